This design comes from an exercise in tuning for small area on the open sky130 flow, not from production work.
At most, simulation tests tie the RTL to the original design; equivalence was not proved.
Runs are listed by start time; runs that overlapped did not see each other's results, and the first one shown may already differ from the original design.
Some runs may be left out. An edit can pass the tests and still lose a function that they never use.
Function not checked in runs 5 to 9: the RTL went through the layout flow alone.
In runs 7 to 11, 13, 15 and 16 the design's own scripts or RTL, not TritonCTS, make the clock network.
The flow treats the clock pin as an ideal source. Dropping or thinning the clock tree relies on that and would not hold on a real chip.
Power is estimated from default activity; no workload was simulated.

File: flow/config.mk
export PLATFORM = sky130hd
export DESIGN_NAME = main
export DESIGN_NICKNAME = main
export VERILOG_FILES = /design/flow/design.v
export SDC_FILE = /design/flow/constraint.sdc
export NUM_CORES = 4
export LEC_CHECK = 0
export CAP_MARGIN = 20
export CORE_MARGIN = 2
export CORE_UTILIZATION = 40
export PLACE_DENSITY = 0.6
export SLEW_MARGIN = 20
File: flow/constraint.sdc
create_clock -name core_clock -period 10.0 [get_ports {clk}]
set_input_delay 2.0000 -clock core_clock [delete_from_list [all_inputs] [get_ports {clk}]]
set_output_delay 2.0000 -clock core_clock [all_outputs]
set_load 0.01 [all_outputs]
File: flow/design.v
module DFF (D, CLK, reset, Q);  
    output Q;  
    input D, CLK, reset;  
    reg Q;  
    always @(posedge CLK or negedge reset)  
        if (~reset)  
            Q <= 1'b0;  
        else Q <= D;  
endmodule
module debouncer #(parameter CLK_FREQUENCY = 4_000, DEBOUNCE_HZ = 2)(  
    input clk,  
    input reset_n,  
    input button,  
    output reg debounce  
);  
    localparam COUNT_VALUE = CLK_FREQUENCY / DEBOUNCE_HZ;  
    reg [1:0] state;  
    reg [25:0] count;  
    reg button_sync, button_sync_prev;  
    always @(posedge clk or negedge reset_n) begin  
        if (!reset_n) begin  
           state <= 0;  
           debounce <= 0;  
           count <= 0;  
           button_sync <= 0;  
           button_sync_prev <= 0;  
        end else begin  
           button_sync_prev <= button_sync;  
           button_sync <= button;  
           debounce <= 0;  
           case (state)  
             0: begin  
                  if (button_sync && !button_sync_prev) begin  
                      state <= 1;  
                      count <= 0;
                  end  
             end  
             1: begin  
                  if (count < COUNT_VALUE - 1) begin  
                      count <= count + 1;  
                  end else begin  
                      debounce <= 1;  
                      state <= 0;  
                  end  
             end  
           endcase  
        end  
    end  
endmodule  
module freqDivider500(input wire clk_in, input wire reset_n, output wire tick);  
    reg [25:0] counter;  
    reg clk_out;
    assign tick = (counter == 4 - 1) & ~clk_out;
    always @(posedge clk_in or negedge reset_n)  
        if (!reset_n) begin
            counter <= 0;
            clk_out <= 0;
        end else if (counter == 4 - 1) begin  
            counter <= 0;  
            clk_out <= ~clk_out;  
        end else counter <= counter + 1;  
endmodule  
module Door_flashing (  
    input wire clk,  
    input wire reset,  
    input wire entry_sensor,  
    input wire exit_sensor,  
    input wire full,  
    output reg door_open  
);  
    reg [25:0] timer;  
    reg [5:0] counter; 
    always @(posedge clk or negedge reset) begin  
        if (~reset) begin
            door_open <= 0;  
            timer <= 0;
            counter <= 0;
        end else if ((entry_sensor & ~full) | exit_sensor) begin  
            counter <= 39;  
            door_open <= 1;  
        end else if (counter > 0)  
            if (timer == 1000 - 1) begin  
                timer <= 0;  
                door_open <= ~door_open;  
                counter <= counter - 1;  
            end else timer <= timer + 1;  
    end  
endmodule  
module Full_flashing (  
    input wire clk,  
    input wire reset,  
    input wire entry_sensor,  
    input wire next_full,  
    output reg full  
);  
    reg [25:0] timer;  
    reg [4:0] counter;  
    always @(posedge clk or negedge reset) begin  
        if (~reset) begin
            full <= 0;
            timer <= 0;
            counter <= 0;
        end else if (next_full & entry_sensor) begin  
            counter <= 7;  
            full <= next_full;  
        end else if (counter > 0)  
            if (timer == 1500 - 1) begin  
                timer <= 0;  
                full <= ~full;  
                counter <= counter - 1;  
            end else timer <= timer + 1;  
        else full <= next_full;  
    end  
endmodule  
module SevenSegment(  
    input clk,  
    input reset_n,  
    input en,  
    input full,  
    input [1:0] L,  
    input [2:0] c,  
    output reg [4:0] seg_sel,  
    output reg [7:0] seg_data  
);  
    function [7:0] bcd_to_7segment(input [2:0] bcd);  
        case (bcd)  
            3'b000: bcd_to_7segment = 8'b00111111;  
            3'b001: bcd_to_7segment = 8'b00000110;  
            3'b010: bcd_to_7segment = 8'b01011011;  
            3'b011: bcd_to_7segment = 8'b01001111;  
            3'b100: bcd_to_7segment = 8'b01100110;  
            3'b101: bcd_to_7segment = 8'b01101101;  
            3'b110: bcd_to_7segment = 8'b01110001;  
            3'b111: bcd_to_7segment = 8'b01000000;  
            default: bcd_to_7segment = 8'b01000000;  
        endcase  
    endfunction  
    reg [1:0] digit_select;  
    reg [2:0] current_digit;  
    always @(posedge clk or negedge reset_n) begin 
        if (!reset_n) begin
            digit_select <= 0;
            current_digit <= 0;
            seg_sel <= 0;
            seg_data <= 0;
        end else if (en) begin
        if (digit_select == 2'b00) begin 
            current_digit <= c; 
            seg_sel <= 5'b01000; 
            digit_select <= digit_select + 1;
        end else if (digit_select == 2'b01) begin
            if (full)
                current_digit <= 3'b111;
            else
                current_digit <= {1'b0, L};
            seg_sel <= 5'b00010; 
            digit_select <= digit_select + 1;
        end else if (digit_select == 2'b10) begin
            if (full)
                current_digit <= 3'b110;
            else
                current_digit <= 3'b111; 
            seg_sel <= 5'b00001; 
            digit_select <= digit_select + 1;
        end else begin
            current_digit <= 3'b111; 
            seg_sel <= 5'b00100; 
            digit_select <= 2'b00;
        end  
        seg_data <= bcd_to_7segment(current_digit);  
        end
    end  
endmodule
module parking_fsm_gate (  
    input wire clk,  
    input wire reset,  
    input wire entry_sensor,  
    input wire exit_sensor,  
    input wire [1:0] switch,  
    output wire [2:0] c,  
    output wire [1:0] L,  
    output wire door_open,  
    output wire full,  
    output wire [3:0] current_state  
);  
    wire [3:0] next_state;  
    wire [2:0] next_c;  
    wire [1:0] next_L;  
    wire next_full;  
    assign next_state[0] = (entry_sensor & ~current_state[0]) ? 1'b1 :  
                           (exit_sensor & (switch == 2'b00)) ? 1'b0 : current_state[0];  
    assign next_state[1] = entry_sensor & current_state[0] & ~current_state[1] ? 1'b1 :  
                           (exit_sensor & (switch == 2'b01)) ? 1'b0 : current_state[1];
    assign next_state[2] = entry_sensor & current_state[0] & current_state[1] & ~current_state[2] ? 1'b1 :  
                           (exit_sensor & (switch == 2'b10)) ? 1'b0 : current_state[2];  
    assign next_state[3] = entry_sensor & current_state[0] & current_state[1] & current_state[2] & ~current_state[3] ? 1'b1 :  
                           (exit_sensor & (switch == 2'b11)) ? 1'b0 : current_state[3];  
    DFF dff_state0 (.D(next_state[0]), .CLK(clk), .reset(reset), .Q(current_state[0]));  
    DFF dff_state1 (.D(next_state[1]), .CLK(clk), .reset(reset), .Q(current_state[1]));  
    DFF dff_state2 (.D(next_state[2]), .CLK(clk), .reset(reset), .Q(current_state[2]));  
    DFF dff_state3 (.D(next_state[3]), .CLK(clk), .reset(reset), .Q(current_state[3]));  
    assign next_c = ~reset ? 3'b100 : (entry_sensor * ~next_full) ? c - 1 :  
                    exit_sensor ? c + 1 : c;  
    DFF dff_c0 (.D(next_c[0]), .CLK(clk) , .reset(1'b1), .Q(c[0]));  
    DFF dff_c1 (.D(next_c[1]), .CLK(clk), .reset(1'b1), .Q(c[1]));  
    DFF dff_c2 (.D(next_c[2]), .CLK(clk), .reset(1'b1), .Q(c[2]));  
    assign next_L[0] =  ~current_state[0] ? 1'b0 :  
                        ~current_state[1] ? 1'b1 :  
                        ~current_state[2] ? 1'b0 : 
                        ~current_state[3] ? 1'b1 : 1'b0;
    assign next_L[1] =  ~current_state[0] ? 1'b0 :  
                        ~current_state[1] ? 1'b0 :  
                        ~current_state[2] ? 1'b1 : 
                        ~current_state[3] ? 1'b1 : 1'b0;  
    DFF dff_L0 (.D(next_L[0]), .CLK(clk) , .reset(reset), .Q(L[0]));  
    DFF dff_L1 (.D(next_L[1]), .CLK(clk), .reset(reset), .Q(L[1]));  
    assign next_full = current_state[0] & current_state[1] & current_state[2] & current_state[3];  
    Door_flashing door_flashing (.clk(clk), .reset(reset), .entry_sensor(entry_sensor), .exit_sensor(exit_sensor), .full(full), .door_open(door_open));  
    Full_flashing full_flashing (.clk(clk), .reset(reset), .entry_sensor(entry_sensor), .next_full(next_full), .full(full));  
endmodule
module main(  
    input clk,  
    input reset,  
    input entry_sensor,  
    input exit_sensor,  
    input [1:0] switch, 
    input beep_in, 
    output beep,  
    output door_open,  
    output full,  
    output [2:0] c,  
    output [1:0] L,  
    output [3:0] state,  
    output [4:0] seg_sel,  
    output [7:0] seg_data  
);  
    wire entry_sensor_dbc;  
    wire exit_sensor_dbc;  
    wire tick_500HZ;  
    assign beep = beep_in; 
    debouncer dbc1 (.clk(clk), .reset_n(reset), .button(~entry_sensor), .debounce(entry_sensor_dbc));  
    debouncer dbc2 (.clk(clk), .reset_n(reset), .button(~exit_sensor), .debounce(exit_sensor_dbc));  
    freqDivider500 fd500 (.clk_in(clk), .reset_n(reset), .tick(tick_500HZ));
    parking_fsm_gate fsm (.clk(clk), .reset(reset), .entry_sensor(entry_sensor_dbc), .exit_sensor(exit_sensor_dbc), .switch(switch),  
        .c(c), .L(L), .door_open(door_open), .full(full), .current_state(state));  
    SevenSegment b (.clk(clk), .reset_n(reset), .en(tick_500HZ), .full(full), .L(L), .c(c), .seg_sel(seg_sel), .seg_data(seg_data));  
endmodule
File: flow/run.sh
#!/bin/bash
# synth_recipe.tcl (not shown) runs the flow's synth.tcl, then flattens the netlist and writes it again
# the make line also repeats each setting of config.mk as NAME=value (left out here)
make -C /OpenROAD-flow-scripts/flow DESIGN_CONFIG=/design/flow/config.mk WORK_HOME=/design/flow/orfs CLKGATE_MAP_FILE= SYNTH_SCRIPT=/design/flow/synth_recipe.tcl finish
==> summary.md, run 1 <==
Status
• outcome: complete, no violations

Worst setup path
• kind of start point of the critical path: input pin
• data required time at the worst endpoint: 8.00 ns
• kind of critical path: in2out
• launching element of the worst setup path: beep_in
• worst setup slack for register-to-register paths: 7.42 ns
• Critical R2R Launch: fsm.full_flashing.timer[19]
• critical register-to-register path endpoint: fsm.full_flashing.timer[6]
• Crit. End Element: primary output
• crit-path max FO: 1
• data arrival time at the worst-slack endpoint: 2.00 ns
• Setup crit end: beep
• CP Depth: 0
• number of cell instances on the worst register-to-register path: 5

STA
• number of slew-limit violations in the final report: 0
• final number of setup-violating endpoints: 0
• Worst Skew: 0.0106 ns
• setup repair after global routing missed its margin: false
• Slew @ Worst Pin: 0.933 ns
• Final Hold Viols: 0
• post-route clock period utilization: 0.400
• worst-case headroom to the max-slew limit: 0.378
• final critical-path required period: 4.00 ns
• final setup TNS: 0 ns
• final hold slack: 0.397 ns
• achievable clock frequency: 0.250 GHz

Synth
• most area-hungry cell type in the Yosys netlist: dfrtp_1
• flip-flop and latch count after synthesis: 177
• top cell type's share of synthesized area: 0.522
• number of enable-type register cells in the synthesized netlist: 0
• sequential-to-total area share from yosys stat: 0.529
• Post-Synthesis Cell Area: 8340 um2
• top post-synthesis cells by area: dfrtp_1 52%, xnor2_1 5.3%, nand2_1 3.6%, ha_1 2.9%, nor2_1 2.6%
• Unique masters post-synth: 62
• count of warnings emitted by yosys: 6
• dominant register cell in the synthesized netlist: dfrtp_1
• number of standard cells after synthesis: 807
• proportion of register bits with asynchronous set or reset after synthesis: 0.983
• Avg Inst Size Synth: 10.3 um2
• Synth top cells by count: 174 x dfrtp_1, 81 x nand2_1, 57 x nor2_1
• cell with the most instances after synthesis: dfrtp_1

Global route
• first-pass GRT wire length: 27.3 mm
• number of antenna violations at the first check in global routing: 0
• GRT Total Usage: 0.152
• pin count of the biggest net entering global routing: 103
• residual overflow from global routing: 0
• number of global-route vias before repair: 5,662

CTS
• Reg clk slew, reported paths: 0.07 ns
• clock tree from TritonCTS: yes
• Setup Buffers After CTS: 0
• worst-skew pair later-pin latency: 0.43 ns
• number of buffers created by CTS: 17
• clock tree sinks: 177
• Resized Gates After CTS: 0
• buffer depth of the longest clock path: 2
• H-tree Lvls: 4
• cts-stage hold buffer count: 0
• cell at the root of the clock tree: clkbuf_16

Floorplanning
• standard-cell rows: 52
• Vert. Die Dim: 148 um
• Die ar.: 22,000 um2
• I/O pin count: 32
• initial core utilization: 0.410
• Core Region: 20,400 um2
• die width: 148 um

Cells and area
• fraction of layout cells with a size suffix above 1: 0.0631
• final standard cell area without fillers: 9390 um2
• Layout Area Growth over Synthesis: 12.5%
• net count of the finished layout: 854
• Inserted Diodes: 0
• total of fill cells in the finished design: 1,927

Worst hold path
• hold crit path type: reg2reg
• startpoint of the tightest hold check path: dbc2.button_sync

Place
• I/O Buffers: 27
• half-perimeter wire length after placement: 10.4 mm
• total placed instance area: 8800 um2
• routability congestion estimate from global placement: 0.801

Power and ir drop
• fraction of power consumed by sequential logic: 0.506
• worst ir drop on vdd: 0.000102 V
• Switching Fraction: 0.241
• total leakage power: 4.42 nW
• combinational cell fraction of total power: 0.056
• internal portion of total power: 1.15 mW
• power density over the cells: 161 nW/um2
• P_sw: 366 uW
• share of power burned in the clock network: 0.438
• Pwr Total: 1.51 mW

Detailed routing
• average detailed-routed wire length per instance: 13.9 um
• vias after detailed routing: 5,714
• per-cell via count in the routed design: 5.15
• first-pass detailed-route iteration total: 5
• total detailed-routing wirelength: 15.4 mm
• DR DRC count: 0
• count of antenna-violating nets left after detailed routing: 0
• initial drt markers: 322

Run
• number of max-cap violations: 0

cells in the final DEF (no fill, tap or decap), types with 4 or more instances in the layout:
master and n:
a21oi_1 17, xnor2_1 50, nand2b_1 5, a31oi_1 6
nor3_1 23, or3_1 11, and3_1 25, mux2i_1 9
nand4_1 32, and2_1 16, or4_1 9, a21o_1 4
xor2_1 21, ha_1 19, and4_1 12, nand3_1 36
nor4_1 24, o21ai_0 27, nor2b_1 22, dfrtp_1 174
inv_1 35, clkbuf_16 17, nor4b_1 6, mux2_2 10
clkdlybuf4s50_1 26, nand2_1 81, nor2_1 57
registers in the layout, indices dropped and copies added, names as in the netlist, 2 cells and up:
signal                     cells
dbc1.count                    26
dbc2.count                    26
fd500.counter                 26
fsm.door_flashing.timer       26
fsm.full_flashing.timer       26
b.seg_data                     7
fsm.door_flashing.counter      6
fsm.full_flashing.counter      5
b.seg_sel                      4
b.current_digit                3
b.digit_select                 2
worst min-delay path by stage:
| stage | endpoint | slack, ns | cells past startpoint |
|---|---|---|---|
| 6_report | dbc2.button_sync_prev | 0.40 | 0 |
| 5_1_grt | dbc2.button_sync_prev | 0.42 | 0 |
| 4_1_cts | dbc1.button_sync_prev | 0.40 | 0 |
| 3_5_place_dp | dbc1.button_sync_prev | 0.38 | 0 |
| 3_3_place_gp | dbc1.button_sync_prev | 0.38 | 0 |
| 2_1_floorplan | dbc1.button_sync_prev | 0.36 | 0 |
layer usage:
layer | track usage | vias up | wire, um
met5 | 0 | - | 0
met4 | 0.0452 | 0 | 121
met3 | 0.0322 | 12 | 425
met2 | 0.240 | 61 | 6960
met1 | 0.213 | 2766 | 7910
li1 | - | 2875 | -
metrics by stage:
stage,util,setup slack [ns],cells
after floorplan,-,5.88,808
after global placement,0.432,6.00,1078
after detailed placement,0.432,6.00,1078
after CTS,0.461,6.00,1110
after global routing,0.461,6.00,1110
final,0.461,6.00,1110
logic make-up (layout without fill, tap and decap cells):
| kind of cell | Yosys count | after routing | synth area share |
|---|---|---|---|
| mux | 19 | 19 | 0.0243 |
| buf+inv | 64 | 96 | 0.0360 |
| xor+xnor | 71 | 71 | 0.0746 |
| other cells | 1 | 2 | 0.000450 |
| compound gates | 85 | 85 | 0.0651 |
| flops | 177 | 177 | 0.529 |
| fa+ha+maj | 20 | 20 | 0.0309 |
| simple gates | 370 | 370 | 0.239 |
power groups by stage:
stage | Combinational (mW) | Sequential [mW] | Clock (mW)
floorplan | 0.0617 | 0.772 | 0
global placement | 0.0840 | 0.778 | 0
detailed placement | 0.0865 | 0.778 | 0
CTS | 0.0876 | 0.765 | 0.680
global route | 0.0996 | 0.769 | 0.713
finish | 0.0852 | 0.766 | 0.664
area by class of cell:
type	instances	area (um2)	share of cell area
Tap cell	270	338	0.0360
Clock inverter	14	156	0.0167
Sequential cell	177	4410	0.470
Inverter	35	131	0.0140
Multi-Input combinational cell	567	3630	0.387
Timing Repair Buffer	29	287	0.0305
Clock buffer	18	429	0.0457
==> run 2: changes to the inputs <==
==> flow/design.v (replaced) <==
module dbc_lfsr (
    input clk,
    input rst_n,
    input button,
    output event_o
);
    localparam [10:0] P = 11'b10000000110;
    reg s1, s2;
    reg [10:0] q;
    wire z = ~|q[9:0];
    wire start = s1 & ~s2 & z;
    wire f = (q[10] ^ q[8]) & ~z;
    assign event_o = z & q[10];
    always @(posedge clk) begin
        s1 <= rst_n & button;
        s2 <= rst_n & s1;
        if (!rst_n) q <= 11'd0;
        else if (start) q <= P;
        else q <= {q[9:0], f};
    end
endmodule
module main(
    input clk,
    input reset,
    input entry_sensor,
    input exit_sensor,
    input [1:0] switch,
    input beep_in,
    output beep,
    output door_open,
    output full,
    output [2:0] c,
    output [1:0] L,
    output [3:0] state,
    output [4:0] seg_sel,
    output [7:0] seg_data
);
    assign beep = beep_in;
    wire rst_n = reset;
    wire ent, ext;
    dbc_lfsr dbc1 (.clk(clk), .rst_n(rst_n), .button(~entry_sensor), .event_o(ent));
    dbc_lfsr dbc2 (.clk(clk), .rst_n(rst_n), .button(~exit_sensor), .event_o(ext));
    reg [3:0] st;
    reg [2:0] cr;
    reg [1:0] Lr;
    assign state = st;
    assign c = cr;
    assign L = Lr;
    wire nf = &st;
    wire [3:0] nst;
    assign nst[0] = (ent & ~st[0]) | (st[0] & ~(ext & (switch == 2'd0)));
    assign nst[1] = (ent & st[0] & ~st[1]) | (st[1] & ~(ext & (switch == 2'd1)));
    assign nst[2] = (ent & st[0] & st[1] & ~st[2]) | (st[2] & ~(ext & (switch == 2'd2)));
    assign nst[3] = (ent & st[0] & st[1] & st[2] & ~st[3]) | (st[3] & ~(ext & (switch == 2'd3)));
    wire [1:0] nL = ~st[0] ? 2'd0 : ~st[1] ? 2'd1 : ~st[2] ? 2'd2 : ~st[3] ? 2'd3 : 2'd0;
    always @(posedge clk) begin
        if (!rst_n) begin
            st <= 4'd0;
            cr <= 3'd4;
            Lr <= 2'd0;
        end else begin
            st <= nst;
            cr <= (ent & ~nf) ? cr - 3'd1 : ext ? cr + 3'd1 : cr;
            Lr <= nL;
        end
    end
    localparam [9:0] DW = 10'b1010110010;
    reg [5:0] dcnt;
    reg [9:0] dt;
    wire dev = (ent & ~full) | ext;
    wire drun = |dcnt;
    wire dwrap = (dt == DW);
    assign door_open = dcnt[0];
    always @(posedge clk) begin
        if (!rst_n) begin
            dcnt <= 6'd0;
            dt <= 10'd0;
        end else if (dev) begin
            dcnt <= 6'd39;
        end else if (drun) begin
            if (dwrap) begin
                dt <= 10'd0;
                dcnt <= dcnt - 6'd1;
            end else
                dt <= {dt[8:0], ~(dt[9] ^ dt[6])};
        end
    end
    localparam [10:0] FW = 11'b00000010111;
    reg fr;
    reg [2:0] fcnt;
    reg [10:0] ft;
    wire ftrig = nf & ent;
    wire frun = |fcnt;
    wire fwrap = (ft == FW);
    assign full = fr;
    always @(posedge clk) begin
        if (!rst_n) begin
            fr <= 1'b0;
            fcnt <= 3'd0;
            ft <= 11'd0;
        end else if (ftrig) begin
            fcnt <= 3'd7;
            fr <= 1'b1;
        end else if (frun) begin
            if (fwrap) begin
                ft <= 11'd0;
                fr <= ~fr;
                fcnt <= fcnt - 3'd1;
            end else
                ft <= {ft[9:0], ~(ft[10] ^ ft[8])};
        end else
            fr <= nf;
    end
    reg [4:0] q;
    reg [2:0] A, B;
    wire tick = &q[2:0];
    wire [1:0] ds = q[4:3];
    reg [2:0] nA;
    always @* begin
        case (ds)
            2'd0: nA = cr;
            2'd1: nA = fr ? 3'd7 : {1'b0, Lr};
            2'd2: nA = fr ? 3'd6 : 3'd7;
            default: nA = 3'd7;
        endcase
    end
    always @(posedge clk) begin
        if (!rst_n) begin
            q <= 5'b00100;
            A <= 3'd0;
            B <= 3'd0;
        end else begin
            q <= q + 5'd1;
            if (tick) begin
                A <= nA;
                B <= A;
            end
        end
    end
    wire blank = (ds == 2'd0) & ~B[2];
    reg [7:0] seg;
    always @* begin
        case (B)
            3'd0: seg = 8'b00111111;
            3'd1: seg = 8'b00000110;
            3'd2: seg = 8'b01011011;
            3'd3: seg = 8'b01001111;
            3'd4: seg = 8'b01100110;
            3'd5: seg = 8'b01101101;
            3'd6: seg = 8'b01110001;
            default: seg = 8'b01000000;
        endcase
    end
    assign seg_data = blank ? 8'd0 : seg;
    assign seg_sel = {1'b0, ds == 2'd1, (ds == 2'd0) & B[2], ds == 2'd2, ds == 2'd3};
endmodule
==> summary.md, run 2 <==
Status
• outcome: complete, no violations

Synth
• top post-synthesis cells by area: dfxtp_1 48%, mux2i_1 4.6%, nand2_1 4.0%, nor2_1 4.0%, nand3_1 3.1%
• cell with the most instances after synthesis: dfxtp_1
• Synth top cells by count: 77 x dfxtp_1, 34 x nand2_1, 34 x nor2_1
• sequential-to-total area share from yosys stat: 0.477
• most area-hungry cell type in the Yosys netlist: dfxtp_1
• flip-flop and latch count after synthesis: 77
• top cell type's share of synthesized area: 0.477
• Unique masters post-synth: 47
• number of enable-type register cells in the synthesized netlist: 0
• Post-Synthesis Cell Area: 3230 um2
• Avg Inst Size Synth: 9.12 um2
• count of warnings emitted by yosys: 2
• number of standard cells after synthesis: 354
• dominant register cell in the synthesized netlist: dfxtp_1
• proportion of register bits with asynchronous set or reset after synthesis: 0

Global route
• number of antenna violations at the first check in global routing: 0
• pin count of the biggest net entering global routing: 60
• number of global-route vias before repair: 2,262
• residual overflow from global routing: 0
• GRT Total Usage: 0.151
• first-pass GRT wire length: 10.6 mm

CTS
• worst-skew pair later-pin latency: 0.33 ns
• buffer depth of the longest clock path: 2
• clock tree from TritonCTS: yes
• H-tree Lvls: 3
• number of buffers created by CTS: 9
• cts-stage hold buffer count: 0
• clock tree sinks: 77
• Setup Buffers After CTS: 0
• Resized Gates After CTS: 0
• cell at the root of the clock tree: clkbuf_8
• Reg clk slew, reported paths: 0.08 ns

Floorplanning
• die width: 93.9 um
• Vert. Die Dim: 93.9 um
• initial core utilization: 0.416
• I/O pin count: 32
• Die ar.: 8810 um2
• standard-cell rows: 32
• Core Region: 7770 um2

Place
• I/O Buffers: 27
• routability congestion estimate from global placement: 0.778
• half-perimeter wire length after placement: 4.26 mm
• placed insts: 468

Cells and area
• Layout Area Growth over Synthesis: 16.5%
• registers with the most flip-flops: dbc1.q (11), dbc2.q (11), ft (11)
• Inserted Diodes: 0
• net count of the finished layout: 390
• most used cells in the layout excluding fill and tap cells: 77 x dfxtp_1, 34 x nand2_1, 34 x nor2_1, 27 x clkdlybuf4s50_1, 20 x nand3_1
• final non-filler cell total: 484
• fraction of layout cells with a size suffix above 1: 0.0785
• most frequent standard cell in the layout excluding fill and tap cells: dfxtp_1

STA
• achievable clock frequency: 0.230 GHz
• number of slew-limit violations in the final report: 0
• Final Hold Viols: 0
• final number of setup-violating endpoints: 0
• setup repair after global routing missed its margin: false
• worst-case headroom to the max-slew limit: 0.444
• Slew @ Worst Pin: 0.830 ns
• Worst Skew: 0.00891 ns
• post-route clock period utilization: 0.434
• final critical-path required period: 4.34 ns
• final setup TNS: 0 ns

Worst setup path
• launching element of the worst setup path: reset
• critical register-to-register path endpoint: cr[2]
• data required time at the worst endpoint: 10.26 ns
• number of cell instances on the worst register-to-register path: 8
• Critical R2R Launch: dbc1.q[8]
• kind of start point of the critical path: input pin
• data arrival time at the worst-slack endpoint: 4.61 ns
• Crit. End Element: flop
• kind of critical path: in2reg
• crit-path max FO: 59
• worst setup slack for register-to-register paths: 7.51 ns

Detailed routing
• first-pass detailed-route iteration total: 4
• count of antenna-violating nets left after detailed routing: 0
• per-cell via count in the routed design: 5.02
• initial drt markers: 91
• total detailed-routing wirelength: 6.17 mm
• DR DRC count: 0
• average detailed-routed wire length per instance: 12.8 um
• vias after detailed routing: 2,428

Run
• number of max-cap violations: 0

Worst hold path
• hold crit path type: reg2reg
• startpoint of the tightest hold check path: A[0]
• Hold Path Cell Cnt: 2
• Worst Hold End: A[0]

Power and ir drop
• total leakage power: 1.43 nW
• worst ir drop on vdd: 0.0000664 V
• power density over the cells: 164 nW/um2
• Pwr Total: 618 uW

## run 2: changes by cell type after synthesis, sizes merged, moves of 15 or more
cell and delta:
xnor2 -42, nand4 -26, nor4 -21, xor2 -17, nor2 -22, inv -25, and3 -15, dfxtp +74
nor2b -19, dfrtp -174, nand2 -47, nand3 -16
## run 2: metrics by stage
step / cell area, um2 / hold slack, ns / worst slack (ns) / util
2_1_floorplan: 3230 / 0.418 / 5.88 / -
3_3_place_gp: 3560 / 0.433 / 5.35 / 0.458
3_5_place_dp: 3560 / 0.441 / 5.29 / 0.458
4_1_cts: 3760 / 0.459 / 5.66 / 0.484
5_1_grt: 3760 / 0.479 / 5.40 / 0.484
6_report: 3760 / 0.458 / 5.66 / 0.484
## run 2: report_power, final
part	total (mW)	leakage, nW	switching (mW)	internal (mW)
clock	0.231	0.0943	0.110	0.121
sequential	0.324	0.624	0.00853	0.316
combinational	0.0625	0.710	0.0335	0.0290
## run 2: layout make-up
cell class                      instances  area [um2]
Sequential cell                        77        1540
Clock inverter                          6        62.6
Tap cell                              102         128
Fill cell                             774        4010
Multi-Input combinational cell        250        1570
Inverter                               11        41.3
Timing Repair Buffer                   28         278
Clock buffer                           10         138
## run 2: worst max-delay path by stage
stage | slack (ns) | to | cells past startpoint
2_1_floorplan | 5.88 | beep | 1
3_3_place_gp | 5.35 | ft[3] | 6
3_5_place_dp | 5.29 | ft[3] | 6
5_1_grt | 5.40 | ft[1] | 6
6_report | 5.66 | ft[5] | 6
4_1_cts | 5.66 | ft[5] | 6
## run 2: layer usage
| metal | share of wire | vias to the layer above | track usage |
|---|---|---|---|
| li1 | - | 1271 | - |
| met1 | 0.51 | 1121 | 0.206 |
| met2 | 0.45 | 30 | 0.236 |
| met3 | 0.027 | 6 | 0.0305 |
| met4 | 0.0096 | 0 | 0.0543 |
| met5 | 0 | - | 0 |
## run 2: critical path, stage by stage
cell             delay [ns]
clkdlybuf4s50_1        0.45
buf_4                  0.43
clkinv_1               0.82
a31oi_1                0.65
nand3_1                0.12
o21ai_0                0.08
## run 2: cells by family after synthesis
family                     count (synthesis)  share of synthesized area
muxes                                     18                     0.0570
xor gates and xnor gates                  12                     0.0325
adders and majority gates                  6                     0.0232
DFF                                       77                      0.477
AOI/OAI and AO/OA                         55                     0.0992
buffers and inverters                     28                     0.0368
other                                      1                    0.00116
and+or+nand+nor                          157                      0.273
==> run 3: changes to the inputs <==
==> flow/flow/run.sh (new file) <==
#!/bin/bash
# Own layout flow: the standard ORFS flow (standard.sh) with three changes:
#  - synthesis is synth_recipe.tcl unchanged except that its abc call uses an
#    area-oriented ABC script (flow/area.abc) instead of ORFS's speed script;
#    registers, their names and cell types are untouched;
#  - every input and output port still gets a buffer, but a buf_1;
#  - CTS uses no dummy loads.
set -euo pipefail
W=$(pwd)
F=$W/flow
cat > "$W/own_synth.tcl" <<TCL
proc abc {args} {
  set i [lsearch -exact \$args -script]
  if {\$i >= 0} { lset args [expr {\$i + 1}] {$F/area.abc} }
  yosys abc {*}\$args
}
source {$W/synth_recipe.tcl}
TCL
CTS="-sink_clustering_enable -repair_clock_nets -dont_use_dummy_load"
if [[ -f "$F/cts_args" ]]; then CTS="$(cat "$F/cts_args")"; fi
bash "$W/standard.sh" \
  "SYNTH_SCRIPT=$W/own_synth.tcl" \
  "BUFFER_PORTS_ARGS=-buffer_cell sky130_fd_sc_hd__buf_1" \
  "CTS_ARGS=$CTS" \
  finish > "$W/own_flow.log" 2>&1
==> flow/flow/area.abc (new file) <==
strash
dc2
dch -f
map -a
topo
==> flow/standard.sh (new file) <==
#!/bin/bash
# synth_recipe.tcl (not shown) runs the flow's synth.tcl, then flattens the netlist and writes it again
# the make line also repeats each setting of config.mk as NAME=value (left out here)
make -C /OpenROAD-flow-scripts/flow DESIGN_CONFIG=/design/flow/config.mk WORK_HOME=/design/flow/orfs CLKGATE_MAP_FILE= SYNTH_SCRIPT=/design/flow/synth_recipe.tcl "${@:-finish}"
removed: flow/run.sh
==> summary.md, run 3 <==
Status
• outcome: complete, no violations

CTS
• cell at the root of the clock tree: clkbuf_8
• clock tree sinks: 77
• Resized Gates After CTS: 0
• Reg clk slew, reported paths: 0.07 ns
• H-tree Lvls: 3
• clock tree from TritonCTS: yes
• cts-stage hold buffer count: 0
• Setup Buffers After CTS: 0
• number of buffers created by CTS: 9
• buffer depth of the longest clock path: 2
• worst-skew pair later-pin latency: 0.35 ns

Global route
• layer with the highest usage after global routing: met2
• GRT Total Usage: 0.149
• pin count of the biggest net entering global routing: 26
• number of global-route vias before repair: 2,302
• number of antenna violations at the first check in global routing: 0
• met3 demand-to-capacity share in global routing: 0.0357
• first-pass GRT wire length: 10.1 mm
• grt met2 use: 0.231
• residual overflow from global routing: 0
• met1 usage in global routing: 0.191

STA
• setup repair after global routing missed its margin: false
• Final Hold Viols: 0
• Worst Skew: 0.0325 ns
• final critical-path required period: 4.00 ns
• final number of setup-violating endpoints: 0
• Slew @ Worst Pin: 0.583 ns
• number of slew-limit violations in the final report: 0
• post-route clock period utilization: 0.400
• achievable clock frequency: 0.250 GHz
• final setup TNS: 0 ns
• worst-case headroom to the max-slew limit: 0.610

Worst setup path
• kind of start point of the critical path: input pin
• CP Depth: 0
• Setup crit end: beep
• Critical R2R Launch: dbc1.q[0]
• critical register-to-register path endpoint: cr[2]
• crit-path max FO: 1
• worst setup slack for register-to-register paths: 7.61 ns
• data arrival time at the worst-slack endpoint: 2.00 ns
• kind of critical path: in2out
• number of cell instances on the worst register-to-register path: 12
• Crit. End Element: primary output
• launching element of the worst setup path: beep_in
• data required time at the worst endpoint: 8.00 ns

Cells and area
• area occupied by multi-input gates: 1210 um2
• total of fill cells in the finished design: 769
• final standard cell area without fillers: 3390 um2
• most used cells in the layout excluding fill and tap cells: 77 x dfxtp_1, 73 x nor2_1, 72 x clkinv_1, 41 x a21oi_1, 31 x o21ai_0
• registers with the most flip-flops: dbc1.q (11), dbc2.q (11), ft (11)
• Inserted Diodes: 0
• fraction of layout cells with a size suffix above 1: 0.0302
• net count of the finished layout: 446
• final non-filler cell total: 530
• register area: 1540 um2
• Layout Area Growth over Synthesis: 11.3%
• most frequent standard cell in the layout excluding fill and tap cells: dfxtp_1

Synth
• number of enable-type register cells in the synthesized netlist: 0
• cell with the most instances after synthesis: dfxtp_1
• number of standard cells after synthesis: 395
• Unique masters post-synth: 22
• Synth top cells by count: 77 x dfxtp_1, 73 x nor2_1, 72 x clkinv_1
• proportion of register bits with asynchronous set or reset after synthesis: 0
• dominant register cell in the synthesized netlist: dfxtp_1
• top cell type's share of synthesized area: 0.506
• sequential-to-total area share from yosys stat: 0.506
• most area-hungry cell type in the Yosys netlist: dfxtp_1
• top post-synthesis cells by area: dfxtp_1 51%, nor2_1 9.0%, clkinv_1 8.9%, a21oi_1 6.7%, o21ai_0 5.1%
• Avg Inst Size Synth: 7.71 um2
• flip-flop and latch count after synthesis: 77
• Post-Synthesis Cell Area: 3040 um2
• count of warnings emitted by yosys: 2

Floorplanning
• I/O pin count: 32
• standard-cell rows: 31
• Die ar.: 8320 um2
• die width: 91.2 um
• initial core utilization: 0.417
• Core Region: 7290 um2
• Vert. Die Dim: 91.2 um

Place
• half-perimeter wire length after placement: 4.18 mm
• routability congestion estimate from global placement: 0.753
• total placed instance area: 3270 um2
• I/O Buffers: 27
• placed insts: 521

Detailed routing
• per-cell via count in the routed design: 4.75
• count of antenna-violating nets left after detailed routing: 0
• DR DRC count: 0
• initial drt markers: 129
• first-pass detailed-route iteration total: 4
• total detailed-routing wirelength: 5.73 mm
• average detailed-routed wire length per instance: 10.8 um
• vias after detailed routing: 2,518

Power and ir drop
• total leakage power: 1.20 nW
• worst ir drop on vdd: 0.0000733 V
• power density over the cells: 169 nW/um2

Worst hold path
• hold crit path type: reg2reg

Run
• number of max-cap violations: 0

==> run 3: worst min path at each step <==
stage              start  cells past startpoint   endpoint
6_report       dbc1.q[5]                      2  dbc1.q[6]
3_5_place_dp     dbc1.s1                      2    dbc1.s2
4_1_cts        dbc1.q[5]                      2  dbc1.q[6]
5_1_grt          dbc1.s1                      2    dbc1.s2
3_3_place_gp   dbc1.q[7]                      2  dbc1.q[8]
2_1_floorplan  dbc1.q[7]                      2  dbc1.q[8]
==> run 3: report_power, final <==
part / total (mW) / switching, mW / internal [mW]
logic: 0.0654 / 0.0428 / 0.0225
clock network: 0.173 / 0.0927 / 0.0803
registers: 0.335 / 0.0120 / 0.323
total: 0.574 / 0.148 / 0.426
==> run 3: cell families after synthesis <==
family | synth area share
flops | 0.506
xor+xnor | 0.0144
buf+inv | 0.0962
other cells | 0.00123
fa+ha+maj | 0.0247
simple gates | 0.192
compound gates | 0.165
==> run 3: layout make-up <==
type                    count  area share
inverters                  72      0.0797
clock buffers               9      0.0365
multi-input cells         244       0.358
well taps                  99      0.0365
flip-flops and latches     77       0.455
repair buffers             29      0.0343
==> run 3: through the flow <==
step / total power [mW] / hold slack (ns) / utilization / worst slack [ns]
finish: 0.574 / 0.412 / 0.465 / 6.00
global route: 0.608 / 0.433 / 0.465 / 6.00
CTS: 0.584 / 0.419 / 0.465 / 6.00
detailed placement: 0.407 / 0.412 / 0.448 / 6.00
global placement: 0.406 / 0.408 / 0.448 / 6.00
floorplan: 0.389 / 0.403 / - / 5.88
==> run 3: per-layer routing <==
metal	share of wire	vias up
li1	-	1363
met5	0	-
met2	0.44	35
met3	0.037	8
met1	0.50	1112
met4	0.015	0
==> run 4: changes to the inputs <==
==> flow/flow/cts_args (new file) <==
-sink_clustering_enable -repair_clock_nets -dont_use_dummy_load -buf_list sky130_fd_sc_hd__clkbuf_16 -root_buf sky130_fd_sc_hd__clkbuf_16 -sink_clustering_size 100 -sink_clustering_max_diameter 500
==> summary.md, run 4 <==
Status
• outcome: complete, no violations

Synth
• top cell type's share of synthesized area: 0.506
• Unique masters post-synth: 22
• proportion of register bits with asynchronous set or reset after synthesis: 0
• flip-flop and latch count after synthesis: 77
• Avg Inst Size Synth: 7.71 um2
• count of warnings emitted by yosys: 2
• cell with the most instances after synthesis: dfxtp_1
• dominant register cell in the synthesized netlist: dfxtp_1
• sequential-to-total area share from yosys stat: 0.506
• Synth top cells by count: 77 x dfxtp_1, 73 x nor2_1, 72 x clkinv_1
• most area-hungry cell type in the Yosys netlist: dfxtp_1
• number of standard cells after synthesis: 395
• Post-Synthesis Cell Area: 3040 um2
• top post-synthesis cells by area: dfxtp_1 51%, nor2_1 9.0%, clkinv_1 8.9%, a21oi_1 6.7%, o21ai_0 5.1%
• number of enable-type register cells in the synthesized netlist: 0

STA
• PnR worst setup slack: 6.00 ns
• Worst Skew: 0.0206 ns
• achievable clock frequency: 0.250 GHz
• number of slew-limit violations in the final report: 0
• final setup TNS: 0 ns
• post-route clock period utilization: 0.400
• worst-case headroom to the max-slew limit: 0.615
• setup repair after global routing missed its margin: false
• Slew @ Worst Pin: 0.576 ns
• final hold slack: 0.417 ns
• final critical-path required period: 4.00 ns
• final number of setup-violating endpoints: 0
• Final Hold Viols: 0

Floorplanning
• I/O pin count: 32
• Vert. Die Dim: 91.2 um
• Core Region: 7290 um2
• Die ar.: 8320 um2
• standard-cell rows: 31
• die width: 91.2 um
• initial core utilization: 0.417

Worst setup path
• Critical R2R Launch: dbc1.q[0]
• Crit. End Element: primary output
• worst setup slack for register-to-register paths: 7.63 ns
• data arrival time at the worst-slack endpoint: 2.00 ns
• kind of start point of the critical path: input pin
• data required time at the worst endpoint: 8.00 ns
• kind of critical path: in2out
• crit-path max FO: 1
• launching element of the worst setup path: beep_in

Cells and area
• final standard cell area without fillers: 3490 um2
• Post-Route Utilization: 0.479
• net count of the finished layout: 446
• most used cells in the layout excluding fill and tap cells: 77 x dfxtp_1, 73 x nor2_1, 72 x clkinv_1, 41 x a21oi_1, 31 x o21ai_0
• registers with the most flip-flops: dbc1.q (11), dbc2.q (11), ft (11)
• total of fill cells in the finished design: 756
• most frequent standard cell in the layout excluding fill and tap cells: dfxtp_1
• fraction of layout cells with a size suffix above 1: 0.0302
• Layout Area Growth over Synthesis: 14.7%
• Inserted Diodes: 0

CTS
• Setup Buffers After CTS: 0
• worst-skew pair later-pin latency: 0.32 ns
• cell at the root of the clock tree: clkbuf_16
• Reg clk slew, reported paths: 0.05 ns
• buffer depth of the longest clock path: 2
• Resized Gates After CTS: 0
• number of buffers created by CTS: 9
• cts-stage hold buffer count: 0
• H-tree Lvls: 3
• clock tree from TritonCTS: yes
• clock tree sinks: 77

Place
• placement-stage worst setup slack: 6.00 ns
• half-perimeter wire length after placement: 4.18 mm
• I/O Buffers: 27
• total placed instance area: 3270 um2
• routability congestion estimate from global placement: 0.753

Global route
• number of global-route vias before repair: 2,329
• first-pass GRT wire length: 10.2 mm
• pin count of the biggest net entering global routing: 26
• number of antenna violations at the first check in global routing: 0
• residual overflow from global routing: 0
• GRT Total Usage: 0.150

Detailed routing
• DR DRC count: 0
• per-cell via count in the routed design: 4.76
• first-pass detailed-route iteration total: 4
• initial drt markers: 124
• total detailed-routing wirelength: 5.74 mm
• count of antenna-violating nets left after detailed routing: 0
• vias after detailed routing: 2,524
• average detailed-routed wire length per instance: 10.8 um

Power and ir drop
• worst ir drop on vdd: 0.000103 V
• power density over the cells: 189 nW/um2
• total leakage power: 1.25 nW

Run
• number of max-cap violations: 0

Worst hold path
• hold crit path type: reg2reg
• startpoint of the tightest hold check path: dbc1.s1

==> run 4: cell counts after synthesis <==
No cell type changed its count.
==> run 4: metrics by stage <==
| step | std cells | total power [mW] |
|---|---|---|
| after global routing | 530 | 0.696 |
| after detailed placement | 521 | 0.407 |
| after floorplan | 396 | 0.389 |
| after global placement | 521 | 0.406 |
| after CTS | 530 | 0.671 |
| final | 530 | 0.660 |
==> run 4: final cells by class <==
cell class	count	area (um2)	share of cell area
sequential	77	1540	0.442
timing repair buffer	29	116	0.0333
multi-input combinational	244	1210	0.348
tap	99	124	0.0355
inverter	72	270	0.0774
clock buffer	9	225	0.0645
==> run 4: logic make-up (layout without fill, tap and decap cells) <==
kind of cell | after synthesis | in the layout | share of synthesized area
buf+inv | 75 | 110 | 0.0962
flops | 77 | 77 | 0.506
fa+ha+maj | 6 | 6 | 0.0247
xor+xnor | 5 | 5 | 0.0144
simple gates | 139 | 139 | 0.192
other cells | 1 | 2 | 0.00123
compound gates | 92 | 92 | 0.165
==> run 4: final timing paths <==
path / to / cells after the start
max: beep / 0
min: dbc1.s2 / 2
max reg2reg: cr[2] / 12
min reg2reg: dbc1.s2 / 2
==> run 4: power breakdown <==
part / internal (mW) / switching [mW] / leakage (nW)
Sequential: 0.324 / 0.0121 / 0.626
Combinational: 0.0225 / 0.0428 / 0.511
Clock: 0.157 / 0.102 / 0.111
Total: 0.504 / 0.157 / 1.25
==> run 4: routing by layer <==
metal | wire, um | vias up | track usage
li1 | - | 1365 | -
met2 | 2590 | 32 | 0.238
met4 | 74 | 0 | 0.0720
met5 | 0 | - | 0
met3 | 177 | 6 | 0.0357
met1 | 2900 | 1121 | 0.192
==> run 5: changes to the inputs <==
==> flow/design.v (replaced) <==
module dbc_lfsr (
    input clk,
    input rst_n,
    input button,
    output event_o
);
    localparam [10:0] P = 11'b10000000110;
    localparam [10:0] POL = 11'b10101010101;
    localparam S1P = 1'b1, S2P = 1'b0;
    reg s1q, s2q;
    reg [10:0] q;
    wire s1 = s1q ^ S1P;
    wire s2 = s2q ^ S2P;
    wire [10:0] t = q ^ POL;
    wire z = ~|t[9:0];
    wire start = s1 & ~s2 & z;
    wire f = (t[10] ^ t[8]) & ~z;
    assign event_o = z & t[10];
    wire [10:0] tn = !rst_n ? 11'd0 : start ? P : {t[9:0], f};
    always @(posedge clk) begin
        s1q <= (rst_n & button) ^ S1P;
        s2q <= (rst_n & s1) ^ S2P;
        q <= tn ^ POL;
    end
endmodule
module slot_fsm (
    input clk,
    input rst_n,
    input ent,
    input ext,
    input [1:0] switch,
    output reg [3:0] st,
    output reg [2:0] cr,
    output reg [1:0] Lr,
    output nf
);
    assign nf = &st;
    wire [3:0] nst;
    assign nst[0] = (ent & ~st[0]) | (st[0] & ~(ext & (switch == 2'd0)));
    assign nst[1] = (ent & st[0] & ~st[1]) | (st[1] & ~(ext & (switch == 2'd1)));
    assign nst[2] = (ent & st[0] & st[1] & ~st[2]) | (st[2] & ~(ext & (switch == 2'd2)));
    assign nst[3] = (ent & st[0] & st[1] & st[2] & ~st[3]) | (st[3] & ~(ext & (switch == 2'd3)));
    wire [1:0] nL = ~st[0] ? 2'd0 : ~st[1] ? 2'd1 : ~st[2] ? 2'd2 : ~st[3] ? 2'd3 : 2'd0;
    always @(posedge clk) begin
        if (!rst_n) begin
            st <= 4'd0;
            cr <= 3'd4;
            Lr <= 2'd0;
        end else begin
            st <= nst;
            cr <= (ent & ~nf) ? cr - 3'd1 : ext ? cr + 3'd1 : cr;
            Lr <= nL;
        end
    end
endmodule
module door_blink (
    input clk,
    input rst_n,
    input dev,
    output door_open
);
    localparam [9:0] DW = 10'b1010110010;
    reg [5:0] dcnt;
    reg [9:0] dt;
    wire drun = |dcnt;
    wire dwrap = (dt == DW);
    wire hold = rst_n & dev;
    wire step = rst_n & ~dev & drun & ~dwrap;
    assign door_open = dcnt[0];
    wire [9:0] sh = {dt[8:0], ~(dt[9] ^ dt[6])};
    always @(posedge clk) begin
        dt <= ({10{hold}} & dt) | ({10{step}} & sh);
        if (!rst_n) dcnt <= 6'd0;
        else if (dev) dcnt <= 6'd39;
        else if (drun & dwrap) dcnt <= dcnt - 6'd1;
    end
endmodule
module full_blink (
    input clk,
    input rst_n,
    input ftrig,
    input nf,
    output full
);
    localparam [10:0] FW = 11'b00000010111;
    reg [2:0] k;
    reg [10:0] ft;
    wire run = |k;
    wire fwrap = (ft == FW);
    assign full = run ? k[0] : ft[0];
    wire hold = rst_n & ftrig & run;
    wire step = rst_n & ~ftrig & run & ~fwrap;
    wire idle = rst_n & ~ftrig & ~run;
    wire [10:0] sh = {ft[9:0], ~(ft[10] ^ ft[8])};
    always @(posedge clk) begin
        ft <= ({11{hold}} & ft) | ({11{step}} & sh) | {10'd0, idle & nf};
        if (!rst_n) k <= 3'd0;
        else if (ftrig) k <= 3'd7;
        else if (run & fwrap) k <= k - 3'd1;
    end
endmodule
module scanner (
    input clk,
    input rst_n,
    input [2:0] cr,
    input [1:0] Lr,
    input fr,
    output [4:0] seg_sel,
    output [7:0] seg_data
);
    reg [4:0] q;
    reg [2:0] A, B;
    wire tick = &q[2:0];
    wire [1:0] ds = q[4:3];
    reg [2:0] nA;
    always @* begin
        case (ds)
            2'd0: nA = cr;
            2'd1: nA = fr ? 3'd7 : {1'b0, Lr};
            2'd2: nA = fr ? 3'd6 : 3'd7;
            default: nA = 3'd7;
        endcase
    end
    always @(posedge clk) begin
        if (!rst_n) begin
            q <= 5'b00100;
            A <= 3'd0;
            B <= 3'd0;
        end else begin
            q <= q + 5'd1;
            if (tick) begin
                A <= nA;
                B <= A;
            end
        end
    end
    wire blank = (ds == 2'd0) & ~B[2];
    reg [7:0] seg;
    always @* begin
        case (B)
            3'd0: seg = 8'b00111111;
            3'd1: seg = 8'b00000110;
            3'd2: seg = 8'b01011011;
            3'd3: seg = 8'b01001111;
            3'd4: seg = 8'b01100110;
            3'd5: seg = 8'b01101101;
            3'd6: seg = 8'b01110001;
            default: seg = 8'b01000000;
        endcase
    end
    assign seg_data = blank ? 8'd0 : seg;
    assign seg_sel = {1'b0, ds == 2'd1, (ds == 2'd0) & B[2], ds == 2'd2, ds == 2'd3};
endmodule
module main(
    input clk,
    input reset,
    input entry_sensor,
    input exit_sensor,
    input [1:0] switch,
    input beep_in,
    output beep,
    output door_open,
    output full,
    output [2:0] c,
    output [1:0] L,
    output [3:0] state,
    output [4:0] seg_sel,
    output [7:0] seg_data
);
    assign beep = beep_in;
    wire ent, ext, nf;
    dbc_lfsr dbc1 (.clk(clk), .rst_n(reset), .button(~entry_sensor), .event_o(ent));
    dbc_lfsr dbc2 (.clk(clk), .rst_n(reset), .button(~exit_sensor), .event_o(ext));
    slot_fsm fsm (.clk(clk), .rst_n(reset), .ent(ent), .ext(ext), .switch(switch),
                  .st(state), .cr(c), .Lr(L), .nf(nf));
    door_blink door (.clk(clk), .rst_n(reset), .dev((ent & ~full) | ext), .door_open(door_open));
    full_blink fb (.clk(clk), .rst_n(reset), .ftrig(nf & ent), .nf(nf), .full(full));
    scanner scan (.clk(clk), .rst_n(reset), .cr(c), .Lr(L), .fr(full), .seg_sel(seg_sel), .seg_data(seg_data));
endmodule
--- a/flow/flow/run.sh
+++ b/flow/flow/run.sh
@@ -21,3 +21,3 @@
 bash "$W/standard.sh" \
-  "SYNTH_SCRIPT=$W/own_synth.tcl" \
+  "SYNTH_SCRIPT=$W/own_synth.tcl" "ADDER_MAP_FILE=" \
   "BUFFER_PORTS_ARGS=-buffer_cell sky130_fd_sc_hd__buf_1" \
==> flow/flow/area.abc (replaced) <==
strash
&get -n
&st
&dch
&nf -a
&put
topo
--- a/flow/config.mk
+++ b/flow/config.mk
@@ -9,4 +9,4 @@
 export CORE_MARGIN = 2
-export CORE_UTILIZATION = 40
-export PLACE_DENSITY = 0.6
+export CORE_UTILIZATION = 70
+export PLACE_DENSITY = 0.8
 export SLEW_MARGIN = 20
removed: flow/flow/cts_args
==> summary.md, run 5 <==
Status
• outcome: complete, no violations

Global route
• first-pass GRT wire length: 9.18 mm
• number of global-route vias before repair: 2,102
• GRT Total Usage: 0.270
• number of antenna violations at the first check in global routing: 0
• pin count of the biggest net entering global routing: 34
• residual overflow from global routing: 0

CTS
• H-tree Lvls: 3
• Resized Gates After CTS: 0
• clock tree sinks: 76
• number of buffers created by CTS: 9
• clock tree from TritonCTS: yes
• buffer depth of the longest clock path: 2
• cts-stage hold buffer count: 0
• cell at the root of the clock tree: clkbuf_8
• worst-skew pair later-pin latency: 0.35 ns
• Reg clk slew, reported paths: 0.08 ns
• Setup Buffers After CTS: 0

STA
• post-route clock period utilization: 0.420
• Worst Skew: 0.0212 ns
• Slew @ Worst Pin: 1.06 ns
• final critical-path required period: 4.20 ns
• setup repair after global routing missed its margin: false
• final setup TNS: 0 ns
• Final Hold Viols: 0
• worst-case headroom to the max-slew limit: 0.289
• number of slew-limit violations in the final report: 0
• final number of setup-violating endpoints: 0
• achievable clock frequency: 0.238 GHz
• final hold slack: 0.394 ns

Synth
• number of enable-type register cells in the synthesized netlist: 0
• proportion of register bits with asynchronous set or reset after synthesis: 0
• cell with the most instances after synthesis: dfxtp_1
• dominant register cell in the synthesized netlist: dfxtp_1
• sequential-to-total area share from yosys stat: 0.539
• top post-synthesis cells by area: dfxtp_1 54%, a22o_1 6.2%, nor2_1 4.4%, a21oi_1 4.3%, o21ai_0 3.7%
• Post-Synthesis Cell Area: 2820 um2
• top cell type's share of synthesized area: 0.539
• flip-flop and latch count after synthesis: 76
• Avg Inst Size Synth: 9.38 um2
• count of warnings emitted by yosys: 5
• number of standard cells after synthesis: 301
• Unique masters post-synth: 40
• most area-hungry cell type in the Yosys netlist: dfxtp_1
• Synth top cells by count: 76 x dfxtp_1, 33 x nor2_1, 24 x a21oi_1

Cells and area
• Layout Area Growth over Synthesis: 10.6%
• area occupied by multi-input gates: 1250 um2
• final non-filler cell total: 389
• most frequent standard cell in the layout excluding fill and tap cells: dfxtp_1
• fraction of layout cells with a size suffix above 1: 0.0383
• Post-Route Utilization: 0.792
• net count of the finished layout: 348
• Inserted Diodes: 0
• register area: 1520 um2
• total of fill cells in the finished design: 280
• registers with the most flip-flops: dbc1.q (11), dbc2.q (11), fb.ft (11)
• most used cells in the layout excluding fill and tap cells: 76 x dfxtp_1, 33 x nor2_1, 27 x buf_1, 24 x a21oi_1, 23 x nand2_1

Floorplanning
• Vert. Die Dim: 67.5 um
• initial core utilization: 0.716
• die width: 67.5 um
• I/O pin count: 32
• standard-cell rows: 23
• Core Region: 3940 um2
• Die ar.: 4560 um2

Detailed routing
• total detailed-routing wirelength: 5.80 mm
• per-cell via count in the routed design: 6.04
• initial drt markers: 136
• average detailed-routed wire length per instance: 14.9 um
• count of antenna-violating nets left after detailed routing: 0
• first-pass detailed-route iteration total: 4
• vias after detailed routing: 2,351
• DR DRC count: 0

Worst hold path
• startpoint of the tightest hold check path: dbc2.q[5]
• Worst Hold End: dbc2.q[6]
• hold crit path type: reg2reg
• Hold Path Cell Cnt: 1

Power and ir drop
• share of power burned in the clock network: 0.326
• total leakage power: 1.17 nW
• Pwr Total: 536 uW
• internal portion of total power: 407 uW
• fraction of power consumed by sequential logic: 0.597
• power density over the cells: 172 nW/um2
• worst ir drop on vdd: 0.000136 V
• Switching Fraction: 0.241
• P_sw: 129 uW
• combinational cell fraction of total power: 0.076

Place
• half-perimeter wire length after placement: 3.92 mm
• routability congestion estimate from global placement: 0.817
• I/O Buffers: 27
• placed insts: 380

Worst setup path
• kind of start point of the critical path: input pin
• critical register-to-register path endpoint: fsm.cr[2]
• Critical R2R Launch: dbc1.q[5]
• worst setup slack for register-to-register paths: 7.44 ns
• data required time at the worst endpoint: 10.30 ns
• number of cell instances on the worst register-to-register path: 5
• kind of critical path: in2reg
• Crit. End Element: flop
• crit-path max FO: 33
• data arrival time at the worst-slack endpoint: 4.49 ns

Run
• number of max-cap violations: 0

-- run 5: cell count changes in the layout (fill, tap and decap cells not counted), sizes merged, moves of 5 or more --
| cell | previous run | this run |
|---|---|---|
| clkinv | 72 | 8 |
| nor2 | 73 | 33 |
| a22o | 0 | 20 |
| a21oi | 41 | 24 |
| o21ai | 31 | 21 |
| or3 | 0 | 9 |
| a22oi | 7 | 0 |
| nand2 | 30 | 23 |
| ha | 6 | 0 |
| nand4 | 7 | 1 |
| nand4b | 0 | 5 |
-- run 5: per-stage QoR --
stage                     setup WS, ns  instance area (um2)
after floorplan                   5.88                 2830
after global placement            5.58                 3000
after detailed placement          5.49                 3000
after CTS                         5.83                 3120
after global routing              5.59                 3120
final                             5.80                 3120
-- run 5: area by class of cell --
class	instances	area share
repair buffers	31	0.0421
well taps	50	0.0200
clock buffers	9	0.0397
flip-flops and latches	76	0.487
multi-input cells	215	0.401
inverters	8	0.00962
-- run 5: routing by layer --
metal	track usage	share of wire	up-vias	wire [um]
li1	-	-	1187	-
met1	0.326	0.46	1107	2700
met2	0.449	0.48	50	2780
met3	0.0867	0.043	7	250
met4	0.102	0.014	0	81
met5	0	0	-	0
-- run 5: power groups by stage --
stage          clock (mW)  sequential, mW  combinational [mW]
2_1_floorplan           0           0.325              0.0287
3_3_place_gp            0           0.327              0.0391
3_5_place_dp            0           0.327              0.0405
4_1_cts             0.177           0.320              0.0410
5_1_grt             0.188           0.322              0.0461
6_report            0.175           0.320              0.0409
-- run 5: cell families after synthesis --
| logic type | after synthesis | share of synthesized area |
|---|---|---|
| other cells | 1 | 0.00133 |
| buf+inv | 11 | 0.0186 |
| fa+ha+maj | 1 | 0.00355 |
| compound gates | 89 | 0.205 |
| flops | 76 | 0.539 |
| simple gates | 118 | 0.216 |
| xor+xnor | 4 | 0.0124 |
| mux | 1 | 0.00355 |
-- run 5: worst max-delay path by stage --
stage	from	endpoint	cells past startpoint
2_1_floorplan	beep_in	beep	1
3_3_place_gp	reset	door.dt[8]	6
3_5_place_dp	reset	door.dt[8]	6
4_1_cts	reset	door.dt[4]	6
5_1_grt	reset	door.dt[8]	6
6_report	reset	door.dt[4]	6
-- run 5: critical path, stage by stage --
cell and delay, ns:
buf_1 0.06, buf_4 0.29, clkinv_1 0.53, a211o_1 0.44, nor3b_1 0.88, a22o_1 0.28
==> run 6: changes to the inputs <==
==> flow/flow/cts_args (new file) <==
-sink_clustering_enable -repair_clock_nets -dont_use_dummy_load -buf_list sky130_fd_sc_hd__clkbuf_4 -root_buf sky130_fd_sc_hd__clkbuf_8
==> summary.md, run 6 <==
Power and ir drop
• internal portion of total power: 407 uW
• power density over the cells: 172 nW/um2
• worst ir drop on vdd: 0.000136 V
• total leakage power: 1.17 nW
• Switching Fraction: 0.241
• share of power burned in the clock network: 0.326
• fraction of power consumed by sequential logic: 0.597
• P_sw: 129 uW
• combinational cell fraction of total power: 0.076

CTS
• number of buffers created by CTS: 9
• Resized Gates After CTS: 0
• clock tree sinks: 76
• Setup Buffers After CTS: 0
• buffer depth of the longest clock path: 2
• worst-skew pair later-pin latency: 0.35 ns
• Reg clk slew, reported paths: 0.08 ns
• clock tree from TritonCTS: yes
• cts-stage hold buffer count: 0
• cell at the root of the clock tree: clkbuf_8
• H-tree Lvls: 3

Synth
• dominant register cell in the synthesized netlist: dfxtp_1
• sequential-to-total area share from yosys stat: 0.539
• top cell type's share of synthesized area: 0.539
• Post-Synthesis Cell Area: 2820 um2
• number of enable-type register cells in the synthesized netlist: 0
• most area-hungry cell type in the Yosys netlist: dfxtp_1
• count of warnings emitted by yosys: 5
• flip-flop and latch count after synthesis: 76
• cell with the most instances after synthesis: dfxtp_1
• Avg Inst Size Synth: 9.38 um2
• number of standard cells after synthesis: 301
• proportion of register bits with asynchronous set or reset after synthesis: 0
• Unique masters post-synth: 40
• top post-synthesis cells by area: dfxtp_1 54%, a22o_1 6.2%, nor2_1 4.4%, a21oi_1 4.3%, o21ai_0 3.7%
• Synth top cells by count: 76 x dfxtp_1, 33 x nor2_1, 24 x a21oi_1

Worst setup path
• worst setup slack for register-to-register paths: 7.44 ns
• number of buffer and inverter instances along the worst setup path: 3
• crit-path max FO: 33
• data arrival time at the worst-slack endpoint: 4.49 ns
• ordered list of cells on the worst path: buf_1, buf_4, clkinv_1, a211o_1, nor3b_1, a22o_1
• kind of start point of the critical path: input pin
• critical register-to-register path endpoint: fsm.cr[2]
• kind of critical path: in2reg
• delay-heaviest family, CP: buffers and inverters
• Crit. End Element: flop
• max incr delay on CP: 0.88 ns
• Critical R2R Launch: dbc1.q[5]
• crit path max-delay cell type: nor3b_1
• number of cell instances on the worst register-to-register path: 5
• data required time at the worst endpoint: 10.30 ns

STA
• setup repair after global routing missed its margin: false
• number of slew-limit violations in the final report: 0
• final setup TNS: 0 ns
• final number of setup-violating endpoints: 0
• post-route clock period utilization: 0.420
• Slew @ Worst Pin: 1.06 ns
• Worst Skew: 0.0212 ns
• final hold slack: 0.394 ns
• achievable clock frequency: 0.238 GHz
• final critical-path required period: 4.20 ns
• worst-case headroom to the max-slew limit: 0.289
• Final Hold Viols: 0

Floorplanning
• Core Region: 3940 um2
• I/O pin count: 32
• initial core utilization: 0.716
• standard-cell rows: 23
• Die ar.: 4560 um2
• Vert. Die Dim: 67.5 um
• die width: 67.5 um

Place
• routability congestion estimate from global placement: 0.817
• half-perimeter wire length after placement: 3.92 mm
• placed insts: 380
• I/O Buffers: 27

Detailed routing
• first-pass detailed-route iteration total: 4
• count of antenna-violating nets left after detailed routing: 0
• initial drt markers: 136
• total detailed-routing wirelength: 5.80 mm
• vias after detailed routing: 2,351
• per-cell via count in the routed design: 6.04
• DR DRC count: 0
• average detailed-routed wire length per instance: 14.9 um

Cells and area
• net count of the finished layout: 348
• most used cells in the layout excluding fill and tap cells: 76 x dfxtp_1, 33 x nor2_1, 27 x buf_1, 24 x a21oi_1, 23 x nand2_1
• registers with the most flip-flops: dbc1.q (11), dbc2.q (11), fb.ft (11)
• most frequent standard cell in the layout excluding fill and tap cells: dfxtp_1
• Layout Area Growth over Synthesis: 10.6%
• fraction of layout cells with a size suffix above 1: 0.0383
• final non-filler cell total: 389
• Inserted Diodes: 0
• Post-Route Utilization: 0.792

Status
• outcome: complete, no violations

Global route
• number of antenna violations at the first check in global routing: 0
• GRT Total Usage: 0.270
• number of global-route vias before repair: 2,102
• pin count of the biggest net entering global routing: 34
• residual overflow from global routing: 0
• first-pass GRT wire length: 9.18 mm

Worst hold path
• Hold Path Cell Cnt: 1
• startpoint of the tightest hold check path: dbc2.q[5]
• Worst Hold End: dbc2.q[6]
• hold crit path type: reg2reg

Run
• number of max-cap violations: 0

## run 6: how the worst max path moves through the flow
stage                 start          to  slack (ns)  cells past startpoint
global placement      reset  door.dt[8]        5.58                      6
finish                reset  door.dt[4]        5.80                      6
global route          reset  door.dt[8]        5.59                      6
floorplan           beep_in        beep        5.88                      1
detailed placement    reset  door.dt[8]        5.49                      6
CTS                   reset  door.dt[4]        5.83                      6
## run 6: final cells by class
| class | count | area [um2] |
|---|---|---|
| Multi-Input combinational cell | 215 | 1250 |
| Fill cell | 280 | 821 |
| Timing Repair Buffer | 31 | 131 |
| Tap cell | 50 | 62.6 |
| Inverter | 8 | 30.0 |
| Clock buffer | 9 | 124 |
| Sequential cell | 76 | 1520 |
## run 6: cell families (layout without fill, tap and decap cells)
logic type	Yosys count	count (layout)	synth area share
AND/OR/NAND/NOR	118	118	0.216
AO/OA/AOI/OAI	89	89	0.205
flip-flops	76	76	0.539
buffers and inverters	11	48	0.0186
XOR/XNOR	4	4	0.0124
adder cells (fa/ha/maj)	1	1	0.00355
other	1	2	0.00133
multiplexers	1	1	0.00355
## run 6: worst reg2reg max path, cell delays in order, from the launching register on
cell and delay [ns]:
dfxtp_1 0.33, or4_1 0.61, or4_1 0.59, o31a_1 0.32, o31a_1 0.24, or3_1 0.34
## run 6: power groups by stage
stage / clock (mW) / sequential, mW / combinational, mW
floorplan: 0 / 0.325 / 0.0287
global placement: 0 / 0.327 / 0.0391
detailed placement: 0 / 0.327 / 0.0405
CTS: 0.177 / 0.320 / 0.0410
global route: 0.188 / 0.322 / 0.0461
finish: 0.175 / 0.320 / 0.0409
## run 6: routing by layer
layer / vias to the layer above / global-route usage / wire [um]
li1: 1187 / - / -
met5: - / 0 / 0
met2: 50 / 0.449 / 2780
met3: 7 / 0.0867 / 250
met1: 1107 / 0.326 / 2700
met4: 0 / 0.102 / 81
## run 6: stage by stage
stage | setup WS (ns) | area (um2) | total power [mW]
global placement | 5.58 | 3000 | 0.366
global route | 5.59 | 3120 | 0.556
CTS | 5.83 | 3120 | 0.538
finish | 5.80 | 3120 | 0.536
detailed placement | 5.49 | 3000 | 0.367
floorplan | 5.88 | 2830 | 0.354
==> run 7: changes to the inputs <==
--- a/flow/design.v
+++ b/flow/design.v
@@ -62,5 +62,7 @@
     localparam [9:0] DW = 10'b1010110010;
-    reg [5:0] dcnt;
+    localparam [4:0] M19 = 5'b00101;
+    reg d;
+    reg [4:0] m;
     reg [9:0] dt;
-    wire drun = |dcnt;
+    wire drun = d | (|m);
     wire dwrap = (dt == DW);
@@ -68,9 +70,12 @@
     wire step = rst_n & ~dev & drun & ~dwrap;
-    assign door_open = dcnt[0];
+    wire adv = ~dev & drun & dwrap;
+    wire mstep = rst_n & adv & ~d;
+    wire mhold = rst_n & ~dev & ~(adv & ~d);
+    assign door_open = d;
     wire [9:0] sh = {dt[8:0], ~(dt[9] ^ dt[6])};
+    wire [4:0] shm = {m[3:0], ~(m[4] ^ m[2])};
     always @(posedge clk) begin
         dt <= ({10{hold}} & dt) | ({10{step}} & sh);
-        if (!rst_n) dcnt <= 6'd0;
-        else if (dev) dcnt <= 6'd39;
-        else if (drun & dwrap) dcnt <= dcnt - 6'd1;
+        d <= rst_n & (dev | (d ^ adv));
+        m <= ({5{mhold}} & m) | ({5{mstep}} & shm) | ({5{hold}} & M19);
     end
==> flow/flow/run.sh (replaced) <==
#!/bin/bash
# Own layout flow: the standard ORFS flow (standard.sh) with these changes:
#  - synthesis is synth_recipe.tcl unchanged except that its abc call uses an
#    area-oriented ABC script (flow/area.abc) instead of ORFS's speed script,
#    and adders are left to ABC instead of ORFS's half/full adder cells;
#    registers, their names and cell types are untouched;
#  - every input and output port still gets a buffer, but a buf_1;
#  - clock tree: one clock buffer (flow/clkbuf) drives all register clock
#    pins, see flow/pre_cts.tcl.
# The make output goes to own_flow.log; ORFS's per-step logs are under orfs/logs.
set -euo pipefail
W=$(pwd)
F=$W/flow
cat > "$W/own_synth.tcl" <<TCL
proc abc {args} {
  set i [lsearch -exact \$args -script]
  if {\$i >= 0} { lset args [expr {\$i + 1}] {$F/area.abc} }
  yosys abc {*}\$args
}
source {$W/synth_recipe.tcl}
TCL
export OWN_FLOW_DIR=$F
bash "$W/standard.sh" \
  "SYNTH_SCRIPT=$W/own_synth.tcl" "ADDER_MAP_FILE=" \
  "BUFFER_PORTS_ARGS=-buffer_cell sky130_fd_sc_hd__buf_1" \
  "PRE_CTS_TCL=$F/pre_cts.tcl" \
  finish > "$W/own_flow.log" 2>&1
==> flow/flow/clkbuf (new file) <==
sky130_fd_sc_hd__clkbuf_8 sky130_fd_sc_hd__clkbuf_8 4
==> flow/flow/pre_cts.tcl (new file) <==
# Sourced by ORFS's cts.tcl before CTS (PRE_CTS_TCL). The design has few
# registers, so instead of TritonCTS's H-tree the clock tree is built here:
# the register clock pins are split into NGROUPS groups of near-equal size by
# recursive median bisection of their positions; each group is driven by one
# LEAF buffer at its centre, and one ROOT buffer at the centre of all
# registers, driven by the clock port, drives the leaf buffers. Every
# register sees the same two buffer levels. flow/clkbuf holds "ROOT LEAF
# NGROUPS".
proc own_split {pts n} {
  if {$n <= 1 || [llength $pts] < 2} { return [list $pts] }
  set xs [lmap p $pts {lindex $p 1}]
  set ys [lmap p $pts {lindex $p 2}]
  set dx [expr {[tcl::mathfunc::max {*}$xs] - [tcl::mathfunc::min {*}$xs]}]
  set dy [expr {[tcl::mathfunc::max {*}$ys] - [tcl::mathfunc::min {*}$ys]}]
  set idx [expr {$dx >= $dy ? 1 : 2}]
  set s [lsort -integer -index $idx $pts]
  set h [expr {[llength $s] / 2}]
  set half [expr {$n / 2}]
  return [concat [own_split [lrange $s 0 [expr {$h - 1}]] $half] \
                 [own_split [lrange $s $h end] [expr {$n - $half}]]]
}
proc own_place {block master name net_in net_out x y} {
  set buf [odb::dbInst_create $block $master $name]
  [$buf findITerm A] connect $net_in
  [$buf findITerm X] connect $net_out
  $buf setLocation $x $y
  $buf setPlacementStatus PLACED
  return $buf
}
proc clock_tree_synthesis {args} {
  set db [ord::get_db]
  set block [ord::get_db_block]
  set f [open $::env(OWN_FLOW_DIR)/clkbuf]
  lassign [string trim [read $f]] rootname leafname ngroups
  close $f
  set clk [[$block findBTerm clk] getNet]
  set pts {}
  foreach it [$clk getITerms] {
    set bb [[$it getInst] getBBox]
    lappend pts [list $it [expr {([$bb xMin] + [$bb xMax]) / 2}] [expr {([$bb yMin] + [$bb yMax]) / 2}]]
  }
  foreach it [$clk getITerms] { $it disconnect }
  set trunk [odb::dbNet_create $block clknet_trunk]
  $trunk setSigType CLOCK
  set g 0
  set ax 0
  set ay 0
  set total 0
  foreach grp [own_split $pts $ngroups] {
    set net [odb::dbNet_create $block clknet_leaf_$g]
    $net setSigType CLOCK
    set sx 0
    set sy 0
    foreach p $grp {
      [lindex $p 0] connect $net
      incr sx [lindex $p 1]
      incr sy [lindex $p 2]
    }
    set n [llength $grp]
    incr ax $sx
    incr ay $sy
    incr total $n
    own_place $block [$db findMaster $leafname] clkbuf_leaf_$g $trunk $net [expr {$sx / $n}] [expr {$sy / $n}]
    puts "own CTS: clkbuf_leaf_$g ($leafname) drives $n clock pins"
    incr g
  }
  own_place $block [$db findMaster $rootname] clkbuf_root $clk $trunk [expr {$ax / $total}] [expr {$ay / $total}]
  global_connect
  set_propagated_clock [all_clocks]
}
removed: flow/flow/cts_args
==> summary.md, run 7 <==
Synth
• most area-hungry cell type in the Yosys netlist: dfxtp_1
• number of standard cells after synthesis: 293
• Unique masters post-synth: 40
• sequential-to-total area share from yosys stat: 0.544
• Avg Inst Size Synth: 9.54 um2
• top cell type's share of synthesized area: 0.544
• proportion of register bits with asynchronous set or reset after synthesis: 0
• Synth top cells by count: 76 x dfxtp_1, 31 x nor2_1, 23 x a21oi_1, 23 x a22o_1, 20 x nand2_1
• flip-flop and latch count after synthesis: 76
• cell with the most instances after synthesis: dfxtp_1
• Post-Synthesis Cell Area: 2800 um2
• top post-synthesis cells by area: dfxtp_1 54%, a22o_1 7.2%, nor2_1 4.2%, a21oi_1 4.1%, o21ai_0 3.4%
• count of warnings emitted by yosys: 5
• dominant register cell in the synthesized netlist: dfxtp_1
• number of enable-type register cells in the synthesized netlist: 0

Power and ir drop
• Pwr Total: 486 uW
• fraction of power consumed by sequential logic: 0.657
• internal portion of total power: 371 uW
• total leakage power: 1.16 nW
• combinational cell fraction of total power: 0.079
• Switching Fraction: 0.236
• P_sw: 115 uW
• power density over the cells: 160 nW/um2
• worst ir drop on vdd: 0.000145 V
• share of power burned in the clock network: 0.264

Cells and area
• net count of the finished layout: 336
• registers with the most flip-flops: dbc1.q (11), dbc2.q (11), fb.ft (11)
• most used cells in the layout excluding fill and tap cells: 76 x dfxtp_1, 31 x nor2_1, 27 x buf_1, 23 x a21oi_1, 23 x a22o_1
• final standard cell area without fillers: 3040 um2
• Post-Route Utilization: 0.813
• Layout Area Growth over Synthesis: 8.82%
• fraction of layout cells with a size suffix above 1: 0.0306
• Inserted Diodes: 0
• most frequent standard cell in the layout excluding fill and tap cells: dfxtp_1

STA
• final number of setup-violating endpoints: 0
• Slew @ Worst Pin: 0.749 ns
• final critical-path required period: 4.00 ns
• post-route clock period utilization: 0.400
• number of slew-limit violations in the final report: 0
• Final Hold Viols: 0
• setup repair after global routing missed its margin: false
• Worst Skew: 0.00947 ns
• achievable clock frequency: 0.250 GHz
• final setup TNS: 0 ns
• worst-case headroom to the max-slew limit: 0.496

Worst setup path
• kind of critical path: in2out
• kind of start point of the critical path: input pin
• data required time at the worst endpoint: 8.00 ns
• Critical R2R Launch: dbc1.q[5]
• data arrival time at the worst-slack endpoint: 2.00 ns
• worst setup slack for register-to-register paths: 7.17 ns
• crit-path max FO: 1
• Crit. End Element: primary output
• number of cell instances on the worst register-to-register path: 5
• critical register-to-register path endpoint: fb.ft[10]

Floorplanning
• standard-cell rows: 22
• I/O pin count: 32
• Core Region: 3740 um2
• initial core utilization: 0.747
• Vert. Die Dim: 67.2 um
• Die ar.: 4510 um2
• die width: 67.2 um

Detailed routing
• total detailed-routing wirelength: 5.59 mm
• initial drt markers: 210
• vias after detailed routing: 2,277
• DR DRC count: 0
• first-pass detailed-route iteration total: 4
• average detailed-routed wire length per instance: 14.9 um
• count of antenna-violating nets left after detailed routing: 0
• per-cell via count in the routed design: 6.07

Global route
• GRT Total Usage: 0.258
• first-pass GRT wire length: 9.34 mm
• pin count of the biggest net entering global routing: 33
• number of antenna violations at the first check in global routing: 0
• number of global-route vias before repair: 2,144
• residual overflow from global routing: 0

Place
• total placed instance area: 2970 um2
• I/O Buffers: 27
• half-perimeter wire length after placement: 4.04 mm
• routability congestion estimate from global placement: 0.887

CTS
• cts-stage hold buffer count: 0
• worst-skew pair later-pin latency: 0.33 ns
• Reg clk slew, reported paths: 0.10 ns
• Resized Gates After CTS: 0
• Setup Buffers After CTS: 0

Worst hold path
• startpoint of the tightest hold check path: dbc2.q[5]
• hold crit path type: reg2reg
• Worst Hold End: dbc2.q[6]
• Hold Path Cell Cnt: 1

Status
• outcome: complete, no violations

Run
• number of max-cap violations: 0

==> run 7: power groups by stage <==
stage	combinational, mW	sequential (mW)	clock [mW]
4_1_cts	0.0381	0.319	0.131
3_5_place_dp	0.0379	0.326	0
6_report	0.0383	0.319	0.128
2_1_floorplan	0.0268	0.324	0
3_3_place_gp	0.0363	0.325	0
5_1_grt	0.0438	0.320	0.141
==> run 7: logic make-up (layout without fill, tap and decap cells) <==
family                    count (synthesis)  after routing  share of synthesized area
and+or+nand+nor                         113            113                      0.212
DFF                                      76             76                      0.544
buffers and inverters                    11             44                     0.0188
AOI/OAI and AO/OA                        89             89                      0.214
other                                     1              2                    0.00134
xor gates and xnor gates                  3              3                    0.00940
==> run 7: how the worst max path moves through the flow <==
| stage | start | end | cells after the start |
|---|---|---|---|
| final | beep_in | beep | 0 |
| after floorplan | beep_in | beep | 1 |
| after detailed placement | reset | door.dt[4] | 6 |
| after global routing | reset | door.dt[4] | 6 |
| after CTS | reset | door.dt[4] | 6 |
| after global placement | reset | door.dt[1] | 6 |
==> run 7: layout make-up <==
cell class              count  area [um2]
multi-input cells         207        1230
flip-flops and latches     76        1520
plain buffers               5        68.8
inverters                   8        30.0
repair buffers             31         131
well taps                  48        60.1
fillers                   255         702
==> run 7: through the flow <==
step                worst slack, ns  hold slack [ns]  std cells
finish                         6.00            0.398        375
global route                   5.99            0.414        375
detailed placement             5.42            0.372        370
global placement               5.57            0.366        370
CTS                            5.77            0.403        375
floorplan                      5.88            0.359        294
==> run 7: layer usage <==
layer,vias to the layer above,global-route usage,wire [um]
met4,0,0.0587,85
li1,1159,-,-
met5,-,0,0
met2,56,0.469,2750
met3,9,0.0267,241
met1,1053,0.330,2510
==> run 8: changes to the inputs <==
==> flow/flow/area.abc (replaced) <==
strash
&get -n
&st
&dc2
&dch -f
&nf -a -R 1000
&put
topo
==> flow/flow/clkbuf (replaced) <==
sky130_fd_sc_hd__clkbuf_2 sky130_fd_sc_hd__clkbuf_4 8
==> summary.md, run 8 <==
Power and ir drop
• power density over the cells: 163 nW/um2
• total leakage power: 1.07 nW
• Pwr Total: 481 uW
• worst ir drop on vdd: 0.000104 V

Worst setup path
• crit-path max FO: 1
• kind of start point of the critical path: input pin
• data required time at the worst endpoint: 8.00 ns
• data arrival time at the worst-slack endpoint: 2.00 ns
• Crit. End Element: primary output
• kind of critical path: in2out

Place
• placed insts: 360
• I/O Buffers: 27
• total placed instance area: 2880 um2
• half-perimeter wire length after placement: 3.80 mm
• routability congestion estimate from global placement: 0.777

Worst hold path
• hold crit path type: reg2reg

Synth
• top cell type's share of synthesized area: 0.558
• sequential-to-total area share from yosys stat: 0.558
• most area-hungry cell type in the Yosys netlist: dfxtp_1
• proportion of register bits with asynchronous set or reset after synthesis: 0
• flip-flop and latch count after synthesis: 76
• Avg Inst Size Synth: 9.56 um2
• Post-Synthesis Cell Area: 2730 um2
• Synth top cells by count: 76 x dfxtp_1, 29 x a21oi_1, 28 x nor2_1
• number of enable-type register cells in the synthesized netlist: 0
• dominant register cell in the synthesized netlist: dfxtp_1
• cell with the most instances after synthesis: dfxtp_1
• number of standard cells after synthesis: 285
• Unique masters post-synth: 34
• top post-synthesis cells by area: dfxtp_1 56%, a22o_1 7.4%, a21oi_1 5.3%, nor2_1 3.9%, o21ai_0 3.7%
• count of warnings emitted by yosys: 5

Cells and area
• most used cells in the layout excluding fill and tap cells: 76 x dfxtp_1, 29 x a21oi_1, 28 x nor2_1, 27 x buf_1, 25 x nand2_1
• Inserted Diodes: 0
• net count of the finished layout: 330
• Layout Area Growth over Synthesis: 8.36%
• final standard cell area without fillers: 2950 um2
• final non-filler cell total: 369
• registers with the most flip-flops: dbc1.q (11), dbc2.q (11), fb.ft (11)
• Post-Route Utilization: 0.801
• fraction of layout cells with a size suffix above 1: 0.0374
• total of fill cells in the finished design: 262
• most frequent standard cell in the layout excluding fill and tap cells: dfxtp_1

CTS
• Reg clk slew, reported paths: 0.08 ns
• Setup Buffers After CTS: 0
• Resized Gates After CTS: 0
• worst-skew pair later-pin latency: 0.50 ns
• cts-stage hold buffer count: 0

Floorplanning
• Die ar.: 4410 um2
• standard-cell rows: 22
• I/O pin count: 32
• Core Region: 3690 um2
• Vert. Die Dim: 66.4 um
• initial core utilization: 0.739
• die width: 66.4 um

Detailed routing
• count of antenna-violating nets left after detailed routing: 0
• first-pass detailed-route iteration total: 5
• total detailed-routing wirelength: 5.39 mm
• initial drt markers: 134
• vias after detailed routing: 2,255
• average detailed-routed wire length per instance: 14.6 um
• per-cell via count in the routed design: 6.11
• DR DRC count: 0

Global route
• number of antenna violations at the first check in global routing: 0
• first-pass GRT wire length: 9.14 mm
• number of global-route vias before repair: 2,123
• residual overflow from global routing: 0
• pin count of the biggest net entering global routing: 29
• GRT Total Usage: 0.257

STA
• number of slew-limit violations in the final report: 0
• Final Hold Viols: 0
• worst-case headroom to the max-slew limit: 0.426
• final number of setup-violating endpoints: 0
• final setup TNS: 0 ns
• achievable clock frequency: 0.250 GHz
• final critical-path required period: 4.00 ns
• Worst Skew: 0.0187 ns
• setup repair after global routing missed its margin: false
• post-route clock period utilization: 0.400
• Slew @ Worst Pin: 0.862 ns

Run
• number of max-cap violations: 0

Status
• outcome: complete, no violations

-- run 8: cell count changes after synthesis, sizes merged, moves of 3 or more --
cell	previous run	this run
a21oi	23	29
nand2	20	25
a211o	4	0
or3	7	3
a221o	0	3
nand4b	4	1
nor2	31	28
nor4	6	3
-- run 8: power by group --
group | switching [mW] | leakage [nW] | internal (mW)
Combinational | 0.0232 | 0.417 | 0.0135
Sequential | 0.00820 | 0.617 | 0.311
Clock | 0.0862 | 0.0410 | 0.0391
-- run 8: cells by family (layout without fill, tap and decap cells) --
| kind of cell | Yosys count | after routing | synth area share |
|---|---|---|---|
| buf+inv | 9 | 44 | 0.0165 |
| xor+xnor | 4 | 4 | 0.0129 |
| compound gates | 86 | 86 | 0.206 |
| simple gates | 109 | 109 | 0.205 |
| flops | 76 | 76 | 0.558 |
| other cells | 1 | 2 | 0.00138 |
-- run 8: per-layer routing --
layer,routed length (um),part of all wire,vias up,global-route usage
met1,2370,0.44,1058,0.334
met3,259,0.048,9,0.0307
met4,65,0.012,0,0.0536
li1,-,-,1127,-
met5,0,0,-,0
met2,2700,0.50,61,0.459
-- run 8: through the flow --
stage | setup slack [ns] | hold slack (ns)
floorplan | 5.88 | 0.358
global placement | 5.76 | 0.361
detailed placement | 5.66 | 0.366
CTS | 6.00 | 0.383
global route | 6.00 | 0.410
finish | 6.00 | 0.387
-- run 8: final timing paths --
kind / startpoint / to / slack (ns) / cells past startpoint
setup / recovery: beep_in / beep / 6.00 / 0
hold / removal: dbc2.q[3] / dbc2.q[4] / 0.39 / 1
setup reg to reg: dbc1.q[3] / fb.ft[0] / 7.56 / 7
hold reg to reg: dbc2.q[3] / dbc2.q[4] / 0.39 / 1
-- run 8: area by class of cell --
class	count	area, um2	area share
Sequential cell	76	1520	0.515
Multi-Input combinational cell	201	1170	0.395
Timing Repair Buffer	29	116	0.0394
Buffer	9	65.1	0.0220
Tap cell	48	60.1	0.0203
Inverter	6	22.5	0.00763
==> run 9: changes to the inputs <==
==> flow/flow/clkbuf (replaced) <==
sky130_fd_sc_hd__clkbuf_2 sky130_fd_sc_hd__clkbuf_8 4
==> summary.md, run 9 <==
Cells and area
• register area: 1520 um2
• fraction of layout cells with a size suffix above 1: 0.0252
• Layout Area Growth over Synthesis: 8.17%
• total of fill cells in the finished design: 257
• most frequent standard cell in the layout excluding fill and tap cells: dfxtp_1
• Inserted Diodes: 0
• most used cells in the layout excluding fill and tap cells: 76 x dfxtp_1, 29 x a21oi_1, 28 x nor2_1, 27 x buf_1, 25 x nand2_1
• area occupied by multi-input gates: 1170 um2
• net count of the finished layout: 326
• registers with the most flip-flops: dbc1.q (11), dbc2.q (11), fb.ft (11)

Floorplanning
• I/O pin count: 32
• Core Region: 3690 um2
• initial core utilization: 0.739
• Die ar.: 4410 um2
• standard-cell rows: 22
• die width: 66.4 um
• Vert. Die Dim: 66.4 um

STA
• final setup TNS: 0 ns
• worst-case headroom to the max-slew limit: 0.419
• final critical-path required period: 4.00 ns
• number of slew-limit violations in the final report: 0
• PnR worst setup slack: 6.00 ns
• setup repair after global routing missed its margin: false
• Final Hold Viols: 0
• achievable clock frequency: 0.250 GHz
• post-route clock period utilization: 0.400
• final number of setup-violating endpoints: 0
• final hold slack: 0.389 ns
• Worst Skew: 0.0156 ns
• Slew @ Worst Pin: 0.871 ns

Detailed routing
• average detailed-routed wire length per instance: 14.5 um
• first-pass detailed-route iteration total: 4
• DR DRC count: 0
• initial drt markers: 142
• vias after detailed routing: 2,252
• total detailed-routing wirelength: 5.28 mm
• per-cell via count in the routed design: 6.17
• count of antenna-violating nets left after detailed routing: 0

Place
• routability congestion estimate from global placement: 0.777
• half-perimeter wire length after placement: 3.80 mm
• I/O Buffers: 27
• placement-stage worst setup slack: 5.66 ns

Synth
• sequential-to-total area share from yosys stat: 0.558
• Compound-Gate Fraction of Synth Area: 0.206
• top post-synthesis cells by area: dfxtp_1 56%, a22o_1 7.4%, a21oi_1 5.3%, nor2_1 3.9%, o21ai_0 3.7%
• count of warnings emitted by yosys: 5
• Unique masters post-synth: 34
• proportion of register bits with asynchronous set or reset after synthesis: 0
• number of standard cells after synthesis: 285
• Synth top cells by count: 76 x dfxtp_1, 29 x a21oi_1, 28 x nor2_1
• dominant register cell in the synthesized netlist: dfxtp_1
• top cell type's share of synthesized area: 0.558
• number of enable-type register cells in the synthesized netlist: 0
• Post-Synthesis Cell Area: 2730 um2
• flip-flop and latch count after synthesis: 76
• simple-gate share of the synthesized area: 0.205
• cell with the most instances after synthesis: dfxtp_1
• share of cell area taken by muxes after synthesis: 0
• xor and xnor fraction of the mapped netlist area: 0.0129
• combinational family with the most area after synthesis: compound AO/OA/AOI/OAI gates
• Avg Inst Size Synth: 9.56 um2
• most area-hungry cell type in the Yosys netlist: dfxtp_1
• arithmetic-cell share of the synthesized area counting full adders, half adders and majority gates: 0

Power and ir drop
• total leakage power: 1.07 nW
• worst ir drop on vdd: 0.000131 V
• power density over the cells: 162 nW/um2

Global route
• GRT Total Usage: 0.253
• first-pass GRT wire length: 8.98 mm
• pin count of the biggest net entering global routing: 29
• number of antenna violations at the first check in global routing: 0
• number of global-route vias before repair: 2,084
• residual overflow from global routing: 0

CTS
• Setup Buffers After CTS: 0
• Reg clk slew, reported paths: 0.10 ns
• Resized Gates After CTS: 0
• worst-skew pair later-pin latency: 0.43 ns
• cts-stage hold buffer count: 0

Worst setup path
• data arrival time at the worst-slack endpoint: 2.00 ns
• crit-path max FO: 1
• kind of critical path: in2out
• worst setup slack for register-to-register paths: 7.56 ns
• data required time at the worst endpoint: 8.00 ns
• Crit. End Element: primary output
• kind of start point of the critical path: input pin

Run
• number of max-cap violations: 0

Worst hold path
• hold crit path type: reg2reg

Status
• outcome: complete, no violations

[run 9: cell counts after synthesis]
Identical to the previous run, type by type.
[run 9: per-layer routing]
| layer | track usage | wire length [um] | up-vias |
|---|---|---|---|
| met5 | 0 | 0 | - |
| met4 | 0.0510 | 67 | 0 |
| li1 | - | - | 1116 |
| met3 | 0.0256 | 258 | 7 |
| met2 | 0.455 | 2610 | 63 |
| met1 | 0.329 | 2350 | 1066 |
[run 9: cell type report]
| type | instances | area share |
|---|---|---|
| Buffer | 5 | 0.0204 |
| Timing Repair Buffer | 29 | 0.0395 |
| Sequential cell | 76 | 0.516 |
| Tap cell | 48 | 0.0204 |
| Inverter | 6 | 0.00764 |
| Multi-Input combinational cell | 201 | 0.396 |
[run 9: kinds of logic (layout without fill, tap and decap cells)]
family | after synthesis | in the layout
simple gates | 109 | 109
compound gates | 86 | 86
flops | 76 | 76
buf+inv | 9 | 40
xor+xnor | 4 | 4
other cells | 1 | 2
[run 9: worst paths after layout]
path         startpoint   endpoint  depth (start not counted)
max             beep_in       beep                          0
min           dbc1.q[5]  dbc1.q[6]                          1
max reg2reg   dbc1.q[3]   fb.ft[3]                          7
min reg2reg   dbc1.q[5]  dbc1.q[6]                          1
[run 9: through the flow]
stage | util | power (mW) | std cells | area (um2)
final | 0.799 | 0.476 | 365 | 2950
after global routing | 0.799 | 0.493 | 365 | 2950
after CTS | 0.798 | 0.476 | 365 | 2940
after detailed placement | 0.782 | 0.362 | 360 | 2880
after global placement | 0.782 | 0.360 | 360 | 2880
after floorplan | - | 0.350 | 286 | 2730
[run 9: report_power, final]
group | internal (mW) | switching (mW) | total, mW
Combinational | 0.0135 | 0.0233 | 0.0367
Sequential | 0.311 | 0.00824 | 0.319
Clock | 0.0386 | 0.0820 | 0.121
==> run 10: changes to the inputs <==
--- a/flow/design.v
+++ b/flow/design.v
@@ -7,3 +7,3 @@
     localparam [10:0] P = 11'b10000000110;
-    localparam [10:0] POL = 11'b10101010101;
+    localparam [10:0] POL = 11'b10101010111;
     localparam S1P = 1'b1, S2P = 1'b0;
@@ -64,4 +64,8 @@
     reg d;
-    reg [4:0] m;
-    reg [9:0] dt;
+    localparam [9:0] DTP = 10'b1000000000;
+    localparam [4:0] MP = 5'b00000;
+    reg [4:0] mq;
+    reg [9:0] dtq;
+    wire [4:0] m = mq ^ MP;
+    wire [9:0] dt = dtq ^ DTP;
     wire drun = d | (|m);
@@ -77,5 +81,5 @@
     always @(posedge clk) begin
-        dt <= ({10{hold}} & dt) | ({10{step}} & sh);
+        dtq <= (({10{hold}} & dt) | ({10{step}} & sh)) ^ DTP;
         d <= rst_n & (dev | (d ^ adv));
-        m <= ({5{mhold}} & m) | ({5{mstep}} & shm) | ({5{hold}} & M19);
+        mq <= (({5{mhold}} & m) | ({5{mstep}} & shm) | ({5{hold}} & M19)) ^ MP;
     end
@@ -90,4 +94,9 @@
     localparam [10:0] FW = 11'b00000010111;
-    reg [2:0] k;
-    reg [10:0] ft;
+    localparam [2:0] KP = 3'b000;
+    localparam [10:0] FP = 11'b00000000000;
+    reg [2:0] kq;
+    reg [10:0] ftq;
+    wire [2:0] k = kq ^ KP;
+    wire [10:0] ft = ftq ^ FP;
+    reg [2:0] kn;
     wire run = |k;
@@ -100,6 +109,10 @@
     always @(posedge clk) begin
-        ft <= ({11{hold}} & ft) | ({11{step}} & sh) | {10'd0, idle & nf};
-        if (!rst_n) k <= 3'd0;
-        else if (ftrig) k <= 3'd7;
-        else if (run & fwrap) k <= k - 3'd1;
+        ftq <= (({11{hold}} & ft) | ({11{step}} & sh) | {10'd0, idle & nf}) ^ FP;
+        kq <= kn ^ KP;
+    end
+    always @* begin
+        if (!rst_n) kn = 3'd0;
+        else if (ftrig) kn = 3'd7;
+        else if (run & fwrap) kn = k - 3'd1;
+        else kn = k;
     end
@@ -115,4 +128,11 @@
 );
-    reg [4:0] q;
-    reg [2:0] A, B;
+    localparam [4:0] QP = 5'b00000;
+    localparam [2:0] AP = 3'b000, BP = 3'b010;
+    reg [4:0] qq;
+    reg [2:0] Aq, Bq;
+    wire [4:0] q = qq ^ QP;
+    wire [2:0] A = Aq ^ AP;
+    wire [2:0] B = Bq ^ BP;
+    reg [4:0] qn;
+    reg [2:0] An, Bn;
     wire tick = &q[2:0];
@@ -128,14 +148,17 @@
     end
-    always @(posedge clk) begin
+    always @* begin
         if (!rst_n) begin
-            q <= 5'b00100;
-            A <= 3'd0;
-            B <= 3'd0;
+            qn = 5'b00100;
+            An = 3'd0;
+            Bn = 3'd0;
         end else begin
-            q <= q + 5'd1;
-            if (tick) begin
-                A <= nA;
-                B <= A;
-            end
+            qn = q + 5'd1;
+            An = tick ? nA : A;
+            Bn = tick ? A : B;
         end
+    end
+    always @(posedge clk) begin
+        qq <= qn ^ QP;
+        Aq <= An ^ AP;
+        Bq <= Bn ^ BP;
     end
==> flow/flow/clkbuf (replaced) <==
sky130_fd_sc_hd__clkbuf_2 sky130_fd_sc_hd__clkbuf_4 8
==> summary.md, run 10 <==
STA
• achievable clock frequency: 0.250 GHz
• post-route clock period utilization: 0.400
• worst-case headroom to the max-slew limit: 0.403
• Worst Skew: 0.0133 ns
• final setup TNS: 0 ns
• number of slew-limit violations in the final report: 0
• PnR worst setup slack: 6.00 ns
• Final Hold Viols: 0
• final number of setup-violating endpoints: 0
• final critical-path required period: 4.00 ns
• setup repair after global routing missed its margin: false
• Slew @ Worst Pin: 0.895 ns

Worst setup path
• kind of start point of the critical path: input pin
• data required time at the worst endpoint: 8.00 ns
• crit-path max FO: 1
• Crit. End Element: primary output
• worst setup slack for register-to-register paths: 7.62 ns
• data arrival time at the worst-slack endpoint: 2.00 ns
• kind of critical path: in2out

Global route
• residual overflow from global routing: 0
• pin count of the biggest net entering global routing: 31
• number of global-route vias before repair: 2,025
• GRT Total Usage: 0.241
• first-pass GRT wire length: 8.67 mm
• number of antenna violations at the first check in global routing: 0

Synth
• most area-hungry cell type in the Yosys netlist: dfxtp_1
• number of standard cells after synthesis: 295
• Post-Synthesis Cell Area: 2740 um2
• flip-flop and latch count after synthesis: 76
• Synth top cells by count: 76 x dfxtp_1, 32 x nor2_1, 27 x a21oi_1
• Avg Inst Size Synth: 9.30 um2
• number of enable-type register cells in the synthesized netlist: 0
• cell with the most instances after synthesis: dfxtp_1
• dominant register cell in the synthesized netlist: dfxtp_1
• top cell type's share of synthesized area: 0.555
• sequential-to-total area share from yosys stat: 0.555
• proportion of register bits with asynchronous set or reset after synthesis: 0
• Unique masters post-synth: 35
• count of warnings emitted by yosys: 5
• top post-synthesis cells by area: dfxtp_1 55%, a22o_1 7.0%, a21oi_1 4.9%, o21ai_0 4.4%, nor2_1 4.4%

Cells and area
• registers with the most flip-flops: dbc1.q (11), dbc2.q (11), fb.ftq (11)
• most frequent standard cell in the layout excluding fill and tap cells: dfxtp_1
• Layout Area Growth over Synthesis: 8.21%
• total of fill cells in the finished design: 249
• most used cells in the layout excluding fill and tap cells: 76 x dfxtp_1, 32 x nor2_1, 27 x a21oi_1, 27 x buf_1, 24 x o21ai_0
• net count of the finished layout: 339
• fraction of layout cells with a size suffix above 1: 0.0364
• Inserted Diodes: 0
• final standard cell area without fillers: 2970 um2
• Post-Route Utilization: 0.799
• final non-filler cell total: 378

Detailed routing
• highest routed metal layer: met4
• first-pass detailed-route iteration total: 5
• average detailed-routed wire length per instance: 13.7 um
• vias after detailed routing: 2,281
• routed wl met2: 2.44 mm
• DR DRC count: 0
• routed length on met3: 252 um
• wire length on met1: 2.39 mm
• per-cell via count in the routed design: 6.03
• count of antenna-violating nets left after detailed routing: 0
• total detailed-routing wirelength: 5.17 mm
• initial drt markers: 188

CTS
• worst-skew pair later-pin latency: 0.48 ns
• Resized Gates After CTS: 0
• Reg clk slew, reported paths: 0.09 ns
• Setup Buffers After CTS: 0
• cts-stage hold buffer count: 0

Floorplanning
• standard-cell rows: 22
• die width: 66.6 um
• Core Region: 3720 um2
• I/O pin count: 32
• Vert. Die Dim: 66.6 um
• Die ar.: 4430 um2
• initial core utilization: 0.738

Place
• placement-stage worst setup slack: 5.87 ns
• placed insts: 369
• total placed instance area: 2890 um2
• I/O Buffers: 27
• half-perimeter wire length after placement: 3.65 mm
• routability congestion estimate from global placement: 0.849

Status
• outcome: complete, no violations

Power and ir drop
• worst ir drop on vdd: 0.000104 V
• total leakage power: 1.09 nW
• power density over the cells: 162 nW/um2

Run
• number of max-cap violations: 0

Worst hold path
• hold crit path type: reg2reg

## run 10: changes by cell type after synthesis, sizes merged, moves of 2 or more
cell | before | now
nand2 | 25 | 22
o21ai | 20 | 24
nor4b | 3 | 1
a21oi | 29 | 27
nand3 | 5 | 8
xnor2 | 4 | 2
clkinv | 6 | 12
nor4 | 3 | 5
nand2b | 4 | 6
nor3 | 13 | 15
and4b | 3 | 0
or4b | 1 | 3
nor2 | 28 | 32
## run 10: per-layer routing
| metal | vias to the layer above | GRT usage |
|---|---|---|
| li1 | 1152 | - |
| met1 | 1060 | 0.329 |
| met2 | 60 | 0.416 |
| met3 | 9 | 0.0186 |
| met4 | 0 | 0.0536 |
| met5 | - | 0 |
## run 10: worst paths after layout
kind | to | startpoint | cells past startpoint
setup reg to reg | door.dtq[0] | dbc1.q[5] | 6
hold / removal | dbc1.q[4] | dbc1.q[3] | 1
hold reg to reg | dbc1.q[4] | dbc1.q[3] | 1
setup / recovery | beep | beep_in | 0
## run 10: final cells by class
type	instances	area [um2]	share of cell area
Buffer	9	65.1	0.0219
Inverter	12	45.0	0.0152
Multi-Input combinational cell	205	1170	0.393
Sequential cell	76	1520	0.513
Tap cell	48	60.1	0.0202
Timing Repair Buffer	28	109	0.0367
## run 10: per-stage QoR
step | hold WS, ns | power, mW
global placement | 0.361 | 0.360
global route | 0.412 | 0.500
detailed placement | 0.369 | 0.362
floorplan | 0.358 | 0.350
CTS | 0.390 | 0.480
finish | 0.387 | 0.481
## run 10: power by group
| part | leakage, nW | switching [mW] | internal, mW |
|---|---|---|---|
| clock | 0.0410 | 0.0867 | 0.0392 |
| sequential | 0.617 | 0.00824 | 0.311 |
| combinational | 0.435 | 0.0228 | 0.0129 |
## run 10: cells by family after synthesis
logic type      count (synthesis)  share of synthesized area
compound gates                 86                      0.201
xor+xnor                        3                    0.00958
buf+inv                        15                     0.0246
flops                          76                      0.555
other cells                     1                    0.00137
simple gates                  114                      0.208
==> run 11: changes to the inputs <==
--- a/flow/config.mk
+++ b/flow/config.mk
@@ -10,2 +10,4 @@
 export CORE_UTILIZATION = 70
+export GPL_ROUTABILITY_DRIVEN = 0
+export GPL_TIMING_DRIVEN = 0
 export PLACE_DENSITY = 0.8
==> summary.md, run 11 <==
Cells and area
• register area: 1520 um2
• fraction of layout cells with a size suffix above 1: 0.0450
• registers with the most flip-flops: dbc1.q (11), dbc2.q (11), fb.ftq (11)
• net count of the finished layout: 342
• most frequent standard cell in the layout excluding fill and tap cells: dfxtp_1
• total of fill cells in the finished design: 263
• most used cells in the layout excluding fill and tap cells: 76 x dfxtp_1, 32 x nor2_1, 27 x a21oi_1, 27 x buf_1, 24 x o21ai_0
• final non-filler cell total: 381
• Post-Route Utilization: 0.804
• area occupied by multi-input gates: 1170 um2
• Inserted Diodes: 0
• Layout Area Growth over Synthesis: 8.94%
• final standard cell area without fillers: 2990 um2

Detailed routing
• average detailed-routed wire length per instance: 14.2 um
• vias after detailed routing: 2,257
• total detailed-routing wirelength: 5.39 mm
• per-cell via count in the routed design: 5.92
• DR DRC count: 0
• first-pass detailed-route iteration total: 5
• initial drt markers: 116
• count of antenna-violating nets left after detailed routing: 0

Floorplanning
• Die ar.: 4430 um2
• I/O pin count: 32
• initial core utilization: 0.738
• standard-cell rows: 22
• Core Region: 3720 um2
• Vert. Die Dim: 66.6 um
• die width: 66.6 um

STA
• worst-case headroom to the max-slew limit: 0.390
• Final Hold Viols: 0
• number of slew-limit violations in the final report: 0
• achievable clock frequency: 0.237 GHz
• PnR worst setup slack: 5.78 ns
• post-route clock period utilization: 0.422
• final hold slack: 0.392 ns
• Slew @ Worst Pin: 0.915 ns
• final setup TNS: 0 ns
• final critical-path required period: 4.22 ns
• final number of setup-violating endpoints: 0
• setup repair after global routing missed its margin: false
• Worst Skew: 0.0172 ns

Global route
• number of global-route vias before repair: 2,013
• pin count of the biggest net entering global routing: 31
• GRT Total Usage: 0.243
• grt met2 use: 0.429
• first-pass GRT wire length: 8.71 mm
• number of antenna violations at the first check in global routing: 0
• residual overflow from global routing: 0
• met1 usage in global routing: 0.322
• layer with the highest usage after global routing: met2
• met3 demand-to-capacity share in global routing: 0.0203

Power and ir drop
• combinational cell fraction of total power: 0.077
• worst ir drop on vdd: 0.000108 V
• Switching Fraction: 0.244
• fraction of power consumed by sequential logic: 0.664
• internal portion of total power: 364 uW
• share of power burned in the clock network: 0.259
• Pwr Total: 481 uW
• total leakage power: 1.11 nW
• power density over the cells: 161 nW/um2
• P_sw: 117 uW

Worst setup path
• Crit. End Element: primary output
• crit path max-delay cell type: buf_1
• max incr delay on CP: 0.11 ns
• crit-path max FO: 1
• kind of critical path: in2out
• number of buffer and inverter instances along the worst setup path: 2
• kind of start point of the critical path: input pin
• ordered list of cells on the worst path: buf_4, buf_1
• data arrival time at the worst-slack endpoint: 2.22 ns
• data required time at the worst endpoint: 8.00 ns
• delay-heaviest family, CP: buffers and inverters

Synth
• most area-hungry cell type in the Yosys netlist: dfxtp_1
• top cell type's share of synthesized area: 0.555
• count of warnings emitted by yosys: 5
• top post-synthesis cells by area: dfxtp_1 55%, a22o_1 7.0%, a21oi_1 4.9%, o21ai_0 4.4%, nor2_1 4.4%
• Avg Inst Size Synth: 9.30 um2
• proportion of register bits with asynchronous set or reset after synthesis: 0
• number of enable-type register cells in the synthesized netlist: 0
• cell with the most instances after synthesis: dfxtp_1
• sequential-to-total area share from yosys stat: 0.555
• Post-Synthesis Cell Area: 2740 um2
• Synth top cells by count: 76 x dfxtp_1, 32 x nor2_1, 27 x a21oi_1
• number of standard cells after synthesis: 295
• flip-flop and latch count after synthesis: 76
• dominant register cell in the synthesized netlist: dfxtp_1
• Unique masters post-synth: 35

Worst hold path
• hold crit path type: reg2reg

CTS
• Reg clk slew, reported paths: 0.08 ns
• Setup Buffers After CTS: 0
• cts-stage hold buffer count: 0
• worst-skew pair later-pin latency: 0.48 ns
• Resized Gates After CTS: 0

Place
• half-perimeter wire length after placement: 3.73 mm
• total placed instance area: 2910 um2
• I/O Buffers: 28
• placed insts: 372
• placement-stage worst setup slack: 4.93 ns

Run
• number of max-cap violations: 0

Status
• outcome: complete, no violations

run 11: cell counts after synthesis:
No cell type changed its count.
run 11: routing by layer:
metal  part of all wire  wire [um]
met5                  0          0
met2               0.49       2620
met3              0.042        226
met1               0.46       2490
met4             0.0096         52
run 11: cell type report:
type | count | area share
Buffer | 12 | 0.0293
Tap cell | 48 | 0.0201
Timing Repair Buffer | 28 | 0.0356
Inverter | 12 | 0.0151
Sequential cell | 76 | 0.509
Multi-Input combinational cell | 205 | 0.391
run 11: path summary, 6_finish.rpt:
path	slack, ns	start	cells past startpoint	end
max reg2reg	7.67	dbc1.q[5]	6	door.dtq[0]
min reg2reg	0.39	dbc1.q[7]	1	dbc1.q[8]
min	0.39	dbc1.q[7]	1	dbc1.q[8]
max	5.78	beep_in	2	beep
run 11: cell families (layout without fill, tap and decap cells):
family / after synthesis / in the layout / synth area share
AND/OR/NAND/NOR: 114 / 114 / 0.208
AO/OA/AOI/OAI: 86 / 86 / 0.201
flip-flops: 76 / 76 / 0.555
buffers and inverters: 15 / 52 / 0.0246
XOR/XNOR: 3 / 3 / 0.00958
other: 1 / 2 / 0.00137
run 11: power groups by stage:
stage	Combinational [mW]	Sequential, mW	Clock (mW)
CTS	0.0372	0.319	0.126
detailed placement	0.0372	0.326	0
floorplan	0.0257	0.325	0
global route	0.0418	0.321	0.139
global placement	0.0358	0.325	0
finish	0.0371	0.319	0.125
==> run 12: changes to the inputs <==
==> flow/flow/area.abc (replaced) <==
strash
&get -n
&st
&dc2
&dc2
&dch -f
&nf -a -R 1000
&put
topo
--- a/flow/config.mk
+++ b/flow/config.mk
@@ -7,8 +7,8 @@
 export LEC_CHECK = 0
-export CAP_MARGIN = 20
+export CAP_MARGIN = 0
 export CORE_MARGIN = 2
-export CORE_UTILIZATION = 70
+export CORE_UTILIZATION = 90
 export GPL_ROUTABILITY_DRIVEN = 0
 export GPL_TIMING_DRIVEN = 0
-export PLACE_DENSITY = 0.8
-export SLEW_MARGIN = 20
+export PLACE_DENSITY = 0.95
+export SLEW_MARGIN = 0
==> summary.md, run 12 <==
Synth
• Synth top cells by count: 76 x dfxtp_1, 29 x nor2_1, 27 x a21oi_1
• flip-flop and latch count after synthesis: 76
• number of standard cells after synthesis: 289
• cell with the most instances after synthesis: dfxtp_1
• Unique masters post-synth: 39
• top post-synthesis cells by area: dfxtp_1 56%, a22o_1 7.1%, a21oi_1 5.0%, o21ai_0 4.4%, nor2_1 4.0%
• dominant register cell in the synthesized netlist: dfxtp_1
• most area-hungry cell type in the Yosys netlist: dfxtp_1
• number of enable-type register cells in the synthesized netlist: 0
• count of warnings emitted by yosys: 5
• Avg Inst Size Synth: 9.38 um2
• Post-Synthesis Cell Area: 2710 um2
• sequential-to-total area share from yosys stat: 0.561
• proportion of register bits with asynchronous set or reset after synthesis: 0
• top cell type's share of synthesized area: 0.561

Floorplanning
• initial core utilization: 0.966
• Vert. Die Dim: 58.9 um
• standard-cell rows: 19
• die width: 58.9 um

Status
• stop err: [ERROR GPL-0301] Utilization 109.412 % exceeds 100%.
• Stop stage: 3_1_place_gp_skip_io
• outcome: aborted with a tool error

==> run 12: cells by family after synthesis <==
| logic type | after synthesis | share of synthesized area |
|---|---|---|
| buffers and inverters | 14 | 0.0235 |
| and+or+nand+nor | 108 | 0.197 |
| DFF | 76 | 0.561 |
| AOI/OAI and AO/OA | 87 | 0.207 |
| xor gates and xnor gates | 3 | 0.00970 |
| other | 1 | 0.00138 |
==> run 13: changes to the inputs <==
--- a/flow/config.mk
+++ b/flow/config.mk
@@ -9,6 +9,6 @@
 export CORE_MARGIN = 2
-export CORE_UTILIZATION = 90
+export CORE_UTILIZATION = 80
 export GPL_ROUTABILITY_DRIVEN = 0
 export GPL_TIMING_DRIVEN = 0
-export PLACE_DENSITY = 0.95
+export PLACE_DENSITY = 0.9
 export SLEW_MARGIN = 0
==> summary.md, run 13 <==
Power and ir drop
• total leakage power: 1.10 nW
• Pwr Total: 483 uW
• power density over the cells: 164 nW/um2
• worst ir drop on vdd: 0.000113 V

Worst hold path
• hold crit path type: reg2reg

Floorplanning
• Core Region: 3280 um2
• Die ar.: 3870 um2
• die width: 62.2 um
• standard-cell rows: 21
• initial core utilization: 0.825
• Vert. Die Dim: 62.2 um
• I/O pin count: 32

Global route
• first-pass GRT wire length: 9.48 mm
• number of antenna violations at the first check in global routing: 0
• pin count of the biggest net entering global routing: 33
• GRT Total Usage: 0.291
• residual overflow from global routing: 0
• number of global-route vias before repair: 2,109

Cells and area
• Inserted Diodes: 0
• Layout Area Growth over Synthesis: 8.54%
• most used cells in the layout excluding fill and tap cells: 76 x dfxtp_1, 29 x nor2_1, 28 x buf_1, 27 x a21oi_1, 25 x nand2_1
• Post-Route Utilization: 0.896
• most frequent standard cell in the layout excluding fill and tap cells: dfxtp_1
• net count of the finished layout: 336
• fraction of layout cells with a size suffix above 1: 0.0367
• registers with the most flip-flops: dbc1.q (11), dbc2.q (11), fb.ftq (11)

Synth
• top post-synthesis cells by area: dfxtp_1 56%, a22o_1 7.1%, a21oi_1 5.0%, o21ai_0 4.4%, nor2_1 4.0%
• number of standard cells after synthesis: 289
• Post-Synthesis Cell Area: 2710 um2
• dominant register cell in the synthesized netlist: dfxtp_1
• cell with the most instances after synthesis: dfxtp_1
• top cell type's share of synthesized area: 0.561
• flip-flop and latch count after synthesis: 76
• Synth top cells by count: 76 x dfxtp_1, 29 x nor2_1, 27 x a21oi_1
• count of warnings emitted by yosys: 5
• Avg Inst Size Synth: 9.38 um2
• sequential-to-total area share from yosys stat: 0.561
• most area-hungry cell type in the Yosys netlist: dfxtp_1
• number of enable-type register cells in the synthesized netlist: 0
• Unique masters post-synth: 39
• proportion of register bits with asynchronous set or reset after synthesis: 0

STA
• Slew @ Worst Pin: 1.31 ns
• worst-case headroom to the max-slew limit: 0.130
• final setup TNS: 0 ns
• final critical-path required period: 4.92 ns
• setup repair after global routing missed its margin: false
• achievable clock frequency: 0.203 GHz
• final number of setup-violating endpoints: 0
• Worst Skew: 0.0114 ns
• post-route clock period utilization: 0.492
• Final Hold Viols: 0
• number of slew-limit violations in the final report: 0

CTS
• cts-stage hold buffer count: 0
• Setup Buffers After CTS: 0
• worst-skew pair later-pin latency: 0.47 ns
• Resized Gates After CTS: 0
• Reg clk slew, reported paths: 0.10 ns

Place
• I/O Buffers: 28
• half-perimeter wire length after placement: 3.92 mm

Detailed routing
• vias after detailed routing: 2,351
• initial drt markers: 272
• total detailed-routing wirelength: 5.69 mm
• first-pass detailed-route iteration total: 5
• count of antenna-violating nets left after detailed routing: 0
• per-cell via count in the routed design: 6.30
• DR DRC count: 0
• average detailed-routed wire length per instance: 15.2 um

Worst setup path
• kind of critical path: in2reg
• data arrival time at the worst-slack endpoint: 5.34 ns
• crit-path max FO: 32
• Crit. End Element: flop
• data required time at the worst endpoint: 10.42 ns
• kind of start point of the critical path: input pin

Run
• number of max-cap violations: 0

Status
• outcome: complete, no violations

run 13: cell counts after synthesis:
No cell type changed its count.
run 13: per-stage QoR:
step                setup WS (ns)  area, um2  cells  hold WS [ns]
floorplan                    5.88       2710    290         0.358
global placement             4.71       2880    364         0.364
detailed placement           4.72       2880    364         0.375
CTS                          5.19       2940    373         0.402
global route                 4.83       2940    373         0.409
finish                       5.08       2940    373         0.394
run 13: worst max-delay path, stage by stage:
cell	delay, ns
buf_1	0.93
clkinv_1	1.00
nor3_1	1.07
a22oi_1	0.21
nand2_1	0.10
run 13: path summary, 6_finish.rpt:
kind,start,end,slack (ns),cells past startpoint
hold / removal,dbc1.q[5],dbc1.q[6],0.39,1
hold reg to reg,dbc1.q[5],dbc1.q[6],0.39,1
setup reg to reg,dbc1.q[8],fb.ftq[0],7.02,9
setup / recovery,reset,fb.ftq[0],5.08,5
run 13: power breakdown:
group	internal (mW)	leakage, nW	switching (mW)
registers	0.311	0.617	0.00865
logic	0.0144	0.445	0.0254
clock network	0.0392	0.0410	0.0846
run 13: cell type report:
class                      instances  area, um2
inverter                          11       41.3
multi-input combinational        200       1130
buffer                            12       87.6
sequential                        76       1520
tap                               46       57.6
timing repair buffer              28        105
fill                             160        343
run 13: cells by family (layout without fill, tap and decap cells):
logic type             count (synthesis)  count (layout)  synth area share
AO/OA/AOI/OAI                         87              87             0.207
XOR/XNOR                               3               3           0.00970
buffers and inverters                 14              51            0.0235
flip-flops                            76              76             0.561
other                                  1               2           0.00138
AND/OR/NAND/NOR                      108             108             0.197
run 13: layer usage:
layer	GRT usage	routed length [um]	vias to the layer above
li1	-	-	1126
met1	0.372	2400	1116
met2	0.541	2900	99
met3	0.0272	310	10
met4	0.0583	83	0
met5	0	0	-
==> run 14: changes to the inputs <==
--- a/flow/design.v
+++ b/flow/design.v
@@ -7,3 +7,3 @@
     localparam [10:0] P = 11'b10000000110;
-    localparam [10:0] POL = 11'b10101010111;
+    localparam [10:0] POL = 11'b10101010101;
     localparam S1P = 1'b1, S2P = 1'b0;
@@ -14,3 +14,3 @@
     wire [10:0] t = q ^ POL;
-    wire z = ~|t[9:0];
+    wire z = ~|{t[9:8], t[6:0]};
     wire start = s1 & ~s2 & z;
@@ -18,3 +18,3 @@
     assign event_o = z & t[10];
-    wire [10:0] tn = !rst_n ? 11'd0 : start ? P : {t[9:0], f};
+    wire [10:0] tn = {11{rst_n}} & ({t[9:0], f} | ({11{start}} & P));
     always @(posedge clk) begin
@@ -93,3 +93,3 @@
 );
-    localparam [10:0] FW = 11'b00000010111;
+    localparam [10:0] FW = 11'b10101111111;
     localparam [2:0] KP = 3'b000;
@@ -102,3 +102,3 @@
     wire run = |k;
-    wire fwrap = (ft == FW);
+    wire fwrap = &{ft[10], ft[6:0]};
     assign full = run ? k[0] : ft[0];
@@ -107,3 +107,3 @@
     wire idle = rst_n & ~ftrig & ~run;
-    wire [10:0] sh = {ft[9:0], ~(ft[10] ^ ft[8])};
+    wire [10:0] sh = {ft[9:0], ~(ft[10] ^ ft[0])};
     always @(posedge clk) begin
--- a/flow/flow/run.sh
+++ b/flow/flow/run.sh
@@ -7,4 +7,5 @@
 #  - every input and output port still gets a buffer, but a buf_1;
-#  - clock tree: one clock buffer (flow/clkbuf) drives all register clock
-#    pins, see flow/pre_cts.tcl.
+#  - clock tree: built by flow/pre_cts.tcl instead of TritonCTS: a root
+#    buffer drives a few leaf buffers, each driving a group of nearby
+#    registers (cells and group count in flow/clkbuf).
 # The make output goes to own_flow.log; ORFS's per-step logs are under orfs/logs.
==> summary.md, run 14 <==
Status
• outcome: aborted with a tool error
• Stop stage: 3_3_place_gp
• stop err: [ERROR GPL-0301] Utilization 100.168 % exceeds 100%.

Synth
• Synth top cells by count: 76 x dfxtp_1, 30 x a21oi_1, 25 x nor2_1
• most area-hungry cell type in the Yosys netlist: dfxtp_1
• flip-flop and latch count after synthesis: 76
• Unique masters post-synth: 35
• proportion of register bits with asynchronous set or reset after synthesis: 0
• Post-Synthesis Cell Area: 2650 um2
• Avg Inst Size Synth: 9.61 um2
• dominant register cell in the synthesized netlist: dfxtp_1
• cell with the most instances after synthesis: dfxtp_1
• number of enable-type register cells in the synthesized netlist: 0
• count of warnings emitted by yosys: 5
• top cell type's share of synthesized area: 0.574
• number of standard cells after synthesis: 276
• top post-synthesis cells by area: dfxtp_1 57%, a22o_1 7.3%, a21oi_1 5.7%, o21ai_0 4.3%, nor2_1 3.5%
• sequential-to-total area share from yosys stat: 0.574

Floorplanning
• standard-cell rows: 20
• Vert. Die Dim: 61.6 um
• die width: 61.6 um
• I/O pin count: 32
• initial core utilization: 0.854

Place
• I/O Buffers: 28

==> run 14: cell types whose count changed after synthesis, moves of 2 or more <==
cell	delta
a21oi_1	+3
nand2b_1	-3
clkinv_1	-4
nor2_1	-4
nand4_1	-2
nand2_1	-2
==> run 14: logic make-up after synthesis <==
kind of cell	share of synthesized area
AO/OA/AOI/OAI	0.216
flip-flops	0.574
AND/OR/NAND/NOR	0.177
other	0.00141
XOR/XNOR	0.0132
buffers and inverters	0.0184
==> run 15: changes to the inputs <==
--- a/flow/config.mk
+++ b/flow/config.mk
@@ -9,6 +9,6 @@
 export CORE_MARGIN = 2
-export CORE_UTILIZATION = 80
+export CORE_UTILIZATION = 70
 export GPL_ROUTABILITY_DRIVEN = 0
 export GPL_TIMING_DRIVEN = 0
-export PLACE_DENSITY = 0.9
+export PLACE_DENSITY = 0.8
 export SLEW_MARGIN = 0
==> summary.md, run 15 <==
Status
• outcome: complete, no violations

Floorplanning
• Vert. Die Dim: 65.5 um
• Core Region: 3660 um2
• Die ar.: 4300 um2
• standard-cell rows: 22
• initial core utilization: 0.724
• I/O pin count: 32
• die width: 65.5 um

Synth
• simple-gate share of the synthesized area: 0.177
• number of standard cells after synthesis: 276
• flip-flop and latch count after synthesis: 76
• share of cell area taken by muxes after synthesis: 0
• combinational family with the most area after synthesis: compound AO/OA/AOI/OAI gates
• cell with the most instances after synthesis: dfxtp_1
• proportion of register bits with asynchronous set or reset after synthesis: 0
• arithmetic-cell share of the synthesized area counting full adders, half adders and majority gates: 0
• Compound-Gate Fraction of Synth Area: 0.216
• most area-hungry cell type in the Yosys netlist: dfxtp_1
• count of warnings emitted by yosys: 5
• Post-Synthesis Cell Area: 2650 um2
• top cell type's share of synthesized area: 0.574
• Unique masters post-synth: 35
• dominant register cell in the synthesized netlist: dfxtp_1
• sequential-to-total area share from yosys stat: 0.574
• top post-synthesis cells by area: dfxtp_1 57%, a22o_1 7.3%, a21oi_1 5.7%, o21ai_0 4.3%, nor2_1 3.5%
• number of enable-type register cells in the synthesized netlist: 0
• xor and xnor fraction of the mapped netlist area: 0.0132
• Synth top cells by count: 76 x dfxtp_1, 30 x a21oi_1, 25 x nor2_1
• Avg Inst Size Synth: 9.61 um2

Cells and area
• most frequent standard cell in the layout excluding fill and tap cells: dfxtp_1
• total of fill cells in the finished design: 271
• register area: 1520 um2
• Layout Area Growth over Synthesis: 8.83%
• registers with the most flip-flops: dbc1.q (11), dbc2.q (11), fb.ftq (11)
• area occupied by multi-input gates: 1080 um2
• most used cells in the layout excluding fill and tap cells: 76 x dfxtp_1, 30 x a21oi_1, 28 x buf_1, 25 x nor2_1
• Inserted Diodes: 0
• net count of the finished layout: 323
• fraction of layout cells with a size suffix above 1: 0.0382

Global route
• number of antenna violations at the first check in global routing: 0
• residual overflow from global routing: 0
• GRT Total Usage: 0.239
• first-pass GRT wire length: 8.49 mm
• number of global-route vias before repair: 1,930
• pin count of the biggest net entering global routing: 32

STA
• Final Hold Viols: 0
• achievable clock frequency: 0.202 GHz
• final critical-path required period: 4.95 ns
• Slew @ Worst Pin: 1.26 ns
• Worst Skew: 0.0121 ns
• final number of setup-violating endpoints: 0
• setup repair after global routing missed its margin: false
• final setup TNS: 0 ns
• number of slew-limit violations in the final report: 0
• post-route clock period utilization: 0.495
• worst-case headroom to the max-slew limit: 0.159

Worst hold path
• startpoint of the tightest hold check path: dbc1.q[7]
• hold crit path type: reg2reg
• Worst Hold End: dbc1.q[8]
• Hold Path Cell Cnt: 1

Detailed routing
• DR DRC count: 0
• count of antenna-violating nets left after detailed routing: 0
• first-pass detailed-route iteration total: 4
• total detailed-routing wirelength: 4.99 mm
• initial drt markers: 155
• per-cell via count in the routed design: 5.96
• average detailed-routed wire length per instance: 13.8 um
• vias after detailed routing: 2,157

Place
• I/O Buffers: 28
• half-perimeter wire length after placement: 3.45 mm

Worst setup path
• worst setup slack for register-to-register paths: 7.43 ns
• crit path max-delay cell type: nor3_1
• crit-path max FO: 31
• max incr delay on CP: 1.13 ns
• Critical R2R Launch: dbc1.q[1]
• ordered list of cells on the worst path: buf_1, clkinv_1, nor3_1, a221o_1
• Crit. End Element: flop
• data required time at the worst endpoint: 10.43 ns
• critical register-to-register path endpoint: fb.ftq[0]
• kind of critical path: in2reg
• data arrival time at the worst-slack endpoint: 5.39 ns
• number of cell instances on the worst register-to-register path: 7
• kind of start point of the critical path: input pin

Power and ir drop
• total leakage power: 1.07 nW
• worst ir drop on vdd: 0.000124 V
• Pwr Total: 478 uW
• power density over the cells: 166 nW/um2

CTS
• Setup Buffers After CTS: 0
• worst-skew pair later-pin latency: 0.48 ns
• Reg clk slew, reported paths: 0.10 ns
• cts-stage hold buffer count: 0
• Resized Gates After CTS: 0

Run
• number of max-cap violations: 0

==> run 15: cell counts after synthesis <==
No cell type changed its count.
==> run 15: worst max-delay path by stage <==
stage	startpoint	endpoint	slack [ns]
4_1_cts	reset	fb.ftq[0]	5.11
3_5_place_dp	reset	fb.ftq[0]	4.63
3_3_place_gp	reset	fb.ftq[0]	4.65
6_report	reset	fb.ftq[0]	5.05
5_1_grt	reset	fb.ftq[0]	4.60
2_1_floorplan	beep_in	beep	5.88
==> run 15: logic make-up (layout without fill, tap and decap cells) <==
family,Yosys count,in the layout
compound gates,89,89
xor+xnor,4,4
other cells,1,2
buf+inv,10,47
flops,76,76
simple gates,96,96
==> run 15: report_power, final <==
| group | leakage (nW) | total, mW | internal (mW) | switching, mW |
|---|---|---|---|---|
| Clock | 0.0410 | 0.124 | 0.0392 | 0.0847 |
| Sequential | 0.617 | 0.319 | 0.311 | 0.00803 |
| Combinational | 0.410 | 0.0355 | 0.0131 | 0.0224 |
| Total | 1.07 | 0.478 | 0.363 | 0.115 |
==> run 15: cell type report <==
class	count	share of cell area
Inverter	7	0.00911
Buffer	12	0.0304
Tap cell	48	0.0208
Timing Repair Buffer	28	0.0364
Sequential cell	76	0.527
Multi-Input combinational cell	191	0.376
==> run 15: per-layer routing <==
layer | wire length (um) | GRT usage | vias to the layer above
met5 | 0 | 0 | -
met3 | 208 | 0.0188 | 13
met1 | 2350 | 0.327 | 1002
met2 | 2350 | 0.418 | 44
li1 | - | - | 1098
met4 | 79 | 0.0469 | 0
==> run 15: critical path, delay by kind of cell <==
family	cells	cell delay [ns]
compound gates	1	0.28
buf+inv	2	1.96
simple gates	1	1.13
==> run 15: stage by stage <==
stage,std cells,setup slack [ns],area [um2],utilization,hold slack [ns]
6_report,362,5.05,2890,0.788,0.381
5_1_grt,362,4.60,2890,0.788,0.396
3_3_place_gp,353,4.65,2820,0.770,0.357
2_1_floorplan,277,5.88,2660,-,0.350
4_1_cts,362,5.11,2890,0.788,0.384
3_5_place_dp,353,4.63,2820,0.770,0.363
==> run 16: changes to the inputs <==
--- a/flow/design.v
+++ b/flow/design.v
@@ -100,3 +100,2 @@
     wire [10:0] ft = ftq ^ FP;
-    reg [2:0] kn;
     wire run = |k;
@@ -112,8 +111,3 @@
     end
-    always @* begin
-        if (!rst_n) kn = 3'd0;
-        else if (ftrig) kn = 3'd7;
-        else if (run & fwrap) kn = k - 3'd1;
-        else kn = k;
-    end
+    wire [2:0] kn = !rst_n ? 3'd0 : ftrig ? 3'd7 : (run & fwrap) ? k - 3'd1 : k;
 endmodule
@@ -135,26 +129,10 @@
     wire [2:0] B = Bq ^ BP;
-    reg [4:0] qn;
-    reg [2:0] An, Bn;
     wire tick = &q[2:0];
     wire [1:0] ds = q[4:3];
-    reg [2:0] nA;
-    always @* begin
-        case (ds)
-            2'd0: nA = cr;
-            2'd1: nA = fr ? 3'd7 : {1'b0, Lr};
-            2'd2: nA = fr ? 3'd6 : 3'd7;
-            default: nA = 3'd7;
-        endcase
-    end
-    always @* begin
-        if (!rst_n) begin
-            qn = 5'b00100;
-            An = 3'd0;
-            Bn = 3'd0;
-        end else begin
-            qn = q + 5'd1;
-            An = tick ? nA : A;
-            Bn = tick ? A : B;
-        end
-    end
+    wire [2:0] nA = (ds == 2'd0) ? cr :
+                    (ds == 2'd1) ? (fr ? 3'd7 : {1'b0, Lr}) :
+                    (ds == 2'd2) ? (fr ? 3'd6 : 3'd7) : 3'd7;
+    wire [4:0] qn = !rst_n ? 5'b00100 : q + 5'd1;
+    wire [2:0] An = !rst_n ? 3'd0 : tick ? nA : A;
+    wire [2:0] Bn = !rst_n ? 3'd0 : tick ? A : B;
     always @(posedge clk) begin
@@ -165,15 +143,9 @@
     wire blank = (ds == 2'd0) & ~B[2];
-    reg [7:0] seg;
-    always @* begin
-        case (B)
-            3'd0: seg = 8'b00111111;
-            3'd1: seg = 8'b00000110;
-            3'd2: seg = 8'b01011011;
-            3'd3: seg = 8'b01001111;
-            3'd4: seg = 8'b01100110;
-            3'd5: seg = 8'b01101101;
-            3'd6: seg = 8'b01110001;
-            default: seg = 8'b01000000;
-        endcase
-    end
+    wire [7:0] seg = (B == 3'd0) ? 8'b00111111 :
+                     (B == 3'd1) ? 8'b00000110 :
+                     (B == 3'd2) ? 8'b01011011 :
+                     (B == 3'd3) ? 8'b01001111 :
+                     (B == 3'd4) ? 8'b01100110 :
+                     (B == 3'd5) ? 8'b01101101 :
+                     (B == 3'd6) ? 8'b01110001 : 8'b01000000;
     assign seg_data = blank ? 8'd0 : seg;
==> summary.md, run 16 <==
Status
• outcome: complete, no violations

Detailed routing
• initial drt markers: 153
• first-pass detailed-route iteration total: 5
• count of antenna-violating nets left after detailed routing: 0
• DR DRC count: 0
• vias after detailed routing: 2,079
• per-cell via count in the routed design: 5.74
• average detailed-routed wire length per instance: 13.0 um
• total detailed-routing wirelength: 4.69 mm

Cells and area
• most used cells in the layout excluding fill and tap cells: 76 x dfxtp_1, 28 x o21ai_0, 28 x buf_1, 27 x nand2_1, 26 x nor2_1
• fraction of layout cells with a size suffix above 1: 0.0382
• final non-filler cell total: 362
• Inserted Diodes: 0
• registers with the most flip-flops: dbc1.q (11), dbc2.q (11), fb.ftq (11)
• net count of the finished layout: 323
• Layout Area Growth over Synthesis: 8.83%
• most frequent standard cell in the layout excluding fill and tap cells: dfxtp_1

Worst hold path
• hold crit path type: reg2reg

STA
• PnR worst setup slack: 5.61 ns
• final hold slack: 0.385 ns
• Worst Skew: 0.0103 ns
• worst-case headroom to the max-slew limit: 0.215
• achievable clock frequency: 0.228 GHz
• Slew @ Worst Pin: 1.18 ns
• setup repair after global routing missed its margin: false
• final number of setup-violating endpoints: 0
• Final Hold Viols: 0
• final setup TNS: 0 ns
• post-route clock period utilization: 0.439
• final critical-path required period: 4.39 ns
• number of slew-limit violations in the final report: 0

Global route
• GRT Total Usage: 0.219
• first-pass GRT wire length: 7.85 mm
• number of antenna violations at the first check in global routing: 0
• number of global-route vias before repair: 1,889
• pin count of the biggest net entering global routing: 32
• residual overflow from global routing: 0

CTS
• Resized Gates After CTS: 0
• Reg clk slew, reported paths: 0.09 ns
• cts-stage hold buffer count: 0
• worst-skew pair later-pin latency: 0.48 ns
• Setup Buffers After CTS: 0

Synth
• cell with the most instances after synthesis: dfxtp_1
• Synth top cells by count: 76 x dfxtp_1, 28 x o21ai_0, 27 x nand2_1
• combinational family with the most area after synthesis: compound AO/OA/AOI/OAI gates
• Compound-Gate Fraction of Synth Area: 0.217
• share of cell area taken by muxes after synthesis: 0
• number of standard cells after synthesis: 276
• count of warnings emitted by yosys: 5
• simple-gate share of the synthesized area: 0.177
• Post-Synthesis Cell Area: 2650 um2
• xor and xnor fraction of the mapped netlist area: 0.0132
• proportion of register bits with asynchronous set or reset after synthesis: 0
• arithmetic-cell share of the synthesized area counting full adders, half adders and majority gates: 0
• top post-synthesis cells by area: dfxtp_1 57%, a22o_1 7.3%, o21ai_0 5.3%, a21oi_1 4.5%, nand2_1 3.8%
• Avg Inst Size Synth: 9.60 um2
• sequential-to-total area share from yosys stat: 0.574
• top cell type's share of synthesized area: 0.574
• number of enable-type register cells in the synthesized netlist: 0
• dominant register cell in the synthesized netlist: dfxtp_1
• Unique masters post-synth: 35
• most area-hungry cell type in the Yosys netlist: dfxtp_1
• flip-flop and latch count after synthesis: 76

Place
• half-perimeter wire length after placement: 3.30 mm
• placement-stage worst setup slack: 5.07 ns
• I/O Buffers: 28
• placed insts: 353

Floorplanning
• die width: 65.5 um
• Vert. Die Dim: 65.5 um
• Die ar.: 4290 um2
• standard-cell rows: 22
• I/O pin count: 32
• Core Region: 3660 um2
• initial core utilization: 0.724

Worst setup path
• data required time at the worst endpoint: 10.42 ns
• kind of critical path: in2reg
• data arrival time at the worst-slack endpoint: 4.81 ns
• ordered list of cells on the worst path: buf_1, clkinv_1, nor2_1, a22o_1
• critical register-to-register path endpoint: door.dtq[2]
• CP Depth: 4
• crit-path max FO: 31
• kind of start point of the critical path: input pin
• worst setup slack for register-to-register paths: 7.22 ns
• Setup crit end: door.dtq[0]
• delay-heaviest family, CP: buffers and inverters
• Critical R2R Launch: dbc2.q[1]
• Crit. End Element: flop
• max incr delay on CP: 0.94 ns
• number of cell instances on the worst register-to-register path: 8
• number of buffer and inverter instances along the worst setup path: 2
• crit path max-delay cell type: clkinv_1
• launching element of the worst setup path: reset

Power and ir drop
• total leakage power: 1.06 nW
• power density over the cells: 166 nW/um2
• worst ir drop on vdd: 0.000115 V
• Pwr Total: 477 uW

Run
• number of max-cap violations: 0

==> run 16: stage by stage <==
stage                     cell area, um2  utilization
after global placement              2820        0.770
after floorplan                     2650            -
after global routing                2880        0.788
after CTS                           2880        0.788
final                               2880        0.788
after detailed placement            2820        0.770
==> run 16: final cells by class <==
cell class              instances  area (um2)
flip-flops and latches         76        1520
multi-input cells             192        1090
fillers                       268         777
repair buffers                 28         105
plain buffers                  12        87.6
well taps                      48        60.1
inverters                       6        22.5
==> run 16: logic make-up after synthesis <==
group           count (synthesis)
compound gates                 90
xor+xnor                        4
buf+inv                         9
simple gates                   96
flops                          76
other cells                     1
==> run 16: power breakdown <==
group	internal, mW	leakage (nW)	switching (mW)
Clock	0.0392	0.0410	0.0839
Sequential	0.311	0.617	0.00745
Combinational	0.0135	0.399	0.0225
==> run 16: metal layers <==
metal  vias up  part of all wire  global-route usage  routed length, um
met3        11             0.038              0.0188                177
met4         0             0.022              0.0547                103
met1       938              0.48               0.298               2260
met5         -                 0                   0                  0
met2        47              0.46               0.379               2150
li1       1083                 -                   -                  -
==> run 16: worst reg2reg max path, delay by kind of cell (launching register included) <==
| kind | cells | cell delay [ns] |
|---|---|---|
| simple gates | 6 | 1.61 |
| flops | 1 | 0.33 |
| compound gates | 2 | 0.80 |
==> run 16: worst min path at each step <==
stage	start	end	depth (start not counted)
2_1_floorplan	dbc1.q[7]	dbc1.q[8]	1
3_3_place_gp	dbc2.q[7]	dbc2.q[8]	1
3_5_place_dp	dbc1.q[7]	dbc1.q[8]	1
4_1_cts	dbc1.q[7]	dbc1.q[8]	1
5_1_grt	dbc1.q[7]	dbc1.q[8]	1
6_report	dbc1.q[7]	dbc1.q[8]	1

## re-timing with driven ports
In the flow no input, the clock included, has a driving cell. The finished layouts below were timed again as built, in two steps. Step 1: set_driving_cell puts a clkbuf_16 on clk and a buf_2 on each other input, an assumption about the parent block. Step 2 adds t to the input delays and takes it off the output delays; t is the mean of the earliest and latest rising clock arrival at the registers after step 1. Input paths then give back, and output paths get back, about the clock's delay inside the block. a / b / c = ideal ports / drivers / drivers and shift; a / b = the first two.
run | shift t [ns] | setup slack, ns | worst setup path at the end | cell pins on the clock port's net
run 1 | 0.463 | 6.000 / 5.959 / 5.959 | input to output | 1
run 2 | 0.357 | 5.656 / 5.662 / 5.305 | input to register | 1
run 3 | 0.358 | 6.000 / 5.959 / 5.959 | input to output | 1
run 4 | 0.349 | 6.000 / 5.959 / 5.959 | input to output | 1
run 5 | 0.367 | 5.802 / 5.806 / 5.439 | input to register | 1
run 6 | 0.367 | 5.802 / 5.806 / 5.439 | input to register | 1
run 7 | 0.356 | 6.000 / 5.956 / 5.813 | input to register | 1
run 8 | 0.508 | 6.000 / 5.959 / 5.823 | input to register | 1
run 9 | 0.448 | 6.000 / 5.959 / 5.787 | input to register | 1
run 10 | 0.494 | 6.000 / 5.956 / 5.854 | input to register | 1
run 11 | 0.494 | 5.784 / 5.763 / 5.597 | input to register | 1
run 13 | 0.488 | 5.078 / 5.069 / 4.581 | input to register | 1
run 15 | 0.499 | 5.048 / 5.040 / 4.541 | input to register | 1
run 16 | 0.502 | 5.611 / 5.604 / 5.102 | input to register | 1
After both steps every run listed still meets setup and hold. The setup slack of run 16, which loses most, moves by -0.007 ns with the drivers and by -0.509 ns with both steps.
